This is an optimization exercise on Yosys and OpenROAD, whose aim is a short achievable clock period and few clock cycles, not a production implementation.
The RTL was checked by simulation tests, not by an equivalence proof against the original design.
The runs stand in the order in which they began. Some may have run side by side, so a run need not build on the results above it, and the first need not be the original design.
The series may have gaps, and a smaller design here may also do less where the tests do not look.

==> design.v <==
`timescale 1ns / 1ps
module maze(
    input clk,
    input rst,
    input [5:0] starting_col, starting_row,
    input maze_in,
    output reg [5:0] row, col,
    output reg maze_oe,
    output reg maze_we,
    output reg done
);
reg [1:0] dir;  
reg [5:0] x, y;  
reg [5:0] prev_x, prev_y;  
reg [4:0] state;  
reg init_flag;  
reg [1:0] dir_n;
reg [5:0] x_n, y_n;
reg [5:0] prev_x_n, prev_y_n;
reg [4:0] next_state;
reg init_flag_n;
reg wall_flag;  
task is_wall_front; begin
    maze_oe = 1'b1;
    case(dir_n)
        0: begin
            row = y_n - 1;
            col = x_n;
        end
        1: begin
            row = y_n;
            col = x_n + 1;
        end
        2: begin
            row = y_n + 1;
            col = x_n;
        end
        3: begin
            row = y_n;
            col = x_n - 1;
        end
    endcase
end endtask
task is_wall_right; begin
    maze_oe = 1'b1;
    case(dir_n)
        0: begin
            row = y_n;
            col = x_n + 1;
        end
        1: begin
            row = y_n + 1;
            col = x_n;
        end
        2: begin
            row = y_n;
            col = x_n - 1;
        end
        3: begin
            row = y_n - 1;
            col = x_n;
        end
    endcase
end endtask
task is_wall_left; begin
    maze_oe = 1'b1;
    case(dir_n)
        0: begin
            row = y_n;
            col = x_n - 1;
        end
        1: begin
            row = y_n - 1;
            col = x_n;
        end
        2: begin
            row = y_n;
            col = x_n + 1;
        end
        3: begin
            row = y_n + 1;
            col = x_n;
        end
    endcase
end endtask
task check_wall; begin
    wall_flag = maze_in;
    maze_oe = 1'b0;
end endtask
task turn_right; begin
    if(dir_n == 3) begin
        dir_n = 0;
    end else begin
        dir_n = dir_n + 1;
    end
end endtask
task turn_left; begin
    if(dir_n == 0) begin
        dir_n = 3;
    end else begin
        dir_n = dir_n - 1;
    end
end endtask
task turn_arround; begin
    turn_right;
    turn_right;
end endtask
task mark_path; begin
    row = y_n;
    col = x_n;
    maze_we = 1'b1;
end endtask
task move_forward; begin
    mark_path;
    prev_x_n = x_n;
    prev_y_n = y_n;
    case(dir_n)
        0: begin
            y_n = y_n - 1;
        end
        1: begin
            x_n = x_n + 1;
        end
        2: begin
            y_n = y_n + 1;
        end
        3: begin
            x_n = x_n - 1;
        end
    endcase
end endtask
task check_end; begin
    if(x_n == 6'd0 || x_n == 6'd63 || y_n == 6'd0 || y_n == 6'd63) begin
        mark_path;
        next_state = 4;
    end else begin
        next_state = 0;
    end
end endtask
always @(posedge clk) begin
    if (rst) begin
        state <= 0;
        init_flag <= 1'b0;
        dir <= 0;
    end else begin
        state <= next_state;
        init_flag <= init_flag_n;
        dir <= dir_n;
        x <= x_n;
        y <= y_n;
        prev_x <= prev_x_n;
        prev_y <= prev_y_n;
    end
end
always @(*) begin
    dir_n = dir;
    x_n = x;
    y_n = y;
    prev_x_n = prev_x;
    prev_y_n = prev_y;
    init_flag_n = init_flag;
    next_state = state;
    row = y;
    col = x;
    done = 1'b0;
    maze_we = 1'b0;  
    check_wall;  
    case(state)
        0: begin
            if(init_flag == 1'b0) begin
                init_flag_n = 1'b1;
                x_n = starting_col;
                y_n = starting_row;
            end
            is_wall_right;
            next_state = 1;
        end
        1: begin
            if(wall_flag == 1'b1) begin
                is_wall_front;
                next_state = 2;
            end else begin
                turn_right;
                move_forward;
                check_end;
            end
        end
        2: begin
            if(wall_flag == 1'b1) begin
                is_wall_left;
                next_state = 3;
            end else begin
                move_forward;
                check_end;
            end
        end
        3: begin
            if(wall_flag == 1'b1) begin
                turn_arround;
                move_forward;
                check_end;
            end else begin
                turn_left;
                move_forward;
                check_end;
            end
        end
        4: begin
            row = prev_y;
            col = prev_x;
            maze_we = 1'b1;
            done = 1'b1;
        end
    endcase
end
endmodule
==> run.sh <==
#!/bin/bash
# synth_recipe.tcl (not shown) runs the flow's synth.tcl, then flattens the netlist and writes it again
# the make line also repeats each setting of config.mk as NAME=value (left out here)
make -C /OpenROAD-flow-scripts/flow DESIGN_CONFIG=/design/flow/config.mk WORK_HOME=/design/flow/orfs CLKGATE_MAP_FILE= SYNTH_SCRIPT=/design/flow/synth_recipe.tcl finish
==> config.mk <==
export PLATFORM = sky130hd
export DESIGN_NAME = maze
export DESIGN_NICKNAME = maze
export VERILOG_FILES = /design/flow/design.v
export SDC_FILE = /design/flow/constraint.sdc
export NUM_CORES = 4
export LEC_CHECK = 0
export CAP_MARGIN = 20
export CORE_MARGIN = 2
export CORE_UTILIZATION = 40
export SETUP_SLACK_MARGIN = 0.2
export SLEW_MARGIN = 20
==> constraint.sdc <==
create_clock -name core_clock -period 5.5 [get_ports {clk}]
set_input_delay 1.1000 -clock core_clock [delete_from_list [all_inputs] [get_ports {clk}]]
set_output_delay 1.1000 -clock core_clock [all_outputs]
set_load 0.01 [all_outputs]
==> flow_summary.ini, run 1 <==
[worst_setup_path]
worst-setup-path-type = flip-flop to primary output
crit_start = dir[0]$_SDFFE_PP0P_
r2r_start = x[3]$_DFFE_PP_
critical_path.max_fanout = 14
cp_cell_sequence = inv_2 -> ha_1 -> buf_6 -> clkinv_1 -> or3_1 -> a32oi_4 -> buf_4 -> nor4_2 -> mux2i_1 -> nand2_1 -> buf_8 -> mux2_2 -> o21ai_0 -> o21ai_0 -> o32a_1 -> clkdlybuf4s50_1
crit_path_max_incr_delay_ps = 470
path_buf_inv = 6
cpLargestDelayFamily = buffers and inverters
regToRegSetupSlack_ps = 2180
worst_path_max_delay_cell = clkdlybuf4s50_1
startpoint_type = flip-flop
crit_path_end_kind = primary output
r2r_end = state[2]$_SDFFE_PP0N_
crit_arrival_ps = 4220
crit_path_frequent_cell = o21ai_0
crit_required_ps = 4400
rr_worst_depth = 12

[timing]
finalHoldViolations = 0
finalSetupViolCount = 0
clock_skew_ps = 12.4
tightestPinTransition_ps = 792
fin_crit_sh_pct = 96.7
min_period_ps = 5320
rsz0062_at_grt = true
drv_slew = 0
fin_tns_setup_ps = 0
timing.fmax_ghz = 0.188
maxSlewHeadroom_pct = 47.0

[placement]
numPortBuffers = 29
placed_cell_area_sq_um = 6060
post-dp-hpwl_mm = 16.4
gp_congestion = 0.993

[logic_synthesis]
async_reset_ff_share_pct = 0
yosys_warnings = 1
syn_inst = 753
ys_types = 70
synth_fp_nets = 788
ys_ff_latch = 30
synth-simple-area-share_pct = 19.9
synth_edf_count = 24
synth-xor-area-share_pct = 5.85
synth_area_sq_um = 5370
syn_area_per_cell_sq_um = 7.13
synth_ff_type = edfxtp_1
synth_mux_area_share_pct = 11.7
synth_compound_area_share_pct = 34.3
synth_top_family_by_area = compound AO/OA/AOI/OAI gates
synth_fa_ha_area_share_pct = 4.94
ys_seq_area_share_pct = 15.7

[cells_and_area]
final_area_sq_um = 6570
nets = 828
post-route-util_pct = 49.8
diodes = 0
nFillCells = 1283
area_delta_synth_final_pct = 22.3
final_layout_size_suffix_gt1_share_pct = 18.9
final_common_cell = a21oi_1
final_cell_mix = a21oi_1, buf_4, nor2_1

[hold_path]
hold_start = dir[1]$_SDFFE_PP0P_
whs_path_depth = 2
hold_class = flip-flop to flip-flop
hold-path-endpoint = dir[1]$_SDFFE_PP0P_

[floorplan]
dieArea_sq_um = 14400
die_height_um = 120
design.core.area_sq_um = 13200
die_w_um = 120
ios = 30
row_count = 42
start_util_pct = 40.7

[status]
status = finished clean

[clock_network]
clock_latency_ps = 280
cts_root_buf = clkbuf_16
cts.path.max_buffers = 2
cts_inserted_buffers = 5
tritoncts = done
clock_sinks = 30
clk_pin_slew_ps = 50
htree_levels = 2

[grt]
grt_pass1_wl_mm = 33.9
grt_pass1_vias = 5786
grt_use_total_pct = 30.3
grt_max_degree = 36
antenna_found_initial = 0
grt.overflow.total = 0

[route]
wl_per_cell_um = 23.0
drtPass1Iterations = 6
drt_iter0_drc = 878
antenna_left = 0
vias_per_cell = 6.57
vias = 6375
wl_mm = 22.3
drcViolationCount = 0

[run]
drv_cap = 0
[worst max-delay path by stage]
| stage | end | slack [ps] | depth (start not counted) |
|---|---|---|---|
| after floorplan | row[0] | 990 | 14 |
| after global placement | col[4] | 190 | 15 |
| after detailed placement | col[4] | 110 | 15 |
| final | col[2] | 180 | 16 |
| after global routing | col[2] | 40 | 16 |
| after CTS | col[2] | 200 | 15 |
[through the flow]
stage               setup WS (ps)  std cells  hold slack [ps]
finish                        182        970              579
global route                 42.2        970              600
CTS                           200        958              577
detailed placement            111        949              569
global placement              189        949              545
floorplan                     986        753              421
[layer usage]
metal	track usage [%]	part of all wire [%]	up-vias
met2	46.5	45	422
met4	7.72	1.8	0
met1	44.5	43	3014
met5	0	0	-
li1	-	-	2891
met3	4.13	10	48
[what timing repair did]
action	in CTS	in global routing
pin swaps	2	5
hold buffers	0	0
setup buffers	1	12
setup endpoints to repair	11	12
gates resized for setup	19	42
[tightest hold or removal path, stage by stage (launching register included)]
cell and delay, ps:
dfxtp_2 340, a21oi_1 130, a211oi_1 60
[sequential cells by signal, summed over array words and instances (netlist names)]
name / cells
y: 6
prev_y: 6
state: 3
x: 6
init_flag: 1
prev_x: 6
dir: 2
[synthesized netlist by cell type, types with 5 or more instances]
master	instances	area share (%)
a32oi_1	8	1.3
a22oi_1	18	2.5
nand3_1	22	2.1
nor2b_1	5	0.58
nor3b_1	6	0.84
o22a_1	5	0.82
ha_1	18	4.2
nor3_1	13	1.2
o21ai_0	62	5.8
mux2i_1	50	9.3
a221oi_1	14	2.3
buf_2	15	1.4
or2_2	5	0.58
mux2_2	10	2.1
dfxtp_1	6	2.2
xor2_1	9	1.5
xnor2_1	25	4.1
nand2b_1	8	0.93
inv_1	25	1.7
nand2_1	57	4.0
o211ai_1	7	0.98
o22ai_1	10	1.2
edfxtp_1	24	13
nor2_1	64	4.5
buf_1	11	0.77
clkbuf_1	42	2.9
a211oi_1	5	0.70
or3_1	12	1.4
a21oi_1	96	8.9
a31oi_1	7	0.82
a21o_1	6	0.84
o21a_1	7	0.98
[kinds of logic after synthesis]
family | after synthesis
buffers and inverters | 100
adder cells (fa/ha/maj) | 20
XOR/XNOR | 35
flip-flops | 30
AO/OA/AOI/OAI | 287
AND/OR/NAND/NOR | 220
multiplexers | 61
[final cells by class]
class / instances / area (sq um) / area share, %
clock inverters: 1 / 3.75 / 0.0572
multi-input cells: 623 / 4370 / 66.5
well taps: 176 / 220 / 3.35
repair buffers: 104 / 891 / 13.6
clock buffers: 7 / 133 / 2.02
inverters: 29 / 109 / 1.66
flip-flops and latches: 30 / 842 / 12.8
Testbench counts, summed over its fixed seeds: cycles 267,051.
Power of run 1 is not shown: the default activity estimate is doubtful for this run.
==> run 2: changes to the inputs <==
==> design.v (replaced) <==
`timescale 1ns / 1ps
module maze(
    input clk,
    input rst,
    input [5:0] starting_col, starting_row,
    input maze_in,
    output reg [5:0] row, col,
    output reg maze_oe,
    output reg maze_we,
    output reg done
);
localparam UP = 2'd0, RIGHT = 2'd1, DOWN = 2'd2, LEFT = 2'd3;
localparam RD_R   = 3'd0;  
localparam RD_F   = 3'd1;  
localparam WAIT_R = 3'd2;  
localparam RD_F2  = 3'd3;  
localparam WAIT_F = 3'd4;  
localparam RD_L   = 3'd5;  
localparam WAIT_L = 3'd6;  
localparam FIN    = 3'd7;  
localparam QN = 8;
reg [2:0] ph;
reg [5:0] x, y;
reg [1:0] d;
reg [5:0] qx [0:QN-1];
reg [5:0] qy [0:QN-1];
reg [3:0] qc;
wire [5:0] xp = x + 6'd1, xm = x - 6'd1, yp = y + 6'd1, ym = y - 6'd1;
function [11:0] nb; input [1:0] k; begin
    case (k)
        UP:    nb = {ym, x};
        RIGHT: nb = {y, xp};
        DOWN:  nb = {yp, x};
        default: nb = {y, xm};
    endcase
end endfunction
function [11:0] dg; input [1:0] k1; input [1:0] k2; reg [5:0] ny, nx; begin
    ny = (k1 == UP || k2 == UP) ? ym : yp;
    nx = (k1 == RIGHT || k2 == RIGHT) ? xp : xm;
    dg = {ny, nx};
end endfunction
function edge_at; input [1:0] k; begin
    case (k)
        UP:    edge_at = (y == 6'd1);
        RIGHT: edge_at = (x == 6'd62);
        DOWN:  edge_at = (y == 6'd62);
        default: edge_at = (x == 6'd1);
    endcase
end endfunction
wire [1:0] dr = d + 2'd1, db = d + 2'd2, dl = d + 2'd3;
reg        mv;
reg [1:0]  md;
reg        push, pop;
reg [2:0]  ph_n;
reg        oe_n, we_n, done_n;
reg [11:0] addr_n;
wire qempty = (qc == 4'd0);
wire [11:0] head = {qy[0], qx[0]};
always @(*) begin
    mv = 1'b0; md = d; push = 1'b0; pop = 1'b0;
    ph_n = ph; oe_n = 1'b0; we_n = 1'b0; done_n = done; addr_n = head;
    case (ph)
        RD_R: begin
            if (qc == QN) begin
                pop = 1'b1; we_n = 1'b1; ph_n = WAIT_R;
            end else begin
                oe_n = 1'b1; addr_n = nb(d); ph_n = RD_F;
            end
        end
        RD_F: begin
            if (!maze_in) begin
                mv = 1'b1; md = dr;
            end else begin
                pop = !qempty; we_n = !qempty; ph_n = WAIT_F;
            end
        end
        WAIT_R: begin
            if (!maze_in) begin
                mv = 1'b1; md = dr;
            end else begin
                oe_n = 1'b1; addr_n = nb(d); ph_n = RD_F2;
            end
        end
        RD_F2: begin
            pop = !qempty; we_n = !qempty; ph_n = WAIT_F;
        end
        WAIT_F: begin
            if (!maze_in) begin
                mv = 1'b1; md = d;
            end else begin
                oe_n = 1'b1; addr_n = nb(dl); ph_n = RD_L;
            end
        end
        RD_L: begin
            pop = !qempty; we_n = !qempty; ph_n = WAIT_L;
        end
        WAIT_L: begin
            mv = 1'b1; md = maze_in ? db : dl;
        end
        default: begin  
            if (!qempty) begin
                pop = 1'b1; we_n = 1'b1;
                if (qc == 4'd1) done_n = 1'b1;
            end
        end
    endcase
    if (mv) begin
        push = 1'b1;
        if (edge_at(md)) begin
            ph_n = FIN;
        end else begin
            oe_n = 1'b1; addr_n = dg(md, md + 2'd1); ph_n = RD_R;
        end
    end
end
wire [11:0] newpos = nb(md);
integer i;
always @(posedge clk) begin
    if (rst) begin
        ph <= RD_R;
        x <= starting_col;
        y <= starting_row;
        d <= UP;
        qc <= 4'd1;
        qx[0] <= starting_col;
        qy[0] <= starting_row;
        row <= starting_row;
        col <= starting_col + 6'd1;
        maze_oe <= 1'b1;
        maze_we <= 1'b0;
        done <= 1'b0;
    end else begin
        ph <= ph_n;
        if (mv) begin
            d <= md;
            x <= newpos[5:0];
            y <= newpos[11:6];
        end
        for (i = 0; i < QN; i = i + 1) begin
            if (push && (i == qc - pop)) begin
                qx[i] <= newpos[5:0];
                qy[i] <= newpos[11:6];
            end else if (pop) begin
                if (i < QN - 1) begin
                    qx[i] <= qx[i+1];
                    qy[i] <= qy[i+1];
                end
            end
        end
        qc <= qc + push - pop;
        row <= addr_n[11:6];
        col <= addr_n[5:0];
        maze_oe <= oe_n;
        maze_we <= we_n;
        done <= done_n;
    end
end
endmodule
--- a/config.mk
+++ b/config.mk
@@ -6,7 +6,8 @@
 export NUM_CORES = 4
 export LEC_CHECK = 0
+export ABC_CLOCK_PERIOD_IN_PS = 2000
 export CAP_MARGIN = 20
 export CORE_MARGIN = 2
 export CORE_UTILIZATION = 40
-export SETUP_SLACK_MARGIN = 0.2
+export SETUP_SLACK_MARGIN = 3.4
 export SLEW_MARGIN = 20
==> run 2 against run 1 <==
Against the previous run:
- synthesized cell count is 3.9% lower
- sequential share of layout area rose by 20 points
- worst setup slack better by 2200 ps
- core utilization up 10 points
- cell count grew 16%
- hold slack got worse by 110 ps
- highest routed layer unchanged
- flip-flop and latch count is 102 higher
- area after synthesis grew 46%
- via count increased by 3.5%
==> flow_summary.ini, run 2 <==
[timing]
hold_ws_ps = 465
clock_skew_ps = 9.82
finalSetupViolCount = 0
fin_tns_setup_ps = 0
fin_crit_sh_pct = 56.6
tightestPinTransition_ps = 829
drv_slew = 0
min_period_ps = 3110
timing.fmax_ghz = 0.321
rsz0062_at_grt = true
finalHoldViolations = 0
maxSlewHeadroom_pct = 44.7

[logic_synthesis]
ys_ff_latch = 132
synthTopCellsByArea = edfxtp_1, mux2_2, dfxtp_1
synth_top_cell_area_share_pct = 41.3
syn_inst = 724
synth_fp_nets = 767
async_reset_ff_share_pct = 0
syn_area_per_cell_sq_um = 10.8
synth_most_common_cell = edfxtp_1
synth_largest_area_cell = edfxtp_1
synth_commonest_cells = edfxtp_1, mux2_2, o21ai_0
synth_ff_type = edfxtp_1
yosys_warnings = 3
synth_edf_count = 108
ys_types = 73
ys_seq_area_share_pct = 47.5
synth_area_sq_um = 7850

[cells_and_area]
final_common_cell = edfxtp_1
final_cell_mix = edfxtp_1, buf_4, mux2_4
post-route-util_pct = 59.9
area_delta_synth_final_pct = 47.6
final_layout_size_suffix_gt1_share_pct = 46.9
diodes = 0
reg_top3 = qx: 48 flops, qy: 48 flops
nets = 892
nFillCells = 1407
instances_no_fill = 1127

[floorplan]
design.core.area_sq_um = 19300
row_count = 51
die_height_um = 144
start_util_pct = 40.6
die_w_um = 144
ios = 30
dieArea_sq_um = 20700

[worst_setup_path]
rr_worst_depth = 15
regToRegSetupSlack_ps = 2480
crit_required_ps = 5670
crit_path_end_kind = flip-flop
startpoint_type = input pin
r2r_end = qy[3][3]$_DFFE_PP_
critical_path.max_fanout = 14
r2r_start = d[1]$_SDFFE_PP0N_
crit_arrival_ps = 3280
worst-setup-path-type = input pin to flip-flop

[hold_path]
hold_start = done$_SDFFE_PP0P_
whs_path_depth = 2
hold-path-endpoint = done$_SDFFE_PP0P_
hold_class = flip-flop to flip-flop

[clock_network]
tritoncts = done
clk_pin_slew_ps = 60
htree_levels = 4
clock_latency_ps = 420
clock_sinks = 132
cts_inserted_buffers = 17
cts_root_buf = clkbuf_16
cts.path.max_buffers = 2

[run]
drv_cap = 0

[placement]
placed_cells = 968
numPortBuffers = 29
post-dp-hpwl_mm = 14.0
gp_congestion = 0.881

[grt]
antenna_found_initial = 0
grt_pass1_vias = 6603
grt.overflow.total = 0
grt_use_total_pct = 24.3
grt_pass1_wl_mm = 37.5
grt_max_degree = 41

[route]
drt_iter0_drc = 644
vias = 6599
drcViolationCount = 0
drtPass1Iterations = 5
vias_per_cell = 5.86
antenna_left = 0
wl_mm = 25.3
wl_per_cell_um = 22.4

[status]
status = finished clean
==> run 2: cell types whose count changed after synthesis, moves of 13 or more <==
cell	before	now
mux2_2	10	66
nand2_1	57	44
mux2i_1	50	19
dfxtp_1	6	24
a21oi_1	96	39
a22oi_1	18	5
edfxtp_1	24	108
nor2_1	64	39
==> run 2: worst max-delay path, cell delays in order <==
cell and delay [ps]:
buf_12 120, buf_4 130, buf_6 110, a21oi_4 160
xnor2_4 190, inv_2 110, ha_4 210, buf_4 160
buf_12 170, o21ai_4 280, o221ai_4 220, mux2_2 320
==> run 2: logic make-up after synthesis <==
family	share of synthesized area (%)
DFF	47.5
muxes	12.0
xor gates and xnor gates	3.84
and+or+nand+nor	10.9
buffers and inverters	5.04
adders and majority gates	4.56
AOI/OAI and AO/OA	16.1
==> run 2: worst max path at each step <==
stage	depth (start not counted)	endpoint	from	slack [ps]
floorplan	13	qx[3][0]$_DFFE_PP_	maze_in	1740
global placement	11	qx[3][3]$_DFFE_PP_	maze_in	840
detailed placement	11	qx[3][2]$_DFFE_PP_	maze_in	750
CTS	13	qx[3][1]$_DFFE_PP_	maze_in	2420
global route	13	qy[3][2]$_DFFE_PP_	maze_in	2330
finish	12	y[5]$_DFFE_PP_	maze_in	2390
==> run 2: per-layer routing <==
metal,GRT usage [%],vias to the layer above,part of all wire [%]
met4,10.9,0,3.5
met1,30.6,3252,41
li1,-,2989,-
met5,0,-,0
met3,5.66,66,6.9
met2,39.8,292,49
==> run 2: cell type report <==
cell class,instances,area [sq um],share of cell area [%]
multi-input combinational,509,5070,43.8
sequential,132,3750,32.4
timing repair buffer,155,1660,14.3
clock buffer,19,433,3.74
tap,265,332,2.86
clock inverter,13,180,1.56
inverter,34,153,1.32
==> run 2: per-stage QoR <==
step                      setup slack [ps]  area, sq um
after floorplan                       1740         8340
after global placement                 838         8660
after detailed placement               750         8660
after CTS                             2420        11100
after global routing                  2330        11600
final                                 2390        11600
==> run 2: repair_timing <==
action                     4_1_cts  5_1_grt
gates resized for setup        239       67
setup buffers                   84       28
pin swaps                       50       33
gates cloned                    14        1
setup endpoints to repair      254      239
hold buffers                     0        0
Testbench counts for the RTL of run 2, summed over its fixed seeds: cycles 282,602.
Power of run 2 is not shown: the default activity estimate is doubtful for this run.
==> run 3: changes to the inputs <==
--- a/config.mk
+++ b/config.mk
@@ -6,8 +6,7 @@
 export NUM_CORES = 4
 export LEC_CHECK = 0
-export ABC_CLOCK_PERIOD_IN_PS = 2000
 export CAP_MARGIN = 20
 export CORE_MARGIN = 2
 export CORE_UTILIZATION = 40
-export SETUP_SLACK_MARGIN = 3.4
+export SETUP_SLACK_MARGIN = 0.2
 export SLEW_MARGIN = 20
==> run 3 against run 2 <==
Against the previous run:
- still clean
- synthesized cell count unchanged
- worst setup slack worse by 1700 ps
- register-to-register slack worse by 1500 ps
- flip-flop and latch count unchanged
- core utilization down 14 points
- count of clock-buffer cells in the layout up 1
- clock skew about the same
- non-clock buffer count down 113
- cell area down 24%
==> flow_summary.ini, run 3 <==
[worst_setup_path]
path_buf_inv = 3
crit_arrival_ps = 5050
crit_path_end_kind = flip-flop
r2r_end = row[0]$_DFF_P_
crit_required_ps = 5760
regToRegSetupSlack_ps = 1000
worst_path_max_delay_cell = clkdlybuf4s50_1
cpLargestDelayFamily = simple AND/OR/NAND/NOR gates
startpoint_type = input pin
r2r_start = d[0]$_SDFFE_PP0N_
rr_worst_depth = 14
worst-setup-path-type = input pin to flip-flop
crit_path_frequent_cell = nor2_1
crit_path_max_incr_delay_ps = 720
critical_path.max_fanout = 17
cp_cell_sequence = clkdlybuf4s50_1 -> nor2_1 -> a32oi_1 -> nor2_1 -> a21oi_1 -> nand3_1 -> inv_1 -> ha_1 -> buf_4 -> nand2_1 -> nor4b_1 -> a31oi_1 -> and3_1 -> a2111oi_0 -> o31ai_1

[timing]
finalHoldViolations = 0
drv_slew = 0
timing.fmax_ghz = 0.209
hold_ws_ps = 482
finalSetupViolCount = 0
fin_crit_sh_pct = 87.1
maxSlewHeadroom_pct = 37.8
rsz0062_at_grt = false
fin_tns_setup_ps = 0
tightestPinTransition_ps = 933
clock_skew_ps = 10.0
min_period_ps = 4790

[clock_network]
clock_sinks = 132
ctsHoldBuffers = 0
cts_resized = 0
post_cts_buffers = 0
cts_inserted_buffers = 17
cts_root_buf = clkbuf_16
clock_latency_ps = 410
tritoncts = done
cts.path.max_buffers = 2
htree_levels = 4
clk_pin_slew_ps = 60

[placement]
placed_cells = 973
post-dp-hpwl_mm = 13.6
numPortBuffers = 29
gp_congestion = 0.907
placed_cell_area_sq_um = 8300

[route]
drtPass1Iterations = 5
drcViolationCount = 0
wl_per_cell_um = 19.1
wl_mm = 19.2
antenna_left = 0
drt_iter0_drc = 470
vias_per_cell = 5.72
vias = 5740

[floorplan]
start_util_pct = 40.6
die_height_um = 144
dieArea_sq_um = 20700
row_count = 51
die_w_um = 144
ios = 30
design.core.area_sq_um = 19300

[grt]
grt_use_total_pct = 19.4
grt_pass1_vias = 5720
grt.overflow.total = 0
antenna_found_initial = 0
grt_max_degree = 48
grt_pass1_wl_mm = 30.8

[cells_and_area]
nFillCells = 1779
instances_no_fill = 1004
final_common_cell = edfxtp_1
final_area_sq_um = 8850
area_delta_synth_final_pct = 12.8
reg_top3 = qx: 48 flops, qy: 48 flops
diodes = 0
final_layout_size_suffix_gt1_share_pct = 18.3
final_cell_mix = edfxtp_1, mux2_2, o21ai_0
nets = 770

[logic_synthesis]
syn_inst = 724
synth_largest_area_cell = edfxtp_1
synth_top_cell_area_share_pct = 41.3
yosys_warnings = 3
synth_ff_type = edfxtp_1
syn_area_per_cell_sq_um = 10.8
synth_area_sq_um = 7850
ys_types = 73
synth_commonest_cells = edfxtp_1, mux2_2, o21ai_0
synth_fp_nets = 767
synth_edf_count = 108
ys_ff_latch = 132
synthTopCellsByArea = edfxtp_1, mux2_2, dfxtp_1
async_reset_ff_share_pct = 0
ys_seq_area_share_pct = 47.5
synth_most_common_cell = edfxtp_1

[hold_path]
hold_class = flip-flop to flip-flop
hold_start = done$_SDFFE_PP0P_
whs_path_depth = 2
hold-path-endpoint = done$_SDFFE_PP0P_

[run]
drv_cap = 0

[status]
status = finished clean
==> run 3: cell counts after synthesis <==
Identical to the previous run, type by type.
==> run 3: cells by family (layout without fill, tap and decap cells) <==
family,Yosys count,count (layout),synth area share [%]
flip-flops,132,132,47.5
adder cells (fa/ha/maj),28,28,4.56
multiplexers,86,86,12.0
AO/OA/AOI/OAI,190,190,16.1
buffers and inverters,92,107,5.04
XOR/XNOR,28,28,3.84
AND/OR/NAND/NOR,168,168,10.9
==> run 3: how the worst max path moves through the flow <==
stage	startpoint	to	slack, ps	cells past startpoint
floorplan	maze_in	qx[3][0]$_DFFE_PP_	1100	13
global placement	maze_in	row[0]$_DFF_P_	360	15
detailed placement	maze_in	row[0]$_DFF_P_	310	15
CTS	maze_in	row[0]$_DFF_P_	760	15
global route	maze_in	row[0]$_DFF_P_	460	15
finish	maze_in	row[0]$_DFF_P_	710	15
==> run 3: through the flow <==
step | worst slack, ps | utilization, %
floorplan | 1100 | -
global placement | 363 | 42.9
detailed placement | 307 | 42.9
CTS | 762 | 45.8
global route | 456 | 45.8
finish | 708 | 45.8
==> run 3: worst register-to-register path, stage by stage, from the launching register on <==
cell       delay, ps
dfxtp_1          640
inv_1            140
ha_1             360
nor2b_1          140
o311ai_0         290
nand3_1          300
inv_1            170
ha_1             270
buf_4            260
nand2_1           80
nor4b_1          510
a31oi_1          180
and3_1           430
a2111oi_0        440
o31ai_1          140
==> run 3: cell type report <==
| class | instances | area, sq um | share of cell area, % |
|---|---|---|---|
| tap | 265 | 332 | 3.75 |
| clock buffer | 20 | 437 | 4.94 |
| sequential | 132 | 3720 | 42.1 |
| inverter | 34 | 128 | 1.44 |
| multi-input combinational | 500 | 3730 | 42.2 |
| timing repair buffer | 42 | 383 | 4.33 |
| clock inverter | 11 | 113 | 1.27 |
==> run 3: metal layers <==
metal  GRT usage [%]  wire length [um]  up-vias
met2            31.7              9250      206
met1            25.6              8460     2800
li1                -                 -     2700
met4            7.84               403        0
met3            3.41              1070       34
met5               0                 0        -
Power of run 3 is not shown: the default activity estimate is doubtful for this run.
==> run 4: changes to the inputs <==
==> design.v (replaced) <==
`timescale 1ns / 1ps
module maze(
    input clk,
    input rst,
    input [5:0] starting_col, starting_row,
    input maze_in,
    output reg [5:0] row, col,
    output reg maze_oe,
    output reg maze_we,
    output reg done
);
localparam UP = 2'd0, RIGHT = 2'd1, DOWN = 2'd2, LEFT = 2'd3;
localparam MR = 2'd1, MF = 2'd0, ML = 2'd3, MB = 2'd2;
localparam RD_R   = 3'd0;  
localparam RD_F   = 3'd1;  
localparam WAIT_R = 3'd2;  
localparam RD_F2  = 3'd3;  
localparam WAIT_F = 3'd4;  
localparam RD_L   = 3'd5;  
localparam WAIT_L = 3'd6;  
localparam GO_R   = 3'd7;  
localparam QN = 8;             
localparam SD = 512;           
localparam SW = 10;            
reg [2:0] ph;
reg fin;
reg [5:0] x, y;
reg [1:0] d;
reg [5:0] qx [0:QN-1];
reg [5:0] qy [0:QN-1];
reg [2:0] qh, qt;
reg [3:0] qc;
reg [1:0] st [0:SD-1];
reg [SW-1:0] sc;             
reg sp_push, sp_pop;
reg [1:0] sp_val;
reg [1:0] top0, top1;
always @(*) begin
    if (sp_push) begin
        top0 = sp_val; top1 = st[0];
    end else if (sp_pop) begin
        top0 = st[1]; top1 = st[2];
    end else begin
        top0 = st[0]; top1 = st[1];
    end
end
wire tv0 = (sc != 0);
wire tv1 = (sc > 1);
wire [5:0] xp = x + 6'd1, xm = x - 6'd1, yp = y + 6'd1, ym = y - 6'd1;
function [11:0] nb; input [1:0] k; begin
    case (k)
        UP:    nb = {ym, x};
        RIGHT: nb = {y, xp};
        DOWN:  nb = {yp, x};
        default: nb = {y, xm};
    endcase
end endfunction
function [11:0] dg; input [1:0] k; begin
    case (k)
        UP:    dg = {ym, xp};
        RIGHT: dg = {yp, xp};
        DOWN:  dg = {yp, xm};
        default: dg = {ym, xm};
    endcase
end endfunction
function edge_at; input [1:0] k; begin
    case (k)
        UP:    edge_at = (y == 6'd1);
        RIGHT: edge_at = (x == 6'd62);
        DOWN:  edge_at = (y == 6'd62);
        default: edge_at = (x == 6'd1);
    endcase
end endfunction
reg [11:0] npos [0:3];
reg [11:0] ndg  [0:3];
reg        par  [0:3];    
reg        gor  [0:3];    
reg        edg  [0:3];
integer k;
always @(*) begin
    for (k = 0; k < 4; k = k + 1) begin
        npos[k] = nb(d + k[1:0]);
        ndg[k]  = dg(d + k[1:0]);
        par[k]  = tv0 && (top0 == d + k[1:0]);
        gor[k]  = tv1 && (top1 == d + k[1:0] + 2'd1);
        edg[k]  = edge_at(d + k[1:0]);
    end
end
wire qempty = (qc == 4'd0);
wire qfull  = (qc == QN);
wire [11:0] head = {qy[qh], qx[qh]};
reg        o_mv   [0:1];
reg [1:0]  o_rel  [0:1];
reg        o_push [0:1];
reg        o_pop  [0:1];
reg        o_back [0:1];
reg [2:0]  o_ph   [0:1];
reg        o_fin  [0:1];
reg        o_oe   [0:1];
reg        o_we   [0:1];
reg        o_done [0:1];
reg [11:0] o_addr [0:1];
integer o;
always @(*) begin
    for (o = 0; o < 2; o = o + 1) begin
        o_mv[o] = 1'b0; o_rel[o] = MF; o_push[o] = 1'b0; o_pop[o] = 1'b0; o_back[o] = 1'b0;
        o_ph[o] = ph; o_fin[o] = fin; o_oe[o] = 1'b0; o_we[o] = 1'b0; o_done[o] = done;
        o_addr[o] = head;
        if (fin) begin
            if (!qempty) begin
                o_pop[o] = 1'b1; o_we[o] = 1'b1;
                if (qc == 4'd1) o_done[o] = 1'b1;
            end
        end else begin
            case (ph)
                RD_R: begin
                    if (qfull || par[MF]) begin
                        o_pop[o] = !qempty; o_we[o] = !qempty; o_ph[o] = WAIT_R;
                    end else begin
                        o_oe[o] = 1'b1; o_addr[o] = npos[MF]; o_ph[o] = RD_F;
                    end
                end
                RD_F: begin
                    if (o == 0) begin
                        o_mv[o] = 1'b1; o_rel[o] = MR;
                    end else begin
                        o_pop[o] = !qempty; o_we[o] = !qempty; o_ph[o] = WAIT_F;
                    end
                end
                WAIT_R: begin
                    if (o == 0) begin
                        o_mv[o] = 1'b1; o_rel[o] = MR;
                    end else if (par[MF]) begin
                        o_mv[o] = 1'b1; o_rel[o] = MF;
                    end else begin
                        o_oe[o] = 1'b1; o_addr[o] = npos[MF]; o_ph[o] = RD_F2;
                    end
                end
                RD_F2: begin
                    o_pop[o] = !qempty; o_we[o] = !qempty; o_ph[o] = WAIT_F;
                end
                WAIT_F: begin
                    if (o == 0) begin
                        o_mv[o] = 1'b1; o_rel[o] = MF;
                    end else if (par[ML]) begin
                        o_mv[o] = 1'b1; o_rel[o] = ML;
                    end else begin
                        o_oe[o] = 1'b1; o_addr[o] = npos[ML]; o_ph[o] = RD_L;
                    end
                end
                RD_L: begin
                    o_pop[o] = !qempty; o_we[o] = !qempty; o_ph[o] = WAIT_L;
                end
                WAIT_L: begin
                    o_mv[o] = 1'b1; o_rel[o] = (o == 0) ? ML : MB;
                end
                default: begin  
                    o_mv[o] = 1'b1; o_rel[o] = MR;
                end
            endcase
            if (o_mv[o]) begin
                o_back[o] = par[o_rel[o]];
                o_push[o] = !par[o_rel[o]];
                if (edg[o_rel[o]]) begin
                    o_fin[o] = 1'b1;
                end else if (par[o_rel[o]] && gor[o_rel[o]]) begin
                    o_ph[o] = GO_R;
                    o_pop[o] = !qempty; o_we[o] = !qempty;
                end else begin
                    o_oe[o] = 1'b1; o_addr[o] = ndg[o_rel[o]]; o_ph[o] = RD_R;
                end
            end
        end
    end
end
wire        mi   = maze_in;
wire        mv   = o_mv[mi];
wire [1:0]  rel  = o_rel[mi];
wire        push = o_push[mi];
wire        pop  = o_pop[mi];
wire        back = o_back[mi];
wire [11:0] newpos0 = npos[o_rel[0]];
wire [11:0] newpos1 = npos[o_rel[1]];
wire [11:0] newpos = mi ? newpos1 : newpos0;
wire [1:0]  md0 = d + o_rel[0];
wire [1:0]  md1 = d + o_rel[1];
wire [1:0]  md = mi ? md1 : md0;
wire [3:0]  qc0 = qc + o_push[0] - o_pop[0];
wire [3:0]  qc1 = qc + o_push[1] - o_pop[1];
wire [SW-1:0] sc0 = !o_mv[0] ? sc : o_back[0] ? sc - 1'b1 : (sc == SD) ? sc : sc + 1'b1;
wire [SW-1:0] sc1 = !o_mv[1] ? sc : o_back[1] ? sc - 1'b1 : (sc == SD) ? sc : sc + 1'b1;
integer i;
always @(posedge clk) begin
    if (rst) begin
        ph <= RD_R;
        fin <= 1'b0;
        x <= starting_col;
        y <= starting_row;
        d <= UP;
        qc <= 4'd1;
        qh <= 3'd0;
        qt <= 3'd1;
        qx[0] <= starting_col;
        qy[0] <= starting_row;
        row <= starting_row;
        col <= starting_col + 6'd1;
        maze_oe <= 1'b1;
        maze_we <= 1'b0;
        done <= 1'b0;
        sc <= 0;
        sp_push <= 1'b0;
        sp_pop <= 1'b0;
    end else begin
        ph <= mi ? o_ph[1] : o_ph[0];
        fin <= mi ? o_fin[1] : o_fin[0];
        if (mv) begin
            d <= md;
            x <= newpos[5:0];
            y <= newpos[11:6];
        end
        for (i = 0; i < QN; i = i + 1) begin
            if (push && qt == i) begin
                qx[i] <= newpos[5:0];
                qy[i] <= newpos[11:6];
            end
        end
        if (push) qt <= qt + 3'd1;
        if (pop) qh <= qh + 3'd1;
        qc <= mi ? qc1 : qc0;
        row <= mi ? o_addr[1][11:6] : o_addr[0][11:6];
        col <= mi ? o_addr[1][5:0] : o_addr[0][5:0];
        maze_oe <= mi ? o_oe[1] : o_oe[0];
        maze_we <= mi ? o_we[1] : o_we[0];
        done <= mi ? o_done[1] : o_done[0];
        sp_push <= mv && !back;
        sp_pop <= mv && back;
        sp_val <= md + 2'd2;
        sc <= mi ? sc1 : sc0;
    end
end
always @(posedge clk) begin
    if (sp_push) begin
        st[0] <= sp_val;
        for (i = 1; i < SD; i = i + 1) st[i] <= st[i-1];
    end else if (sp_pop) begin
        for (i = 0; i < SD - 1; i = i + 1) st[i] <= st[i+1];
    end
end
endmodule
--- a/config.mk
+++ b/config.mk
@@ -6,7 +6,8 @@
 export NUM_CORES = 4
 export LEC_CHECK = 0
+export ABC_CLOCK_PERIOD_IN_PS = 2000
 export CAP_MARGIN = 20
 export CORE_MARGIN = 2
 export CORE_UTILIZATION = 40
-export SETUP_SLACK_MARGIN = 0.2
+export SETUP_SLACK_MARGIN = 3.4
 export SLEW_MARGIN = 20
==> run 4 against run 3 <==
Against the previous run:
- cell count increased to 5.5 times the previous value
- area after synthesis grew to 6.9 times the previous value
- clock skew grew 42 ps
- critical path depth is 2 higher
- via count rose to 5.4 times the previous value
- non-clock buffer count up 231
- flip-flop and latch count grew 1045
- hold slack got worse by 33 ps
- maximum frequency is 25% higher
- largest cell class is now registers
==> flow_summary.ini, run 4 <==
[cells_and_area]
seqCellArea_sq_um = 34900
multi_input_area_sq_um = 19500
area_delta_synth_final_pct = 18.9
reg_top3 = st: 1024 flops, qx: 48 flops, qy: 48 flops
largest_register_ff_count = 1024
final_cell_mix = edfxtp_1, mux2_2, clkbuf_16
diodes = 0
instances_no_fill = 5536
final_area_sq_um = 64200
largest-register = st
final_layout_size_suffix_gt1_share_pct = 45.4
nFillCells = 11400
nets = 3727
final_common_cell = edfxtp_1

[logic_synthesis]
synthTopCellsByArea = edfxtp_1, mux2_2, dfxtp_1
synth_area_sq_um = 54100
syn_inst = 3477
synth_most_common_cell = edfxtp_1
ys_ff_latch = 1177
ys_seq_area_share_pct = 64.5
synth_fp_nets = 3533
synth_commonest_cells = edfxtp_1, mux2_2, clkbuf_1
ys_types = 85
synth_top_cell_area_share_pct = 62.8
synth_edf_count = 1130
synth_largest_area_cell = edfxtp_1
synth_ff_type = edfxtp_1
syn_area_per_cell_sq_um = 15.5
yosys_warnings = 20
async_reset_ff_share_pct = 0

[floorplan]
die_height_um = 372
die_w_um = 372
design.core.area_sq_um = 134000
dieArea_sq_um = 138000
start_util_pct = 40.4
ios = 30
row_count = 134

[worst_setup_path]
crit_path_max_incr_delay_ps = 470
crit_start = y[0]$_DFFE_PP_
startpoint_type = flip-flop
regToRegSetupSlack_ps = 1660
r2r_start = y[0]$_DFFE_PP_
r2r_end = qc[2]$_SDFF_PP0_
crit_arrival_ps = 4450
worst-setup-path-type = flip-flop to flip-flop
critical_path.max_fanout = 4
endpoint = qc[2]$_SDFF_PP0_
rr_worst_depth = 17
worst_path_max_delay_cell = edfxtp_1
crit_path_end_kind = flip-flop
cp_cell_sequence = buf_6 -> ha_1 -> nor4b_4 -> and2_1 -> a221o_1 -> a22oi_2 -> o221ai_2 -> nand4b_1 -> a31oi_2 -> ha_1 -> inv_1 -> ha_2 -> inv_1 -> fa_1 -> mux2i_2 -> xnor2_1 -> nor2_1
crit_required_ps = 6120

[route]
wl_per_cell_um = 20.2
vias = 30900
met1_length_mm = 50.4
wl_mm = 112
drt_iter0_drc = 3134
drcViolationCount = 0
drtPass1Iterations = 6
met3_length_mm = 6.92
dr_wl_met2_mm = 49.7
antenna_left = 0
vias_per_cell = 5.57
top_layer = met5

[timing]
maxSlewHeadroom_pct = 26.7
drv_slew = 0
finalHoldViolations = 0
min_period_ps = 3840
fin_crit_sh_pct = 69.8
clock_skew_ps = 52.0
tightestPinTransition_ps = 1100
finalSetupViolCount = 0
rsz0062_at_grt = true
timing.fmax_ghz = 0.261

[clock_network]
cts.path.max_buffers = 3
tritoncts = done
htree_levels = 4
clock_latency_ps = 760
ctsHoldBuffers = 0
clock_sinks = 1177
cts_inserted_buffers = 131
cts_root_buf = clkbuf_16
clk_pin_slew_ps = 60

[hold_path]
hold_class = flip-flop to flip-flop

[placement]
numPortBuffers = 29
placed_cell_area_sq_um = 56400
gp_congestion = 1.01
post-dp-hpwl_mm = 61.1
placed_cells = 5112

[grt]
grt.overflow.total = 0
antenna_found_initial = 1
grt_use_total_pct = 15.7
grt_pass1_wl_mm = 173
grt_pass1_vias = 30900
grt_max_degree = 93

[run]
drv_cap = 0

[status]
status = finished clean
==> run 4: critical path, delay by kind of cell, from the launching register on <==
kind                     cells  cell delay [ps]
AND/OR/NAND/NOR              4              620
XOR/XNOR                     1              140
flip-flops                   1              470
buffers and inverters        3              280
adder cells (fa/ha/maj)      4             1020
multiplexers                 1              180
AO/OA/AOI/OAI                4             1010
==> run 4: what timing repair did <==
item / in CTS / in global routing
gates resized for setup: 396 / 82
pin swaps: 65 / 33
setup endpoints to repair: 2137 / 1002
cloned: 30 / 12
buffers inserted: 126 / 26
==> run 4: how the worst min path moves through the flow <==
stage	start	cells after the start	slack, ps	end
after floorplan	st[510][0]$_DFFE_PP_	0	420	st[511][0]$_DFFE_PP_
after global placement	st[510][0]$_DFFE_PP_	0	430	st[511][0]$_DFFE_PP_
after detailed placement	st[510][1]$_DFFE_PP_	0	450	st[511][1]$_DFFE_PP_
after CTS	st[510][1]$_DFFE_PP_	0	460	st[511][1]$_DFFE_PP_
after global routing	st[510][1]$_DFFE_PP_	0	460	st[511][1]$_DFFE_PP_
final	st[510][1]$_DFFE_PP_	0	450	st[511][1]$_DFFE_PP_
==> run 4: layout make-up <==
type / instances / share of cell area [%]
clock inverter: 66 / 0.943
multi-input combinational: 2044 / 30.4
sequential: 1177 / 54.3
clock buffer: 164 / 5.36
tap: 1768 / 3.44
timing repair buffer: 273 / 5.27
inverter: 44 / 0.279
==> run 4: cell families (layout without fill, tap and decap cells) <==
family | count (synthesis) | count (layout) | share of synthesized area (%)
buffers and inverters | 266 | 547 | 1.88
AND/OR/NAND/NOR | 398 | 408 | 3.42
XOR/XNOR | 41 | 41 | 0.664
adder cells (fa/ha/maj) | 41 | 41 | 0.977
flip-flops | 1177 | 1177 | 64.5
multiplexers | 1076 | 1076 | 22.4
AO/OA/AOI/OAI | 478 | 478 | 6.18
==> run 4: per-layer routing <==
| layer | track usage [%] | vias up |
|---|---|---|
| met5 | 0 | - |
| met4 | 7.65 | 2 |
| met3 | 3.33 | 305 |
| met2 | 23.5 | 978 |
| met1 | 21.7 | 15500 |
| li1 | - | 14100 |
==> run 4: through the flow <==
step,hold WS [ps],TNS [ps],util [%],setup slack [ps]
finish,450,0,48.0,1660
CTS,456,0,47.4,1720
global placement,428,0,42.2,1240
global route,458,0,48.0,1570
floorplan,422,-3429610,-,-3370
detailed placement,449,0,42.2,1130
Testbench counts for the RTL of run 4, summed over its fixed seeds: cycles 243,671.
Power of run 4 is not shown: the default activity estimate is doubtful for this run.
==> run 5: changes to the inputs <==
--- a/design.v
+++ b/design.v
@@ -11,17 +11,19 @@
 );
 localparam UP = 2'd0, RIGHT = 2'd1, DOWN = 2'd2, LEFT = 2'd3;
-localparam MR = 2'd1, MF = 2'd0, ML = 2'd3, MB = 2'd2;
-localparam RD_R   = 3'd0;  
-localparam RD_F   = 3'd1;  
-localparam WAIT_R = 3'd2;  
-localparam RD_F2  = 3'd3;  
-localparam WAIT_F = 3'd4;  
-localparam RD_L   = 3'd5;  
-localparam WAIT_L = 3'd6;  
-localparam GO_R   = 3'd7;  
+localparam MF = 2'd0, MR = 2'd1, MB = 2'd2, ML = 2'd3;
+localparam RD_R   = 4'd0;  
+localparam RD_F   = 4'd1;  
+localparam WAIT_R = 4'd2;  
+localparam RD_F2  = 4'd3;  
+localparam WAIT_F = 4'd4;  
+localparam RD_L   = 4'd5;  
+localparam WAIT_L = 4'd6;  
+localparam GO_R   = 4'd7;  
+localparam SPEC   = 4'd8;  
 localparam QN = 8;             
 localparam SD = 512;           
 localparam SW = 10;            
-reg [2:0] ph;
+localparam SCAP = SD + 2;      
+reg [3:0] ph;
 reg fin;
 reg [5:0] x, y;
@@ -31,21 +33,18 @@
 reg [2:0] qh, qt;
 reg [3:0] qc;
-reg [1:0] st [0:SD-1];
+reg [1:0] p0, p1;
+reg tv0, tv1;                
 reg [SW-1:0] sc;             
-reg sp_push, sp_pop;
-reg [1:0] sp_val;
-reg [1:0] top0, top1;
+reg [1:0] sr [0:SD-1];
+reg sp_push, sp_pop, sp_push2;
+reg [1:0] sp_a, sp_b;
+reg [1:0] l2;
 always @(*) begin
-    if (sp_push) begin
-        top0 = sp_val; top1 = st[0];
-    end else if (sp_pop) begin
-        top0 = st[1]; top1 = st[2];
-    end else begin
-        top0 = st[0]; top1 = st[1];
-    end
-end
-wire tv0 = (sc != 0);
-wire tv1 = (sc > 1);
+    if (sp_push || sp_push2) l2 = sp_a;
+    else if (sp_pop) l2 = sr[1];
+    else l2 = sr[0];
+end
 wire [5:0] xp = x + 6'd1, xm = x - 6'd1, yp = y + 6'd1, ym = y - 6'd1;
+wire [5:0] xp2 = x + 6'd2, xm2 = x - 6'd2, yp2 = y + 6'd2, ym2 = y - 6'd2;
 function [11:0] nb; input [1:0] k; begin
     case (k)
@@ -62,4 +61,12 @@
         DOWN:  dg = {yp, xm};
         default: dg = {ym, xm};
+    endcase
+end endfunction
+function [11:0] rb_rd; input [1:0] k; begin
+    case (k)
+        UP:    rb_rd = {yp2, xp};
+        RIGHT: rb_rd = {yp, xm2};
+        DOWN:  rb_rd = {ym2, xm};
+        default: rb_rd = {ym, xp2};
     endcase
 end endfunction
@@ -82,9 +89,11 @@
         npos[k] = nb(d + k[1:0]);
         ndg[k]  = dg(d + k[1:0]);
-        par[k]  = tv0 && (top0 == d + k[1:0]);
-        gor[k]  = tv1 && (top1 == d + k[1:0] + 2'd1);
+        par[k]  = tv0 && (p0 == k[1:0]);
+        gor[k]  = tv1 && (p1 == k[1:0] + 2'd1);
         edg[k]  = edge_at(d + k[1:0]);
     end
 end
+wire [11:0] rb_t = ndg[MR];
+wire rb_edge = (rb_t[5:0] == 6'd0) || (rb_t[5:0] == 6'd63) || (rb_t[11:6] == 6'd0) || (rb_t[11:6] == 6'd63);
 wire qempty = (qc == 4'd0);
 wire qfull  = (qc == QN);
@@ -95,5 +104,6 @@
 reg        o_pop  [0:1];
 reg        o_back [0:1];
-reg [2:0]  o_ph   [0:1];
+reg        o_rb   [0:1];    
+reg [3:0]  o_ph   [0:1];
 reg        o_fin  [0:1];
 reg        o_oe   [0:1];
@@ -106,5 +116,5 @@
         o_mv[o] = 1'b0; o_rel[o] = MF; o_push[o] = 1'b0; o_pop[o] = 1'b0; o_back[o] = 1'b0;
         o_ph[o] = ph; o_fin[o] = fin; o_oe[o] = 1'b0; o_we[o] = 1'b0; o_done[o] = done;
-        o_addr[o] = head;
+        o_addr[o] = head; o_rb[o] = 1'b0;
         if (fin) begin
             if (!qempty) begin
@@ -114,7 +124,11 @@
         end else begin
             case (ph)
-                RD_R: begin
-                    if (qfull || par[MF]) begin
+                RD_R, SPEC: begin
+                    if (ph == SPEC && o == 0) begin
+                        o_rb[o] = 1'b1;
+                    end else if (qfull || (par[MF] && gor[MF])) begin
                         o_pop[o] = !qempty; o_we[o] = !qempty; o_ph[o] = WAIT_R;
+                    end else if (par[MF]) begin
+                        o_mv[o] = 1'b1; o_rel[o] = MF;
                     end else begin
                         o_oe[o] = 1'b1; o_addr[o] = npos[MF]; o_ph[o] = RD_F;
@@ -168,5 +182,14 @@
                     o_pop[o] = !qempty; o_we[o] = !qempty;
                 end else begin
-                    o_oe[o] = 1'b1; o_addr[o] = ndg[o_rel[o]]; o_ph[o] = RD_R;
+                    o_oe[o] = 1'b1; o_addr[o] = ndg[o_rel[o]];
+                    o_ph[o] = (ph == RD_R || ph == SPEC) ? SPEC : RD_R;
+                end
+            end
+            if (o_rb[o]) begin
+                o_push[o] = 1'b1;
+                if (rb_edge) begin
+                    o_fin[o] = 1'b1;
+                end else begin
+                    o_oe[o] = 1'b1; o_addr[o] = rb_rd(d); o_ph[o] = RD_R;
                 end
             end
@@ -174,20 +197,38 @@
     end
 end
-wire        mi   = maze_in;
-wire        mv   = o_mv[mi];
-wire [1:0]  rel  = o_rel[mi];
-wire        push = o_push[mi];
-wire        pop  = o_pop[mi];
-wire        back = o_back[mi];
-wire [11:0] newpos0 = npos[o_rel[0]];
-wire [11:0] newpos1 = npos[o_rel[1]];
-wire [11:0] newpos = mi ? newpos1 : newpos0;
-wire [1:0]  md0 = d + o_rel[0];
-wire [1:0]  md1 = d + o_rel[1];
-wire [1:0]  md = mi ? md1 : md0;
-wire [3:0]  qc0 = qc + o_push[0] - o_pop[0];
-wire [3:0]  qc1 = qc + o_push[1] - o_pop[1];
-wire [SW-1:0] sc0 = !o_mv[0] ? sc : o_back[0] ? sc - 1'b1 : (sc == SD) ? sc : sc + 1'b1;
-wire [SW-1:0] sc1 = !o_mv[1] ? sc : o_back[1] ? sc - 1'b1 : (sc == SD) ? sc : sc + 1'b1;
+wire [3:0] qc_inc = qc + 4'd1, qc_dec = qc - 4'd1;
+wire [SW-1:0] sc_inc  = (sc == SCAP) ? sc : sc + 1'b1;
+wire [SW-1:0] sc_inc2 = (sc >= SCAP - 1) ? SCAP : sc + 2'd2;
+wire [SW-1:0] sc_dec  = sc - 1'b1;
+wire sc_ge3 = (sc >= 3);
+wire [1:0] l2r = l2 - d;     
+reg [11:0] n_pos [0:1];
+reg [1:0]  n_d   [0:1];
+reg [3:0]  n_qc  [0:1];
+reg [SW-1:0] n_sc [0:1];
+reg [1:0]  n_p0 [0:1], n_p1 [0:1];
+reg        n_tv0 [0:1], n_tv1 [0:1];
+always @(*) begin
+    for (o = 0; o < 2; o = o + 1) begin
+        n_pos[o] = o_rb[o] ? rb_t : npos[o_rel[o]];
+        n_d[o] = o_rb[o] ? d + 2'd1 : d + o_rel[o];
+        n_qc[o] = (o_push[o] && !o_pop[o]) ? qc_inc : (!o_push[o] && o_pop[o]) ? qc_dec : qc;
+        n_sc[o] = sc; n_p0[o] = p0; n_p1[o] = p1; n_tv0[o] = tv0; n_tv1[o] = tv1;
+        if (o_rb[o]) begin
+            n_sc[o] = sc_inc2; n_p0[o] = 2'd2; n_p1[o] = 2'd3; n_tv0[o] = 1'b1; n_tv1[o] = 1'b1;
+        end else if (o_mv[o] && o_back[o]) begin
+            n_sc[o] = sc_dec; n_p0[o] = p1 - o_rel[o]; n_p1[o] = l2r - o_rel[o];
+            n_tv0[o] = tv1; n_tv1[o] = sc_ge3;
+        end else if (o_mv[o]) begin
+            n_sc[o] = sc_inc; n_p0[o] = 2'd2; n_p1[o] = p0 - o_rel[o];
+            n_tv0[o] = 1'b1; n_tv1[o] = tv0;
+        end
+    end
+end
+wire mi = maze_in;
+wire mv = o_mv[mi] || o_rb[mi];
+wire push = o_push[mi];
+wire pop = o_pop[mi];
+wire [11:0] newpos = n_pos[mi];
 integer i;
 always @(posedge clk) begin
@@ -209,11 +250,14 @@
         done <= 1'b0;
         sc <= 0;
+        tv0 <= 1'b0;
+        tv1 <= 1'b0;
         sp_push <= 1'b0;
         sp_pop <= 1'b0;
+        sp_push2 <= 1'b0;
     end else begin
-        ph <= mi ? o_ph[1] : o_ph[0];
-        fin <= mi ? o_fin[1] : o_fin[0];
+        ph <= o_ph[mi];
+        fin <= o_fin[mi];
         if (mv) begin
-            d <= md;
+            d <= n_d[mi];
             x <= newpos[5:0];
             y <= newpos[11:6];
@@ -227,22 +271,32 @@
         if (push) qt <= qt + 3'd1;
         if (pop) qh <= qh + 3'd1;
-        qc <= mi ? qc1 : qc0;
-        row <= mi ? o_addr[1][11:6] : o_addr[0][11:6];
-        col <= mi ? o_addr[1][5:0] : o_addr[0][5:0];
-        maze_oe <= mi ? o_oe[1] : o_oe[0];
-        maze_we <= mi ? o_we[1] : o_we[0];
-        done <= mi ? o_done[1] : o_done[0];
-        sp_push <= mv && !back;
-        sp_pop <= mv && back;
-        sp_val <= md + 2'd2;
-        sc <= mi ? sc1 : sc0;
+        qc <= n_qc[mi];
+        row <= o_addr[mi][11:6];
+        col <= o_addr[mi][5:0];
+        maze_oe <= o_oe[mi];
+        maze_we <= o_we[mi];
+        done <= o_done[mi];
+        sc <= n_sc[mi];
+        p0 <= n_p0[mi];
+        p1 <= n_p1[mi];
+        tv0 <= n_tv0[mi];
+        tv1 <= n_tv1[mi];
+        sp_push2 <= o_rb[mi];
+        sp_push <= o_mv[mi] && !o_back[mi];
+        sp_pop <= o_mv[mi] && o_back[mi];
+        sp_a <= o_rb[mi] ? p0 + d : p1 + d;
+        sp_b <= p1 + d;
     end
 end
 always @(posedge clk) begin
-    if (sp_push) begin
-        st[0] <= sp_val;
-        for (i = 1; i < SD; i = i + 1) st[i] <= st[i-1];
+    if (sp_push2) begin
+        sr[0] <= sp_a;
+        sr[1] <= sp_b;
+        for (i = 2; i < SD; i = i + 1) sr[i] <= sr[i-2];
+    end else if (sp_push) begin
+        sr[0] <= sp_a;
+        for (i = 1; i < SD; i = i + 1) sr[i] <= sr[i-1];
     end else if (sp_pop) begin
-        for (i = 0; i < SD - 1; i = i + 1) st[i] <= st[i+1];
+        for (i = 0; i < SD - 1; i = i + 1) sr[i] <= sr[i+1];
     end
 end
==> run 5 against run 4 <==
Against the previous run:
- via count increased by 53%
- global-route usage increased by 2.0 points
- maximum frequency grew 11%
- area after synthesis grew 19%
- critical path type unchanged
- still clean on timing, DRC and antenna
- core utilization is 0.85 points lower
==> flow_summary.ini, run 5 <==
[clock_network]
clk_pin_slew_ps = 60
cts_root_buf = clkbuf_16
clock_latency_ps = 790
tritoncts = done
cts_inserted_buffers = 138
htree_levels = 4
clock_sinks = 1187
cts.path.max_buffers = 3

[logic_synthesis]
synth_commonest_cells = nand2_1, edfxtp_1, o21ai_0
synth_edf_count = 1138
yosys_warnings = 29
synth_largest_area_cell = edfxtp_1
ys_ff_latch = 1187
syn_area_per_cell_sq_um = 10.8
synth_fp_nets = 6072
synthTopCellsByArea = edfxtp_1, mux2i_1, o21ai_0
ys_seq_area_share_pct = 54.5
async_reset_ff_share_pct = 0
synth_ff_type = edfxtp_1
syn_inst = 5996
synth_most_common_cell = nand2_1
synth_area_sq_um = 64500
ys_types = 91
synth_top_cell_area_share_pct = 53.0

[worst_setup_path]
path_buf_inv = 1
crit_start = y[0]$_DFFE_PP_
worst-setup-path-type = flip-flop to flip-flop
crit_required_ps = 6200
rr_worst_depth = 15
crit_path_end_kind = flip-flop
r2r_start = y[0]$_DFFE_PP_
worst_path_max_delay_cell = edfxtp_1
crit_arrival_ps = 4140
cp_cell_sequence = inv_2 -> ha_4 -> and3_4 -> and4_4 -> a2111oi_4 -> o2bb2ai_2 -> or3b_4 -> nor2_4 -> o31ai_2 -> ha_2 -> nor2_2 -> nor2_1 -> o21a_2 -> or3_4 -> a21oi_2
startpoint_type = flip-flop
regToRegSetupSlack_ps = 2060
crit_path_max_incr_delay_ps = 580
cpLargestDelayFamily = simple AND/OR/NAND/NOR gates
critical_path.max_fanout = 6
r2r_end = qc[3]$_SDFFE_PP0P_

[placement]
gp_congestion = 0.944
numPortBuffers = 29
placed_cell_area_sq_um = 66600
post-dp-hpwl_mm = 80.5
placed_cells = 7774

[cells_and_area]
final_area_sq_um = 75700
final_common_cell = nand2_1
final_cell_mix = nand2_1, edfxtp_1, o21ai_0
nets = 6084
diodes = 0
area_delta_synth_final_pct = 17.3
final_layout_size_suffix_gt1_share_pct = 13.8
instances_no_fill = 8277
largest-register = sr
largest_register_ff_count = 1024
reg_top3 = sr: 1024 flops, qx: 48 flops, qy: 48 flops

[run]
drv_cap = 0

[grt]
grt_max_degree = 296
grt_pass1_vias = 44600
grt_pass1_wl_mm = 241
grt.overflow.total = 0
antenna_found_initial = 0
grt_use_total_pct = 17.7

[route]
vias = 47300
drtPass1Iterations = 6
drt_iter0_drc = 4552
wl_mm = 156
antenna_left = 0
vias_per_cell = 5.71
drcViolationCount = 0
wl_per_cell_um = 18.8

[timing]
finalHoldViolations = 0
min_period_ps = 3440
fin_crit_sh_pct = 62.6
hold_ws_ps = 486
rsz0062_at_grt = true
fin_tns_setup_ps = 0
timing.fmax_ghz = 0.291
maxSlewHeadroom_pct = 15.6
tightestPinTransition_ps = 1260
clock_skew_ps = 33.2
finalSetupViolCount = 0
drv_slew = 0

[status]
status = finished clean

[hold_path]
hold_class = flip-flop to flip-flop
whs_path_depth = 2
hold-path-endpoint = done$_SDFFE_PP0P_
hold_start = done$_SDFFE_PP0P_

[floorplan]
ios = 30
die_w_um = 406
start_util_pct = 40.2
design.core.area_sq_um = 160000
dieArea_sq_um = 164000
die_height_um = 406
row_count = 147
[run 5: changes by cell type after synthesis, sizes merged, moves of 10 or more]
cell	previous run	this run
nand2	123	1186
mux2i	34	1058
mux2	1042	34
o21ai	109	1116
clkbuf	195	447
a21oi	88	111
nor3	25	46
ha	39	59
xnor2	27	45
nor2	121	134
a31oi	11	22
o211ai	17	28
a221oi	36	46
[run 5: final cells by class]
type,instances,area [sq um]
clock buffer,176,3690
clock inverter,73,711
fill,14600,84700
inverter,36,150
multi-input combinational,4298,28900
sequential,1187,35200
tap,2160,2700
timing repair buffer,346,4240
timing repair inverter,1,5.00
[run 5: worst register-to-register path, cell delays in order, from the launching register on]
cell,delay (ps)
edfxtp_1,580
inv_2,110
ha_4,170
and3_4,190
and4_4,190
a2111oi_4,340
o2bb2ai_2,120
or3b_4,440
nor2_4,90
o31ai_2,60
ha_2,290
nor2_2,70
nor2_1,50
o21a_2,150
or3_4,380
a21oi_2,130
[run 5: how the worst max path moves through the flow]
stage	endpoint	slack [ps]	depth (start not counted)
finish	qc[3]$_SDFFE_PP0P_	2060	15
global route	qc[3]$_SDFFE_PP0P_	1950	15
CTS	qc[3]$_SDFFE_PP0P_	2170	15
detailed placement	col[0]$_DFF_P_	1310	12
global placement	col[0]$_DFF_P_	1430	12
floorplan	sr[100][0]$_DFFE_PP_	-3080	6
[run 5: kinds of logic after synthesis]
family,share of synthesized area [%]
mux,17.0
fa+ha+maj,1.21
compound gates,13.9
flops,54.5
simple gates,9.46
xor+xnor,0.842
buf+inv,3.06
[run 5: timing repair]
action / in CTS / in global routing
resized for setup: 355 / 203
pin swaps: 38 / 61
endpoints found under the setup margin: 2186 / 830
hold buffers: 0 / 0
cloned: 24 / 11
hold endpoints to repair: 0 / 0
setup buffers: 128 / 90
[run 5: through the flow]
| step | utilization [%] | setup WS, ps |
|---|---|---|
| floorplan | - | -3080 |
| global placement | 41.5 | 1430 |
| detailed placement | 41.5 | 1310 |
| CTS | 46.0 | 2170 |
| global route | 47.2 | 1950 |
| finish | 47.2 | 2060 |
[run 5: layer usage]
layer / share of wire, % / global-route usage, % / routed length (um) / vias up
met1: 45 / 24.5 / 70300 / 23100
met5: 0 / 0 / 0 / -
li1: - / - / - / 22300
met4: 4.5 / 8.34 / 6940 / 0
met2: 44 / 27.0 / 69100 / 1433
met3: 5.9 / 3.28 / 9220 / 429
Testbench counts for the RTL of run 5, summed over its fixed seeds: cycles 225,904.
Power of run 5 is not shown: the default activity estimate is doubtful for this run.
==> run 6: changes to the inputs <==
--- a/design.v
+++ b/design.v
@@ -22,6 +22,6 @@
 localparam SPEC   = 4'd8;  
 localparam QN = 8;             
-localparam SD = 512;           
-localparam SW = 10;            
+localparam SD = 2;           
+localparam SW = 3;            
 localparam SCAP = SD + 2;      
 reg [3:0] ph;
==> run 6 against run 5 <==
Against the previous run:
- via count fell by 69%
- critical path depth decreased by 3
- cell count down 75%
- clock skew is 10 ps lower
- first-iteration DRC count fell by 49%
- flip-flop and latch count fell by 1027
- die area fell by 80%
- area after synthesis down 80%
- global-route usage up 17 points
- highest routed layer is now met5
==> flow_summary.ini, run 6 <==
[logic_synthesis]
synth_top_cell_area_share_pct = 27.7
async_reset_ff_share_pct = 0
synth_edf_count = 118
ys_types = 106
synth_ff_type = edfxtp_1
ys_ff_latch = 160
ys_seq_area_share_pct = 34.3
yosys_warnings = 29
synth_fp_nets = 1516
synth_most_common_cell = nand2_1
synthTopCellsByArea = edfxtp_1, dfxtp_1, ha_1
syn_inst = 1443
synth_area_sq_um = 12800
syn_area_per_cell_sq_um = 8.86
synth_largest_area_cell = edfxtp_1
synth_commonest_cells = nand2_1, nor2_1, edfxtp_1

[worst_setup_path]
regToRegSetupSlack_ps = 2160
worst-setup-path-type = flip-flop to flip-flop
crit_arrival_ps = 3660
cp_cell_sequence = clkinvlp_4 -> ha_4 -> or2_4 -> a221o_1 -> and2_4 -> or4_4 -> mux2i_4 -> nor2_4 -> buf_12 -> a311o_1 -> a21oi_2 -> o41ai_2
path_buf_inv = 2
worst_path_max_delay_cell = or4_4
critical_path.max_fanout = 6
crit_path_max_incr_delay_ps = 490
crit_path_end_kind = flip-flop
startpoint_type = flip-flop
crit_required_ps = 5830
cpLargestDelayFamily = simple AND/OR/NAND/NOR gates

[clock_network]
cts_root_buf = clkbuf_16
clk_pin_slew_ps = 90
htree_levels = 4
ctsHoldBuffers = 0
clock_sinks = 160
clock_latency_ps = 460
tritoncts = done
cts_inserted_buffers = 17
cts.path.max_buffers = 2

[route]
met3_length_mm = 9.02
vias = 14800
dr_wl_met2_mm = 25.4
wl_mm = 61.5
drtPass1Iterations = 10
vias_per_cell = 7.08
top_layer = met5
drcViolationCount = 0
drt_iter0_drc = 2307
wl_per_cell_um = 29.4
antenna_left = 0
met1_length_mm = 21.7

[timing]
fin_crit_sh_pct = 60.7
timing.fmax_ghz = 0.300
tightestPinTransition_ps = 843
min_period_ps = 3340
maxSlewHeadroom_pct = 43.4
clock_skew_ps = 22.9
fin_tns_setup_ps = 0
drv_slew = 0
finalSetupViolCount = 0
finalHoldViolations = 0
rsz0062_at_grt = true

[grt]
grt_max_degree = 40
grt_pass1_wl_mm = 86.1
grt_use_total_pct = 34.6
grt.overflow.total = 0
grt_pass1_vias = 13500
antenna_found_initial = 3

[cells_and_area]
area_delta_synth_final_pct = 44.0
reg_top3 = qx: 48 flops, qy: 48 flops
seqCellArea_sq_um = 4430
multi_input_area_sq_um = 9600
final_cell_mix = buf_4, edfxtp_1, nand2_1
final_common_cell = buf_4
final_layout_size_suffix_gt1_share_pct = 41.8
nets = 1752
nFillCells = 2589

[floorplan]
die_height_um = 183
dieArea_sq_um = 33400
row_count = 65
ios = 30
start_util_pct = 40.5
die_w_um = 183
design.core.area_sq_um = 31600

[placement]
gp_congestion = 1.05
numPortBuffers = 29
post-dp-hpwl_mm = 33.8

[status]
status = finished clean

[run]
drv_cap = 0

[hold_path]
hold_class = flip-flop to flip-flop
[run 6: path summary, 6_finish.rpt]
check,from,end,cells after the start
worst max-delay path,d[1]$_SDFFE_PP0P_,row[0]$_DFF_P_,12
worst min-delay path,done$_SDFFE_PP0P_,done$_SDFFE_PP0P_,2
worst max register to register,d[1]$_SDFFE_PP0P_,row[0]$_DFF_P_,12
worst min register to register,done$_SDFFE_PP0P_,done$_SDFFE_PP0P_,2
[run 6: final cells by class]
type | count | share of cell area, %
clock inverters | 15 | 1.01
clock buffers | 17 | 2.31
multi-input cells | 1137 | 52.2
repair inverters | 1 | 0.0883
repair buffers | 327 | 16.8
diodes | 1 | 0.0136
inverters | 35 | 0.843
flip-flops and latches | 160 | 24.1
well taps | 402 | 2.73
[run 6: cells by family after synthesis]
group           Yosys count  synth area share [%]
flops                   160                  34.3
buf+inv                 155                  4.92
xor+xnor                 57                  3.90
simple gates            432                  16.8
fa+ha+maj                58                  5.79
compound gates          524                  29.5
mux                      57                  4.80
[run 6: metal layers]
| layer | vias up | GRT usage, % |
|---|---|---|
| met5 | - | 0 |
| met4 | 6 | 22.0 |
| met3 | 436 | 11.6 |
| met2 | 1278 | 51.1 |
| met1 | 7023 | 43.4 |
| li1 | 6088 | - |
[run 6: worst min-delay path: cells and delay by family, from the launching register on]
| family | cells | cell delay, ps |
|---|---|---|
| and+or+nand+nor | 1 | 70 |
| AOI/OAI and AO/OA | 1 | 40 |
| DFF | 1 | 340 |
[run 6: timing repair]
action / in CTS / in global routing
endpoints found under the hold margin: 0 / 0
resized for setup: 344 / 146
cloned: 13 / 0
pin swaps: 99 / 89
setup endpoints to repair: 280 / 269
buffers inserted: 202 / 68
[run 6: metrics by stage]
step           util [%]  std cells  instance area [sq um]  setup WS [ps]  hold WS [ps]
5_1_grt            58.3       2094                  18400           2100           514
2_1_floorplan         -       1443                  13400           2440           489
3_3_place_gp       43.4       1779                  13700           1320           503
6_report           58.4       2095                  18400           2160           486
3_5_place_dp       43.4       1779                  13700           1240           500
4_1_cts            54.4       2026                  17200           2310           488
Testbench counts for the RTL of run 6, summed over its fixed seeds: cycles 271,850.
Power of run 6 is not shown: the default activity estimate is doubtful for this run.
==> run 7: changes to the inputs <==
==> design.v (replaced) <==
`timescale 1ns / 1ps
module maze(
    input clk,
    input rst,
    input [5:0] starting_col, starting_row,
    input maze_in,
    output reg [5:0] row, col,
    output reg maze_oe,
    output reg maze_we,
    output reg done
);
localparam UP = 2'd0, RIGHT = 2'd1, DOWN = 2'd2, LEFT = 2'd3;
localparam MF = 0, MR = 1, MB = 2, ML = 3;
localparam RB = 4;             
localparam RD_R   = 0;  
localparam RD_F   = 1;  
localparam WAIT_R = 2;  
localparam RD_F2  = 3;  
localparam WAIT_F = 4;  
localparam RD_L   = 5;  
localparam WAIT_L = 6;  
localparam GO_R   = 7;  
localparam SPEC   = 8;  
localparam NPH    = 9;
localparam QN = 8;             
localparam SD = 512;           
localparam SW = 10;            
localparam SCAP = SD + 2;      
reg [NPH-1:0] ph;
reg fin;
reg [1:0] d;
reg [5:0] xm2, xm1, x0, xp1, xp2, ym2, ym1, y0, yp1, yp2;
function [5:0] XO; input integer j; begin
    case (j) 0: XO = xm2; 1: XO = xm1; 2: XO = x0; 3: XO = xp1; default: XO = xp2; endcase
end endfunction
function [5:0] YO; input integer j; begin
    case (j) 0: YO = ym2; 1: YO = ym1; 2: YO = y0; 3: YO = yp1; default: YO = yp2; endcase
end endfunction
reg        eg [0:3];
reg        et;               
reg [5:0] qx [0:QN-1];
reg [5:0] qy [0:QN-1];
reg [2:0] qh;
reg [QN-1:0] qt;             
reg [3:0] qc;
reg qempty, qfull;
reg [1:0] p0, p1;
reg tv0, tv1;
reg [SW-1:0] sc;
reg [1:0] sr [0:SD-1];
reg sp_push, sp_pop, sp_push2;
reg [1:0] sp_a, sp_b;
reg [1:0] l2;
always @(*) begin
    if (sp_push || sp_push2) l2 = sp_a;
    else if (sp_pop) l2 = sr[1];
    else l2 = sr[0];
end
function integer ef; input integer k; begin
    case (k & 3) 0: ef = 1; 2: ef = -1; default: ef = 0; endcase
end endfunction
function integer es; input integer k; begin
    case (k & 3) 1: es = 1; 3: es = -1; default: es = 0; endcase
end endfunction
function [11:0] fc; input integer f; input integer s; reg [5:0] cx, cy; begin
    case (d)
        UP:    begin cx = XO(2 + s); cy = YO(2 - f); end
        RIGHT: begin cx = XO(2 + f); cy = YO(2 + s); end
        DOWN:  begin cx = XO(2 - s); cy = YO(2 + f); end
        default: begin cx = XO(2 - f); cy = YO(2 - s); end
    endcase
    fc = {cy, cx};
end endfunction
wire [4:0] bxo, byo;
genvar gj;
generate for (gj = 0; gj < 5; gj = gj + 1) begin : g_b
    assign bxo[gj] = (XO(gj) == 6'd0) || (XO(gj) == 6'd63);
    assign byo[gj] = (YO(gj) == 6'd0) || (YO(gj) == 6'd63);
end endgenerate
function bfc; input integer f; input integer s; begin
    case (d)
        UP:    bfc = bxo[2 + s] || byo[2 - f];
        RIGHT: bfc = bxo[2 + f] || byo[2 + s];
        DOWN:  bfc = bxo[2 - s] || byo[2 + f];
        default: bfc = bxo[2 - f] || byo[2 - s];
    endcase
end endfunction
reg        c_eg [0:4][0:3];
reg [11:0] c_pos [0:4];
reg        c_et [0:4];
reg [1:0]  c_d [0:4];
reg signed [2:0] c_dx [0:4], c_dy [0:4];
integer m, k, bf, bs, af, as_;
always @(*) begin
    for (m = 0; m < 5; m = m + 1) begin
        if (m < 4) begin
            bf = ef(m); bs = es(m);
            af = m; as_ = m + 1;
        end else begin
            bf = -1; bs = 1;
            af = 1; as_ = 2;
        end
        c_pos[m] = fc(bf, bs);
        case (d)
            UP:    begin c_dx[m] = bs;  c_dy[m] = -bf; end
            RIGHT: begin c_dx[m] = bf;  c_dy[m] = bs;  end
            DOWN:  begin c_dx[m] = -bs; c_dy[m] = bf;  end
            default: begin c_dx[m] = -bf; c_dy[m] = -bs; end
        endcase
        c_d[m] = d + af[1:0];
        c_et[m] = bfc(bf + (-1) * ef(af) + 1 * ef(as_), bs + (-1) * es(af) + 1 * es(as_));
        for (k = 0; k < 4; k = k + 1) begin
            c_eg[m][k] = bfc(bf + ef(k) * ef(af) + es(k) * ef(as_),
                             bs + ef(k) * es(af) + es(k) * es(as_));
        end
    end
end
reg [3:0] par, gor;
wire [11:0] head = {qy[qh], qx[qh]};
wire [4:0] pm_fin, pm_gor, pm_rd, pm_back;
genvar gm;
generate for (gm = 0; gm < 4; gm = gm + 1) begin : g_pm
    assign pm_fin[gm] = eg[gm];
    assign pm_gor[gm] = !eg[gm] && par[gm] && gor[gm];
    assign pm_rd[gm]  = !eg[gm] && !(par[gm] && gor[gm]);
    assign pm_back[gm] = par[gm];
end endgenerate
assign pm_fin[4] = et;
assign pm_gor[4] = 1'b0;
assign pm_rd[4] = !et;
assign pm_back[4] = 1'b0;
wire a_wr = qfull || (par[MF] && gor[MF]);
wire a_mv = !a_wr && par[MF];
wire a_rd = !a_wr && !par[MF];
reg [4:0]  o_sel  [0:1];    
reg        o_mv   [0:1];
reg        o_push [0:1];
reg        o_pop  [0:1];
reg        o_back [0:1];
reg [NPH-1:0] o_ph [0:1];
reg        o_fin  [0:1];
reg        o_oe   [0:1];
reg        o_done [0:1];
reg        o_rdf  [0:1], o_rdl [0:1], o_wr [0:1];
integer o;
reg o1, o0, s_rdr;
reg [4:0] rdm;
always @(*) begin
    for (o = 0; o < 2; o = o + 1) begin
        o1 = (o == 1); o0 = (o == 0);
        s_rdr = ph[RD_R] || (ph[SPEC] && o1);
        o_sel[o][MF] = !fin && ((s_rdr && a_mv) || (ph[WAIT_R] && o1 && par[MF]) || (ph[WAIT_F] && o0));
        o_sel[o][MR] = !fin && ((ph[RD_F] && o0) || (ph[WAIT_R] && o0) || ph[GO_R]);
        o_sel[o][MB] = !fin && (ph[WAIT_L] && o1);
        o_sel[o][ML] = !fin && ((ph[WAIT_F] && o1 && par[ML]) || (ph[WAIT_L] && o0));
        o_sel[o][RB] = !fin && (ph[SPEC] && o0);
        o_mv[o] = |o_sel[o];
        rdm = o_sel[o] & pm_rd;
        o_rdf[o] = !fin && ((s_rdr && a_rd) || (ph[WAIT_R] && o1 && !par[MF]));
        o_rdl[o] = !fin && (ph[WAIT_F] && o1 && !par[ML]);
        o_wr[o] = fin || (!fin && ((s_rdr && a_wr) || (ph[RD_F] && o1) || ph[RD_F2] || ph[RD_L]))
                  || |(o_sel[o] & pm_gor);
        o_fin[o] = fin || |(o_sel[o] & pm_fin);
        o_back[o] = |(o_sel[o] & pm_back);
        o_push[o] = (o_mv[o] && !o_back[o]);
        o_pop[o] = o_wr[o] && !qempty;
        o_oe[o] = o_rdf[o] || o_rdl[o] || |rdm;
        o_done[o] = done || (fin && qc == 4'd1);
        o_ph[o] = 0;
        o_ph[o][WAIT_R] = !fin && s_rdr && a_wr;
        o_ph[o][RD_F]   = !fin && s_rdr && a_rd;
        o_ph[o][RD_F2]  = !fin && ph[WAIT_R] && o1 && !par[MF];
        o_ph[o][WAIT_F] = !fin && ((ph[RD_F] && o1) || ph[RD_F2]);
        o_ph[o][RD_L]   = o_rdl[o];
        o_ph[o][WAIT_L] = !fin && ph[RD_L];
        o_ph[o][GO_R]   = |(o_sel[o] & pm_gor);
        o_ph[o][SPEC]   = s_rdr && rdm[MF];
        o_ph[o][RD_R]   = |(rdm & ~(s_rdr ? 5'b00001 : 5'b00000));
    end
end
reg [11:0] n_addr [0:1];
reg [11:0] n_pos  [0:1];
reg [5:0]  n_xo   [0:1][0:4];
reg [5:0]  n_yo   [0:1][0:4];
wire [5:0] xo_m3 = XO(0) - 6'd1, xo_p3 = XO(4) + 6'd1;
wire [5:0] yo_m3 = YO(0) - 6'd1, yo_p3 = YO(4) + 6'd1;
reg xinc, xdec, yinc, ydec;
integer j;
reg [1:0]  n_d    [0:1];
wire [11:0] a_f = fc(1, 0), a_l = fc(0, -1), a_rb = fc(-2, 1);
wire [11:0] a_dg [0:3];
assign a_dg[0] = fc(1, 1);
assign a_dg[1] = fc(-1, 1);
assign a_dg[2] = fc(-1, -1);
assign a_dg[3] = fc(1, -1);
reg        n_eg   [0:1][0:3];
reg        n_et   [0:1];
reg [3:0]  n_qc   [0:1];
reg [SW-1:0] n_sc [0:1];
reg [1:0]  n_p0 [0:1], n_p1 [0:1];
reg        n_tv0 [0:1], n_tv1 [0:1];
reg [3:0]  n_par [0:1], n_gor [0:1];
reg [1:0]  n_spa [0:1];
wire [3:0] qc_inc = qc + 4'd1, qc_dec = qc - 4'd1;
wire [SW-1:0] sc_inc  = (sc == SCAP) ? sc : sc + 1'b1;
wire [SW-1:0] sc_inc2 = (sc >= SCAP - 1) ? SCAP : sc + 2'd2;
wire [SW-1:0] sc_dec  = sc - 1'b1;
wire sc_ge3 = (sc >= 3);
wire [1:0] l2r = l2 - d;
integer mm;
always @(*) begin
    for (o = 0; o < 2; o = o + 1) begin
        n_addr[o] = 12'd0;
        if (o_wr[o]) n_addr[o] = n_addr[o] | head;
        if (o_rdf[o]) n_addr[o] = n_addr[o] | a_f;
        if (o_rdl[o]) n_addr[o] = n_addr[o] | a_l;
        for (mm = 0; mm < 4; mm = mm + 1)
            if (o_sel[o][mm] && pm_rd[mm]) n_addr[o] = n_addr[o] | a_dg[mm];
        if (o_sel[o][RB] && pm_rd[RB]) n_addr[o] = n_addr[o] | a_rb;
        n_pos[o] = 12'd0; n_d[o] = 2'd0; n_et[o] = 1'b0;
        xinc = 1'b0; xdec = 1'b0; yinc = 1'b0; ydec = 1'b0;
        for (k = 0; k < 4; k = k + 1) begin
            n_eg[o][k] = o_mv[o] ? 1'b0 : eg[k];
        end
        if (!o_mv[o]) begin n_d[o] = d; n_et[o] = et; end
        for (mm = 0; mm < 5; mm = mm + 1) begin
            if (o_sel[o][mm]) begin
                n_pos[o] = n_pos[o] | c_pos[mm];
                n_d[o] = n_d[o] | c_d[mm];
                n_et[o] = n_et[o] | c_et[mm];
                xinc = xinc | (c_dx[mm] == 3'sd1);
                xdec = xdec | (c_dx[mm] == -3'sd1);
                yinc = yinc | (c_dy[mm] == 3'sd1);
                ydec = ydec | (c_dy[mm] == -3'sd1);
                for (k = 0; k < 4; k = k + 1) begin
                    n_eg[o][k] = n_eg[o][k] | c_eg[mm][k];
                end
            end
        end
        for (j = 0; j < 5; j = j + 1) begin
            n_xo[o][j] = xinc ? ((j == 4) ? xo_p3 : XO(j + 1)) : xdec ? ((j == 0) ? xo_m3 : XO(j - 1)) : XO(j);
            n_yo[o][j] = yinc ? ((j == 4) ? yo_p3 : YO(j + 1)) : ydec ? ((j == 0) ? yo_m3 : YO(j - 1)) : YO(j);
        end
        n_qc[o] = (o_push[o] && !o_pop[o]) ? qc_inc : (!o_push[o] && o_pop[o]) ? qc_dec : qc;
        n_sc[o] = sc; n_p0[o] = p0; n_p1[o] = p1; n_tv0[o] = tv0; n_tv1[o] = tv1;
        n_spa[o] = p1 + d;
        if (o_sel[o][RB]) begin
            n_sc[o] = sc_inc2; n_p0[o] = 2'd2; n_p1[o] = 2'd3; n_tv0[o] = 1'b1; n_tv1[o] = 1'b1;
            n_spa[o] = p0 + d;
        end else if (o_mv[o] && o_back[o]) begin
            n_sc[o] = sc_dec; n_tv0[o] = tv1; n_tv1[o] = sc_ge3;
            n_p0[o] = 2'd0; n_p1[o] = 2'd0;
            for (mm = 0; mm < 4; mm = mm + 1)
                if (o_sel[o][mm]) begin
                    n_p0[o] = n_p0[o] | (p1 - mm[1:0]);
                    n_p1[o] = n_p1[o] | (l2r - mm[1:0]);
                end
        end else if (o_mv[o]) begin
            n_sc[o] = sc_inc; n_p0[o] = 2'd2; n_tv0[o] = 1'b1; n_tv1[o] = tv0;
            n_p1[o] = 2'd0;
            for (mm = 0; mm < 4; mm = mm + 1)
                if (o_sel[o][mm]) n_p1[o] = n_p1[o] | (p0 - mm[1:0]);
        end
        n_par[o] = {n_tv0[o] && (n_p0[o] == 2'd3), n_tv0[o] && (n_p0[o] == 2'd2),
                    n_tv0[o] && (n_p0[o] == 2'd1), n_tv0[o] && (n_p0[o] == 2'd0)};
        n_gor[o] = {n_tv1[o] && (n_p1[o] == 2'd0), n_tv1[o] && (n_p1[o] == 2'd3),
                    n_tv1[o] && (n_p1[o] == 2'd2), n_tv1[o] && (n_p1[o] == 2'd1)};
    end
end
wire mi = maze_in;
wire mv = o_mv[mi];
wire push = o_push[mi];
wire pop = o_pop[mi];
wire [11:0] newpos = n_pos[mi];
integer i;
function [11:0] sfc; input integer f; input integer s; reg [5:0] cx, cy; begin
    cx = starting_col + s; cy = starting_row - f;
    sfc = {cy, cx};
end endfunction
function sbfc; input integer f; input integer s; reg [5:0] cx, cy; begin
    cx = starting_col + s; cy = starting_row - f;
    sbfc = (cx == 6'd0) || (cx == 6'd63) || (cy == 6'd0) || (cy == 6'd63);
end endfunction
always @(posedge clk) begin
    if (rst) begin
        ph <= 1 << RD_R;
        fin <= 1'b0;
        xm2 <= starting_col - 6'd2; xm1 <= starting_col - 6'd1; x0 <= starting_col;
        xp1 <= starting_col + 6'd1; xp2 <= starting_col + 6'd2;
        ym2 <= starting_row - 6'd2; ym1 <= starting_row - 6'd1; y0 <= starting_row;
        yp1 <= starting_row + 6'd1; yp2 <= starting_row + 6'd2;
        d <= UP;
        for (k = 0; k < 4; k = k + 1) begin
            eg[k] <= sbfc(ef(k), es(k));
        end
        et <= sbfc(-1, 1);
        qc <= 4'd1;
        qempty <= 1'b0;
        qfull <= 1'b0;
        qh <= 3'd0;
        qt <= 2;
        qx[0] <= starting_col;
        qy[0] <= starting_row;
        row <= starting_row;
        col <= starting_col + 6'd1;
        maze_oe <= 1'b1;
        maze_we <= 1'b0;
        done <= 1'b0;
        sc <= 0;
        tv0 <= 1'b0;
        tv1 <= 1'b0;
        par <= 4'd0;
        gor <= 4'd0;
        sp_push <= 1'b0;
        sp_pop <= 1'b0;
        sp_push2 <= 1'b0;
    end else begin
        ph <= o_ph[mi];
        fin <= o_fin[mi];
        d <= n_d[mi];
        xm2 <= n_xo[mi][0]; xm1 <= n_xo[mi][1]; x0 <= n_xo[mi][2]; xp1 <= n_xo[mi][3]; xp2 <= n_xo[mi][4];
        ym2 <= n_yo[mi][0]; ym1 <= n_yo[mi][1]; y0 <= n_yo[mi][2]; yp1 <= n_yo[mi][3]; yp2 <= n_yo[mi][4];
        for (k = 0; k < 4; k = k + 1) begin
            eg[k] <= n_eg[mi][k];
        end
        et <= n_et[mi];
        for (i = 0; i < QN; i = i + 1) begin
            if (push && qt[i]) begin
                qx[i] <= newpos[5:0];
                qy[i] <= newpos[11:6];
            end
        end
        if (push) qt <= {qt[QN-2:0], qt[QN-1]};
        if (pop) qh <= qh + 3'd1;
        qc <= n_qc[mi];
        qempty <= (n_qc[mi] == 4'd0);
        qfull <= (n_qc[mi] == QN);
        row <= n_addr[mi][11:6];
        col <= n_addr[mi][5:0];
        maze_oe <= o_oe[mi];
        maze_we <= pop;
        done <= o_done[mi];
        sc <= n_sc[mi];
        p0 <= n_p0[mi];
        p1 <= n_p1[mi];
        tv0 <= n_tv0[mi];
        tv1 <= n_tv1[mi];
        par <= n_par[mi];
        gor <= n_gor[mi];
        sp_push2 <= o_sel[mi][RB];
        sp_push <= mv && !o_sel[mi][RB] && !o_back[mi];
        sp_pop <= o_back[mi];
        sp_a <= n_spa[mi];
        sp_b <= p1 + d;
    end
end
always @(posedge clk) begin
    if (sp_push2) begin
        sr[0] <= sp_a;
        sr[1] <= sp_b;
        for (i = 2; i < SD; i = i + 1) sr[i] <= sr[i-2];
    end else if (sp_push) begin
        sr[0] <= sp_a;
        for (i = 1; i < SD; i = i + 1) sr[i] <= sr[i-1];
    end else if (sp_pop) begin
        for (i = 0; i < SD - 1; i = i + 1) sr[i] <= sr[i+1];
    end
end
endmodule
--- a/config.mk
+++ b/config.mk
@@ -8,6 +8,8 @@
 export ABC_CLOCK_PERIOD_IN_PS = 2000
 export CAP_MARGIN = 20
+export CELL_PAD_IN_SITES_DETAIL_PLACEMENT = 1
 export CORE_MARGIN = 2
 export CORE_UTILIZATION = 40
+export PLACE_DENSITY = 0.5
 export SETUP_SLACK_MARGIN = 3.4
 export SLEW_MARGIN = 20
==> run 7 against run 6 <==
Against the previous run:
- flip-flop and latch count rose by 1100
- global-route usage fell by 13 points
- cell count rose to 4.3 times the previous value
- synthesized cell count rose to 4.5 times the previous value
- via count rose to 3.6 times the previous value
- critical path depth fell by 2
- highest routed layer unchanged
- die area rose to 5.2 times the previous value
- still clean on timing, DRC and antenna
- maximum frequency rose by 14%
==> flow_summary.ini, run 7 <==
[status]
status = finished clean

[cells_and_area]
nets = 6733
instances_no_fill = 9102
multi_input_area_sq_um = 33000
final_common_cell = nand2_1
reg_top3 = sr: 1024 flops, qx: 48 flops, qy: 48 flops
seqCellArea_sq_um = 37200
final_cell_mix = nand2_1, edfxtp_1, o21ai_0
post-route-util_pct = 49.5
area_delta_synth_final_pct = 23.3
final_layout_size_suffix_gt1_share_pct = 20.1
largest_register_ff_count = 1024
nFillCells = 17800
largest-register = sr

[hold_path]
hold_class = flip-flop to flip-flop
hold_start = sc[8]$_SDFFE_PP0P_

[route]
vias_per_cell = 5.94
wl_per_cell_um = 22.7
vias = 54100
wl_mm = 207
drtPass1Iterations = 7
drcViolationCount = 0
drt_iter0_drc = 4782
antenna_left = 0

[floorplan]
start_util_pct = 40.2
row_count = 152
design.core.area_sq_um = 171000
ios = 30
dieArea_sq_um = 175000
die_height_um = 419
die_w_um = 419

[worst_setup_path]
crit_start = d[1]$_SDFF_PP0_
startpoint_type = flip-flop
r2r_start = d[1]$_SDFF_PP0_
crit_path_end_kind = flip-flop
critical_path.max_fanout = 26
crit_required_ps = 6150
crit_arrival_ps = 3570
worst-setup-path-type = flip-flop to flip-flop

[logic_synthesis]
ys_seq_area_share_pct = 53.9
ys_ff_latch = 1260
synth_top_cell_area_share_pct = 51.7
synth_most_common_cell = nand2_1
ys_types = 96
synth_area_sq_um = 68800
synthTopCellsByArea = edfxtp_1, mux2i_1, o21ai_0
yosys_warnings = 39
synth_commonest_cells = nand2_1, edfxtp_1, o21ai_0
synth_largest_area_cell = edfxtp_1
syn_area_per_cell_sq_um = 10.6
async_reset_ff_share_pct = 0
synth_fp_nets = 6538
synth_edf_count = 1184
syn_inst = 6472
synth_ff_type = edfxtp_1

[clock_network]
htree_levels = 4
cts_inserted_buffers = 150
tritoncts = done
clock_latency_ps = 860
cts_root_buf = clkbuf_16
clk_pin_slew_ps = 60
clock_sinks = 1260
cts.path.max_buffers = 3
ctsHoldBuffers = 0

[timing]
fin_tns_setup_ps = 0
finalSetupViolCount = 0
min_period_ps = 2920
tightestPinTransition_ps = 932
drv_slew = 0
fin_crit_sh_pct = 53.1
rsz0062_at_grt = true
maxSlewHeadroom_pct = 37.7
timing.fmax_ghz = 0.342
clock_skew_ps = 77.7
finalHoldViolations = 0

[grt]
grt.overflow.total = 0
grtUsageMet2_pct = 33.3
top_usage_layer = met2
grt_use_total_pct = 21.9
grt_max_degree = 137
antenna_found_initial = 7
grt_pass1_vias = 54300
grtUsageMet1_pct = 29.9
met3_usage_pct = 4.55
grt_pass1_wl_mm = 312

[run]
drv_cap = 0

[placement]
gp_congestion = 0.880
numPortBuffers = 29
placed_cells = 8334
post-dp-hpwl_mm = 101
-- run 7: what timing repair did --
| action | CTS | global route |
|---|---|---|
| setup buffers | 324 | 103 |
| cloned | 56 | 8 |
| resized for setup | 854 | 310 |
| pin swaps | 191 | 221 |
| setup endpoints to repair | 2377 | 803 |
-- run 7: path summary, 6_finish.rpt --
path | endpoint | slack, ps | cells after the start
max | row[4]$_DFF_P_ | 2580 | 10
min | sc[8]$_SDFFE_PP0P_ | 540 | 2
max reg2reg | row[4]$_DFF_P_ | 2580 | 10
min reg2reg | sc[8]$_SDFFE_PP0P_ | 540 | 2
-- run 7: cell type report --
class	count	share of cell area [%]
sequential	1260	43.8
multi-input combinational	4629	38.8
timing repair buffer	576	8.14
clock buffer	203	4.80
tap	2310	3.41
clock inverter	69	0.711
inverter	50	0.264
antenna	5	0.0147
-- run 7: cell families (layout without fill, tap and decap cells) --
kind of cell | after synthesis | after routing | share of synthesized area [%]
AO/OA/AOI/OAI | 1757 | 1763 | 15.2
buffers and inverters | 601 | 898 | 3.38
other | 0 | 5 | 0
multiplexers | 1081 | 1081 | 15.8
flip-flops | 1260 | 1260 | 53.9
AND/OR/NAND/NOR | 1662 | 1674 | 10.1
adder cells (fa/ha/maj) | 51 | 51 | 0.927
XOR/XNOR | 60 | 60 | 0.764
-- run 7: metal layers --
layer	wire length (um)	up-vias
met5	59	-
met1	90700	26900
met4	9840	8
met2	92600	1821
met3	13500	708
li1	-	24600
-- run 7: per-stage QoR --
stage | hold WS, ps | setup WS (ps) | instance area (sq um)
6_report | 544 | 2580 | 84900
5_1_grt | 566 | 2610 | 84800
4_1_cts | 536 | 2810 | 82500
3_5_place_dp | 507 | 1720 | 70800
3_3_place_gp | 498 | 1790 | 70800
2_1_floorplan | 460 | -3090 | 69100
-- run 7: worst max-delay path: stages (launching register included) --
cell and delay [ps]:
dfxtp_4 360, buf_6 140, ha_4 180, buf_12 140, buf_6 190, a22oi_1 730
a211oi_1 230, a21oi_1 200, o2111ai_1 140, a221oi_2 270, o31ai_2 140
Testbench counts for the RTL of run 7, summed over its fixed seeds: cycles 225,904.
Power of run 7 is not shown: the default activity estimate is doubtful for this run.
==> run 8: changes to the inputs <==
--- a/design.v
+++ b/design.v
@@ -30,4 +30,5 @@
 reg fin;
 reg [1:0] d;
+reg [3:0] dh;                 
 reg [5:0] xm2, xm1, x0, xp1, xp2, ym2, ym1, y0, yp1, yp2;
 function [5:0] XO; input integer j; begin
@@ -43,5 +44,8 @@
 reg [2:0] qh;
 reg [QN-1:0] qt;             
-reg [3:0] qc;
+reg [3:0] qc;                
+reg qpend;
+reg [3:0] pc;                
+reg qpe;                     
 reg qempty, qfull;
 reg [1:0] p0, p1;
@@ -64,9 +68,9 @@
 end endfunction
 function [11:0] fc; input integer f; input integer s; reg [5:0] cx, cy; begin
-    case (d)
-        UP:    begin cx = XO(2 + s); cy = YO(2 - f); end
-        RIGHT: begin cx = XO(2 + f); cy = YO(2 + s); end
-        DOWN:  begin cx = XO(2 - s); cy = YO(2 + f); end
-        default: begin cx = XO(2 - f); cy = YO(2 - s); end
+    case (1'b1)
+        dh[UP]:    begin cx = XO(2 + s); cy = YO(2 - f); end
+        dh[RIGHT]: begin cx = XO(2 + f); cy = YO(2 + s); end
+        dh[DOWN]:  begin cx = XO(2 - s); cy = YO(2 + f); end
+        default:   begin cx = XO(2 - f); cy = YO(2 - s); end
     endcase
     fc = {cy, cx};
@@ -79,10 +83,6 @@
 end endgenerate
 function bfc; input integer f; input integer s; begin
-    case (d)
-        UP:    bfc = bxo[2 + s] || byo[2 - f];
-        RIGHT: bfc = bxo[2 + f] || byo[2 + s];
-        DOWN:  bfc = bxo[2 - s] || byo[2 + f];
-        default: bfc = bxo[2 - f] || byo[2 - s];
-    endcase
+    bfc = (dh[UP] && (bxo[2 + s] || byo[2 - f])) || (dh[RIGHT] && (bxo[2 + f] || byo[2 + s])) ||
+          (dh[DOWN] && (bxo[2 - s] || byo[2 + f])) || (dh[LEFT] && (bxo[2 - f] || byo[2 - s]));
 end endfunction
 reg        c_eg [0:4][0:3];
@@ -102,10 +102,6 @@
         end
         c_pos[m] = fc(bf, bs);
-        case (d)
-            UP:    begin c_dx[m] = bs;  c_dy[m] = -bf; end
-            RIGHT: begin c_dx[m] = bf;  c_dy[m] = bs;  end
-            DOWN:  begin c_dx[m] = -bs; c_dy[m] = bf;  end
-            default: begin c_dx[m] = -bf; c_dy[m] = -bs; end
-        endcase
+        c_dx[m] = ({3{dh[UP]}} & bs) | ({3{dh[RIGHT]}} & bf) | ({3{dh[DOWN]}} & -bs) | ({3{dh[LEFT]}} & -bf);
+        c_dy[m] = ({3{dh[UP]}} & -bf) | ({3{dh[RIGHT]}} & bs) | ({3{dh[DOWN]}} & bf) | ({3{dh[LEFT]}} & -bs);
         c_d[m] = d + af[1:0];
         c_et[m] = bfc(bf + (-1) * ef(af) + 1 * ef(as_), bs + (-1) * es(af) + 1 * es(as_));
@@ -117,5 +113,5 @@
 end
 reg [3:0] par, gor;
-wire [11:0] head = {qy[qh], qx[qh]};
+wire [11:0] head = qpe ? {y0, x0} : {qy[qh], qx[qh]};
 wire [4:0] pm_fin, pm_gor, pm_rd, pm_back;
 genvar gm;
@@ -150,14 +146,14 @@
         o1 = (o == 1); o0 = (o == 0);
         s_rdr = ph[RD_R] || (ph[SPEC] && o1);
-        o_sel[o][MF] = !fin && ((s_rdr && a_mv) || (ph[WAIT_R] && o1 && par[MF]) || (ph[WAIT_F] && o0));
-        o_sel[o][MR] = !fin && ((ph[RD_F] && o0) || (ph[WAIT_R] && o0) || ph[GO_R]);
-        o_sel[o][MB] = !fin && (ph[WAIT_L] && o1);
-        o_sel[o][ML] = !fin && ((ph[WAIT_F] && o1 && par[ML]) || (ph[WAIT_L] && o0));
-        o_sel[o][RB] = !fin && (ph[SPEC] && o0);
+        o_sel[o][MF] = ((s_rdr && a_mv) || (ph[WAIT_R] && o1 && par[MF]) || (ph[WAIT_F] && o0));
+        o_sel[o][MR] = ((ph[RD_F] && o0) || (ph[WAIT_R] && o0) || ph[GO_R]);
+        o_sel[o][MB] = (ph[WAIT_L] && o1);
+        o_sel[o][ML] = ((ph[WAIT_F] && o1 && par[ML]) || (ph[WAIT_L] && o0));
+        o_sel[o][RB] = (ph[SPEC] && o0);
         o_mv[o] = |o_sel[o];
         rdm = o_sel[o] & pm_rd;
-        o_rdf[o] = !fin && ((s_rdr && a_rd) || (ph[WAIT_R] && o1 && !par[MF]));
-        o_rdl[o] = !fin && (ph[WAIT_F] && o1 && !par[ML]);
-        o_wr[o] = fin || (!fin && ((s_rdr && a_wr) || (ph[RD_F] && o1) || ph[RD_F2] || ph[RD_L]))
+        o_rdf[o] = ((s_rdr && a_rd) || (ph[WAIT_R] && o1 && !par[MF]));
+        o_rdl[o] = (ph[WAIT_F] && o1 && !par[ML]);
+        o_wr[o] = fin || (((s_rdr && a_wr) || (ph[RD_F] && o1) || ph[RD_F2] || ph[RD_L]))
                   || |(o_sel[o] & pm_gor);
         o_fin[o] = fin || |(o_sel[o] & pm_fin);
@@ -168,10 +164,10 @@
         o_done[o] = done || (fin && qc == 4'd1);
         o_ph[o] = 0;
-        o_ph[o][WAIT_R] = !fin && s_rdr && a_wr;
-        o_ph[o][RD_F]   = !fin && s_rdr && a_rd;
-        o_ph[o][RD_F2]  = !fin && ph[WAIT_R] && o1 && !par[MF];
-        o_ph[o][WAIT_F] = !fin && ((ph[RD_F] && o1) || ph[RD_F2]);
+        o_ph[o][WAIT_R] = s_rdr && a_wr;
+        o_ph[o][RD_F]   = s_rdr && a_rd;
+        o_ph[o][RD_F2]  = ph[WAIT_R] && o1 && !par[MF];
+        o_ph[o][WAIT_F] = ((ph[RD_F] && o1) || ph[RD_F2]);
         o_ph[o][RD_L]   = o_rdl[o];
-        o_ph[o][WAIT_L] = !fin && ph[RD_L];
+        o_ph[o][WAIT_L] = ph[RD_L];
         o_ph[o][GO_R]   = |(o_sel[o] & pm_gor);
         o_ph[o][SPEC]   = s_rdr && rdm[MF];
@@ -180,5 +176,4 @@
 end
 reg [11:0] n_addr [0:1];
-reg [11:0] n_pos  [0:1];
 reg [5:0]  n_xo   [0:1][0:4];
 reg [5:0]  n_yo   [0:1][0:4];
@@ -197,4 +192,6 @@
 reg        n_et   [0:1];
 reg [3:0]  n_qc   [0:1];
+reg        n_qe   [0:1], n_qf [0:1];
+wire qc_is1 = (qc == 4'd1), qc_is7 = (qc == QN - 1);
 reg [SW-1:0] n_sc [0:1];
 reg [1:0]  n_p0 [0:1], n_p1 [0:1];
@@ -218,5 +215,5 @@
             if (o_sel[o][mm] && pm_rd[mm]) n_addr[o] = n_addr[o] | a_dg[mm];
         if (o_sel[o][RB] && pm_rd[RB]) n_addr[o] = n_addr[o] | a_rb;
-        n_pos[o] = 12'd0; n_d[o] = 2'd0; n_et[o] = 1'b0;
+        n_d[o] = 2'd0; n_et[o] = 1'b0;
         xinc = 1'b0; xdec = 1'b0; yinc = 1'b0; ydec = 1'b0;
         for (k = 0; k < 4; k = k + 1) begin
@@ -226,5 +223,4 @@
         for (mm = 0; mm < 5; mm = mm + 1) begin
             if (o_sel[o][mm]) begin
-                n_pos[o] = n_pos[o] | c_pos[mm];
                 n_d[o] = n_d[o] | c_d[mm];
                 n_et[o] = n_et[o] | c_et[mm];
@@ -243,4 +239,6 @@
         end
         n_qc[o] = (o_push[o] && !o_pop[o]) ? qc_inc : (!o_push[o] && o_pop[o]) ? qc_dec : qc;
+        n_qe[o] = (o_push[o] && !o_pop[o]) ? 1'b0 : (!o_push[o] && o_pop[o]) ? qc_is1 : qempty;
+        n_qf[o] = (o_push[o] && !o_pop[o]) ? qc_is7 : (!o_push[o] && o_pop[o]) ? 1'b0 : qfull;
         n_sc[o] = sc; n_p0[o] = p0; n_p1[o] = p1; n_tv0[o] = tv0; n_tv1[o] = tv1;
         n_spa[o] = p1 + d;
@@ -271,6 +269,7 @@
 wire mv = o_mv[mi];
 wire push = o_push[mi];
+wire ppush = qpend && !(pop && qpe);
+wire ppop = pop && !qpe;
 wire pop = o_pop[mi];
-wire [11:0] newpos = n_pos[mi];
 integer i;
 function [11:0] sfc; input integer f; input integer s; reg [5:0] cx, cy; begin
@@ -291,4 +290,5 @@
         yp1 <= starting_row + 6'd1; yp2 <= starting_row + 6'd2;
         d <= UP;
+        dh <= 4'b0001;
         for (k = 0; k < 4; k = k + 1) begin
             eg[k] <= sbfc(ef(k), es(k));
@@ -300,4 +300,7 @@
         qh <= 3'd0;
         qt <= 2;
+        qpend <= 1'b0;
+        pc <= 4'd1;
+        qpe <= 1'b0;
         qx[0] <= starting_col;
         qy[0] <= starting_row;
@@ -319,4 +322,5 @@
         fin <= o_fin[mi];
         d <= n_d[mi];
+        dh <= 4'b0001 << n_d[mi];
         xm2 <= n_xo[mi][0]; xm1 <= n_xo[mi][1]; x0 <= n_xo[mi][2]; xp1 <= n_xo[mi][3]; xp2 <= n_xo[mi][4];
         ym2 <= n_yo[mi][0]; ym1 <= n_yo[mi][1]; y0 <= n_yo[mi][2]; yp1 <= n_yo[mi][3]; yp2 <= n_yo[mi][4];
@@ -326,14 +330,17 @@
         et <= n_et[mi];
         for (i = 0; i < QN; i = i + 1) begin
-            if (push && qt[i]) begin
-                qx[i] <= newpos[5:0];
-                qy[i] <= newpos[11:6];
+            if (ppush && qt[i]) begin
+                qx[i] <= x0;
+                qy[i] <= y0;
             end
         end
-        if (push) qt <= {qt[QN-2:0], qt[QN-1]};
-        if (pop) qh <= qh + 3'd1;
+        if (ppush) qt <= {qt[QN-2:0], qt[QN-1]};
+        if (ppop) qh <= qh + 3'd1;
+        qpend <= push;
+        pc <= (ppush && !ppop) ? pc + 4'd1 : (!ppush && ppop) ? pc - 4'd1 : pc;
+        qpe <= (ppush && !ppop) ? 1'b0 : (!ppush && ppop) ? (pc == 4'd1) : qpe;
         qc <= n_qc[mi];
-        qempty <= (n_qc[mi] == 4'd0);
-        qfull <= (n_qc[mi] == QN);
+        qempty <= n_qe[mi];
+        qfull <= n_qf[mi];
         row <= n_addr[mi][11:6];
         col <= n_addr[mi][5:0];
==> run 8 against run 7 <==
Against the previous run:
- first-iteration DRC count decreased by 5.9%
- clock skew down 38 ps
- die area decreased by 1.3%
- cell area decreased by 4.0%
- hold slack got worse by 46 ps
- worst setup slack improved by 230 ps
- count of clock-buffer cells in the layout is 2 higher
- synthesized cell count decreased by 3.0%
- area after synthesis is 1.3% lower
==> flow_summary.ini, run 8 <==
[clock_network]
cts_root_buf = clkbuf_16
htree_levels = 4
tritoncts = done
clk_pin_slew_ps = 60
cts.path.max_buffers = 3
clock_latency_ps = 810
clock_sinks = 1270
cts_inserted_buffers = 153
ctsHoldBuffers = 0

[timing]
hold_ws_ps = 497
rsz0062_at_grt = true
finalHoldViolations = 0
maxSlewHeadroom_pct = 14.2
finalSetupViolCount = 0
fin_crit_sh_pct = 49.0
drv_slew = 0
min_period_ps = 2690
clock_skew_ps = 39.8
tightestPinTransition_ps = 1270
timing.fmax_ghz = 0.371

[worst_setup_path]
r2r_start = par[0]$_SDFF_PP0_
crit_required_ps = 6180
crit_path_max_incr_delay_ps = 440
cpLargestDelayFamily = compound AO/OA/AOI/OAI gates
critical_path.max_fanout = 7
rr_worst_depth = 10
startpoint_type = flip-flop
cp_cell_sequence = and4bb_4 -> buf_4 -> buf_6 -> nor2_4 -> o21ai_4 -> buf_4 -> mux2i_1 -> mux2i_1 -> a311o_1 -> a32o_1
r2r_end = gor[0]$_SDFF_PP0_
crit_path_end_kind = flip-flop
crit_arrival_ps = 3370
path_buf_inv = 3
worst_path_max_delay_cell = dfxtp_4
worst-setup-path-type = flip-flop to flip-flop
regToRegSetupSlack_ps = 2810

[route]
vias = 51700
drtPass1Iterations = 7
wl_per_cell_um = 22.4
antenna_left = 0
drt_iter0_drc = 4501
drcViolationCount = 0
wl_mm = 196
vias_per_cell = 5.90

[grt]
grt.overflow.total = 0
grt_pass1_vias = 52200
grt_max_degree = 155
antenna_found_initial = 4
grt_use_total_pct = 21.2
grt_pass1_wl_mm = 301

[cells_and_area]
largest_register_ff_count = 1024
final_area_sq_um = 81500
seqCellArea_sq_um = 37400
multi_input_area_sq_um = 30500
post-route-util_pct = 48.2
instances_no_fill = 8760
reg_top3 = sr: 1024 flops, qx: 48 flops, qy: 48 flops
nets = 6485
final_cell_mix = edfxtp_1, nand2_1, o21ai_0
largest-register = sr
area_delta_synth_final_pct = 20.0
final_common_cell = edfxtp_1
final_layout_size_suffix_gt1_share_pct = 16.7
nFillCells = 17700

[placement]
placed_cell_area_sq_um = 69900
post-dp-hpwl_mm = 99.1
numPortBuffers = 29
placed_cells = 8081
gp_congestion = 0.935

[run]
drv_cap = 0

[logic_synthesis]
ys_seq_area_share_pct = 54.9
synth_largest_area_cell = edfxtp_1
synth_fp_nets = 6345
ys_ff_latch = 1270
synth_edf_count = 1186
synth_area_sq_um = 67900
syn_inst = 6279
async_reset_ff_share_pct = 0
synth_ff_type = edfxtp_1
syn_area_per_cell_sq_um = 10.8
ys_types = 99
synth_commonest_cells = nand2_1, edfxtp_1, o21ai_0
synth_most_common_cell = nand2_1
synthTopCellsByArea = edfxtp_1, mux2i_1, o21ai_0
synth_top_cell_area_share_pct = 52.4
yosys_warnings = 40

[hold_path]
hold-path-endpoint = done$_SDFF_PP0_
hold_class = flip-flop to flip-flop
hold_start = done$_SDFF_PP0_
whs_path_depth = 2

[floorplan]
ios = 30
dieArea_sq_um = 173000
row_count = 151
die_w_um = 416
die_height_um = 416
start_util_pct = 40.2
design.core.area_sq_um = 169000

[status]
status = finished clean
-- run 8: cell count changes in the layout (fill, tap and decap cells not counted), moves of 16 or more --
cell,change
buf_12,-18
buf_4,-29
a221oi_1,-16
buf_6,-42
mux2i_1,+16
a222oi_1,+30
inv_1,+37
a22oi_2,-41
nand2_1,-30
o21ai_1,-25
nand3_1,-20
-- run 8: cell families (layout without fill, tap and decap cells) --
group                    after synthesis  in the layout  share of synthesized area, %
AO/OA/AOI/OAI                       1632           1640                          14.2
AND/OR/NAND/NOR                     1573           1587                          9.56
flip-flops                          1270           1270                          54.9
multiplexers                        1087           1087                          16.1
buffers and inverters                603            841                          3.49
XOR/XNOR                              63             63                         0.823
adder cells (fa/ha/maj)               51             51                         0.939
other                                  0              3                             0
-- run 8: tightest hold or removal path, cell delays in order, from the launching register on --
cell and delay (ps):
dfxtp_2 350, a31oi_1 50, nor2_1 70
-- run 8: per-stage QoR --
step	worst slack (ps)	TNS, ps
floorplan	-3050	-3115190
CTS	2920	0
detailed placement	1550	0
finish	2810	0
global placement	1730	0
global route	2730	0
-- run 8: how the worst max path moves through the flow --
stage,start,end,slack [ps],cells after the start
after floorplan,sp_push2$_SDFF_PP0_,sr[100][0]$_DFFE_PP_,-3050,6
after global placement,starting_row[2],eg[0]$_DFF_P_,1730,9
after global routing,eg[1]$_DFF_P_,pc[3]$_SDFFE_PP0P_,2730,11
after CTS,sp_push$_SDFF_PP0_,p1[1]$_DFFE_PN_,2920,10
after detailed placement,starting_row[2],eg[0]$_DFF_P_,1550,9
final,par[0]$_SDFF_PP0_,gor[0]$_SDFF_PP0_,2810,10
-- run 8: area by class of cell --
cell class / instances / area share [%]
Sequential cell: 1270 / 45.9
Multi-Input combinational cell: 4428 / 37.4
Timing Repair Buffer: 475 / 6.91
Clock buffer: 205 / 5.15
Tap cell: 2218 / 3.41
Clock inverter: 70 / 0.725
Inverter: 91 / 0.451
Antenna cell: 3 / 0.00921
-- run 8: timing repair --
action / in CTS / in global routing
gates cloned: 49 / 16
gates resized for setup: 612 / 210
buffers inserted: 245 / 91
endpoints found under the setup margin: 2252 / 1582
pin swaps: 149 / 115
-- run 8: layer usage --
metal / routed length, um / GRT usage [%] / up-vias
li1: - / - / 23700
met1: 88300 / 29.1 / 26000
met2: 90000 / 33.0 / 1457
met3: 10500 / 4.19 / 507
met4: 7340 / 8.52 / 0
met5: 0 / 0 / -
Testbench counts for the RTL of run 8, summed over its fixed seeds: cycles 225,904.
Power of run 8 is not shown: the default activity estimate is doubtful for this run.
==> run 9: changes to the inputs <==
--- a/config.mk
+++ b/config.mk
@@ -10,6 +10,6 @@
 export CELL_PAD_IN_SITES_DETAIL_PLACEMENT = 1
 export CORE_MARGIN = 2
-export CORE_UTILIZATION = 40
-export PLACE_DENSITY = 0.5
+export CORE_UTILIZATION = 45
+export PLACE_DENSITY = 0.55
 export SETUP_SLACK_MARGIN = 3.4
 export SLEW_MARGIN = 20
==> run 9 against run 8 <==
Against the previous run:
- synthesized cell count did not move
- global-route usage rose by 2.6 points
- register-to-register slack got worse by 160 ps
- maximum frequency fell by 5.7%
- hold slack got worse by 22 ps
- highest routed layer unchanged
- count of clock-buffer cells in the layout fell by 4
- cell count fell by 2.7%
- wire length rose by 0.49%
- die area fell by 11%
- cell area fell by 0.62%
- still clean on timing, DRC and antenna
==> flow_summary.ini, run 9 <==
[logic_synthesis]
synth_edf_count = 1186
async_reset_ff_share_pct = 0
ys_types = 99
synth_most_common_cell = nand2_1
ys_seq_area_share_pct = 54.9
synth_commonest_cells = nand2_1, edfxtp_1, o21ai_0
synth_ff_type = edfxtp_1
synth_area_sq_um = 67900
synth_top_cell_area_share_pct = 52.4
syn_inst = 6279
synthTopCellsByArea = edfxtp_1, mux2i_1, o21ai_0
yosys_warnings = 40
synth_fp_nets = 6345
ys_ff_latch = 1270
synth_largest_area_cell = edfxtp_1
syn_area_per_cell_sq_um = 10.8

[route]
drtPass1Iterations = 10
wl_mm = 197
vias = 52100
antenna_left = 0
drt_iter0_drc = 5349
vias_per_cell = 6.11
drcViolationCount = 0
wl_per_cell_um = 23.1

[worst_setup_path]
rr_worst_depth = 12
crit_path_max_incr_delay_ps = 440
crit_path_end_kind = flip-flop
crit_arrival_ps = 3510
r2r_end = sc[6]$_SDFFE_PP0P_
startpoint_type = flip-flop
worst_path_max_delay_cell = or3_4
worst-setup-path-type = flip-flop to flip-flop
crit_path_frequent_cell = buf_6
r2r_start = ph[7]$_SDFF_PP0_
cp_cell_sequence = buf_12 -> or3_4 -> a22oi_4 -> a21boi_4 -> buf_6 -> buf_6 -> buf_6 -> buf_6 -> mux2i_4 -> nor3_1 -> o21ai_2 -> a21oi_2
critical_path.max_fanout = 6
crit_required_ps = 6160
regToRegSetupSlack_ps = 2640

[cells_and_area]
largest-register = sr
final_cell_mix = edfxtp_1, nand2_1, o21ai_0
multi_input_area_sq_um = 30700
instances_no_fill = 8527
area_delta_synth_final_pct = 19.2
nFillCells = 15500
nets = 6462
reg_top3 = sr: 1024 flops, qx: 48 flops, qy: 48 flops
seqCellArea_sq_um = 37400
largest_register_ff_count = 1024
final_common_cell = edfxtp_1
final_layout_size_suffix_gt1_share_pct = 16.6

[floorplan]
ios = 30
start_util_pct = 45.4
dieArea_sq_um = 154000
row_count = 142
die_height_um = 393
design.core.area_sq_um = 150000
die_w_um = 393

[placement]
gp_congestion = 0.914
numPortBuffers = 29
post-dp-hpwl_mm = 95.4
placed_cells = 7868

[timing]
fin_tns_setup_ps = 0
drv_slew = 0
fin_crit_sh_pct = 51.9
clock_skew_ps = 42.3
timing.fmax_ghz = 0.350
maxSlewHeadroom_pct = 22.1
finalHoldViolations = 0
tightestPinTransition_ps = 1160
min_period_ps = 2860
finalSetupViolCount = 0
rsz0062_at_grt = true

[status]
status = finished clean

[grt]
grt_pass1_wl_mm = 299
grt_pass1_vias = 52800
grt_max_degree = 151
grt_use_total_pct = 23.9
grt.overflow.total = 0
antenna_found_initial = 2

[hold_path]
hold-path-endpoint = ph[6]$_SDFF_PP0_
hold_start = ph[5]$_SDFF_PP0_
hold_class = flip-flop to flip-flop
whs_path_depth = 1

[clock_network]
htree_levels = 4
clock_latency_ps = 810
clk_pin_slew_ps = 80
ctsHoldBuffers = 0
cts_root_buf = clkbuf_16
cts_inserted_buffers = 150
tritoncts = done
cts.path.max_buffers = 3
clock_sinks = 1270

[run]
drv_cap = 0
[run 9: cell counts after synthesis]
No cell type changed its count.
[run 9: what timing repair did]
item                                    4_1_cts  5_1_grt
pin swaps                                   182      147
endpoints found under the setup margin     2330     1304
cloned                                       41       11
endpoints found under the hold margin         0        0
gates resized for setup                     675      178
setup buffers                               275       65
[run 9: routing by layer]
layer / vias to the layer above / share of wire, % / global-route usage, %
met3: 722 / 6.7 / 4.91
met2: 1907 / 45 / 37.1
met5: - / 0 / 0
li1: 23600 / - / -
met1: 25900 / 43 / 32.5
met4: 0 / 4.6 / 9.82
[run 9: worst max-delay path by stage]
stage	cells past startpoint	start	slack, ps	endpoint
after floorplan	6	sp_push2$_SDFF_PP0_	-3050	sr[100][0]$_DFFE_PP_
after global placement	9	starting_row[2]	1770	eg[0]$_DFF_P_
after detailed placement	9	starting_row[2]	1690	eg[0]$_DFF_P_
after CTS	8	ph[5]$_SDFF_PP0_	2860	pc[2]$_SDFFE_PP0P_
after global routing	8	ph[7]$_SDFF_PP0_	2630	p1[1]$_DFFE_PN_
final	12	ph[7]$_SDFF_PP0_	2640	sc[6]$_SDFFE_PP0P_
[run 9: metrics by stage]
stage | setup WS, ps | hold slack [ps] | cell area, sq um | utilization [%]
after floorplan | -3050 | 430 | 68100 | -
after global placement | 1770 | 447 | 69500 | 46.4
after detailed placement | 1690 | 452 | 69500 | 46.4
after CTS | 2860 | 459 | 79500 | 53.1
after global routing | 2630 | 485 | 81000 | 54.1
final | 2640 | 476 | 81000 | 54.1
[run 9: final cells by class]
type | instances | area share [%]
Sequential cell | 1270 | 46.2
Multi-Input combinational cell | 4424 | 37.9
Timing Repair Buffer | 458 | 6.53
Clock buffer | 201 | 5.09
Tap cell | 2016 | 3.12
Clock inverter | 65 | 0.709
Inverter | 91 | 0.470
Timing Repair inverter | 1 | 0.00927
Antenna cell | 1 | 0.00309
[run 9: cells by family (layout without fill, tap and decap cells)]
logic type,Yosys count,after routing,share of synthesized area [%]
muxes,1087,1087,16.1
adders and majority gates,51,51,0.939
AOI/OAI and AO/OA,1632,1637,14.2
and+or+nand+nor,1573,1586,9.56
other,0,1,0
DFF,1270,1270,54.9
xor gates and xnor gates,63,63,0.823
buffers and inverters,603,816,3.49
[run 9: worst max-delay path, delay by kind of cell, from the launching register on]
kind | cells | cell delay [ps]
flip-flops | 1 | 360
buffers and inverters | 5 | 610
AO/OA/AOI/OAI | 4 | 950
multiplexers | 1 | 240
AND/OR/NAND/NOR | 2 | 550
Power of run 9 is not shown: the default activity estimate is doubtful for this run.
==> run 10: changes to the inputs <==
--- a/config.mk
+++ b/config.mk
@@ -12,4 +12,5 @@
 export CORE_UTILIZATION = 45
 export PLACE_DENSITY = 0.55
-export SETUP_SLACK_MARGIN = 3.4
+export SETUP_SLACK_MARGIN = 3.0
 export SLEW_MARGIN = 20
+export TNS_END_PERCENT = 30
==> run 10 against run 9 <==
Against the previous run:
- via count shrank 4.9%
- first-iteration DRC count shrank 21%
- still clean on timing, DRC and antenna
- non-clock buffer count shrank 98
- clock skew shrank 9.1 ps
- critical path depth shrank 2
- cell area shrank 3.5%
- count of clock-buffer cells in the layout shrank 2
- maximum frequency grew 1.6%
==> flow_summary.ini, run 10 <==
[logic_synthesis]
syn_inst = 6279
ys_ff_latch = 1270
async_reset_ff_share_pct = 0
ys_seq_area_share_pct = 54.9
synth_fp_nets = 6345
synth_ff_type = edfxtp_1
yosys_warnings = 40
synthTopCellsByArea = edfxtp_1, mux2i_1, o21ai_0
synth_edf_count = 1186
ys_types = 99
synth_area_sq_um = 67900
synth_commonest_cells = nand2_1, edfxtp_1, o21ai_0
synth_top_cell_area_share_pct = 52.4
synth_most_common_cell = nand2_1
synth_largest_area_cell = edfxtp_1
syn_area_per_cell_sq_um = 10.8

[route]
drtPass1Iterations = 9
wl_per_cell_um = 20.4
vias_per_cell = 5.89
drcViolationCount = 0
wl_mm = 172
vias = 49600
drt_iter0_drc = 4226
antenna_left = 0

[floorplan]
die_w_um = 393
row_count = 142
design.core.area_sq_um = 150000
dieArea_sq_um = 154000
start_util_pct = 45.4
die_height_um = 393
ios = 30

[clock_network]
clock_latency_ps = 780
cts_inserted_buffers = 149
cts.path.max_buffers = 3
clk_pin_slew_ps = 60
ctsHoldBuffers = 0
clock_sinks = 1270
cts_root_buf = clkbuf_16
tritoncts = done
htree_levels = 4

[timing]
finalHoldViolations = 0
clock_skew_ps = 33.2
tightestPinTransition_ps = 1210
rsz0062_at_grt = true
maxSlewHeadroom_pct = 19.0
finalSetupViolCount = 0
min_period_ps = 2810
timing.fmax_ghz = 0.356
fin_crit_sh_pct = 51.1
drv_slew = 0

[hold_path]
hold_class = flip-flop to flip-flop

[cells_and_area]
final_area_sq_um = 78200
final_cell_mix = nand2_1, edfxtp_1, o21ai_0
nets = 6352
final_layout_size_suffix_gt1_share_pct = 12.4
largest_register_ff_count = 1024
reg_top3 = sr: 1024 flops, qx: 48 flops, qy: 48 flops
instances_no_fill = 8415
final_common_cell = nand2_1
area_delta_synth_final_pct = 15.1
diodes = 0
largest-register = sr
nFillCells = 15700
post-route-util_pct = 52.2

[run]
drv_cap = 0

[grt]
grt_max_degree = 259
grt_pass1_vias = 49700
antenna_found_initial = 1
grt_use_total_pct = 21.3
grt_pass1_wl_mm = 271
grt.overflow.total = 0

[worst_setup_path]
crit_start = gor[0]$_SDFF_PP0_
critical_path.max_fanout = 8
regToRegSetupSlack_ps = 2690
rr_worst_depth = 10
crit_required_ps = 6020
crit_path_end_kind = flip-flop
r2r_start = gor[0]$_SDFF_PP0_
crit_arrival_ps = 3330
startpoint_type = flip-flop
worst-setup-path-type = flip-flop to flip-flop

[placement]
post-dp-hpwl_mm = 95.1
gp_congestion = 0.904
placed_cells = 7880
placed_cell_area_sq_um = 69500
numPortBuffers = 29

[status]
status = finished clean
## run 10: changes by cell type in the layout (fill, tap and decap cells not counted), moves of 12 or more
| cell | previous run | this run |
|---|---|---|
| a21oi_1 | 65 | 80 |
| a221oi_1 | 13 | 25 |
| buf_16 | 31 | 8 |
| buf_6 | 101 | 25 |
| dlymetal6s2s_1 | 0 | 15 |
| nand2_1 | 1177 | 1190 |
| nor2_1 | 105 | 119 |
| o21ai_0 | 1102 | 1143 |
| o21ai_1 | 31 | 7 |
| o21ai_2 | 22 | 9 |
## run 10: worst min-delay path by stage
stage	from	endpoint	slack, ps	depth (start not counted)
2_1_floorplan	ph[3]$_SDFF_PP0_	ph[4]$_SDFF_PP0_	430	2
3_3_place_gp	qt[0]$_SDFFE_PP0P_	qt[0]$_SDFFE_PP0P_	440	2
3_5_place_dp	ph[3]$_SDFF_PP0_	ph[4]$_SDFF_PP0_	450	2
4_1_cts	qt[2]$_SDFFE_PP0P_	qt[3]$_SDFFE_PP0P_	470	2
5_1_grt	ph[5]$_SDFF_PP0_	ph[6]$_SDFF_PP0_	520	1
6_report	qt[2]$_SDFFE_PP0P_	qt[3]$_SDFFE_PP0P_	490	2
## run 10: critical path: stages, from the launching register on
cell and delay [ps]:
dfxtp_4 370, buf_4 140, nor2_2 230, a21oi_4 130, buf_4 180, o31ai_4 500
nor2b_4 110, mux2i_4 240, nor2_4 130, clkbuf_16 220, a221o_1 290
## run 10: repair_timing
item	CTS	global route
buffers inserted	112	138
endpoints found under the setup margin	2136	924
cloned	11	10
gates resized for setup	251	177
pin swaps	63	72
## run 10: cell type report
cell class	instances	area [sq um]	area share (%)
clock inverters	65	457	0.584
repair buffers	360	3710	4.74
multi-input cells	4414	29600	37.9
flip-flops and latches	1270	37400	47.8
inverters	91	348	0.445
clock buffers	199	4140	5.29
well taps	2016	2520	3.23
## run 10: metrics by stage
step,setup TNS (ps),setup WS [ps],hold slack [ps]
3_3_place_gp,0,1740,444
4_1_cts,0,2710,468
5_1_grt,0,2650,522
3_5_place_dp,0,1690,452
6_report,0,2690,491
2_1_floorplan,-3115190,-3050,430
## run 10: routing by layer
metal / track usage [%] / vias up / share of wire (%)
li1: - / 23300 / -
met1: 29.2 / 24500 / 45
met2: 33.9 / 1280 / 47
met3: 4.16 / 414 / 5.6
met4: 7.09 / 2 / 3.0
met5: 0 / - / 0.0064
## run 10: cell families after synthesis
| logic type | synth area share [%] |
|---|---|
| fa+ha+maj | 0.939 |
| compound gates | 14.2 |
| flops | 54.9 |
| mux | 16.1 |
| buf+inv | 3.49 |
| xor+xnor | 0.823 |
| simple gates | 9.56 |
Power of run 10 is not shown: the default activity estimate is doubtful for this run.
==> run 11: changes to the inputs <==
--- a/design.v
+++ b/design.v
@@ -271,4 +271,6 @@
 wire ppush = qpend && !(pop && qpe);
 wire ppop = pop && !qpe;
+wire [3:0] pc_inc = pc + 4'd1, pc_dec = pc - 4'd1;
+wire pc_is1 = (pc == 4'd1);
 wire pop = o_pop[mi];
 integer i;
@@ -338,6 +340,6 @@
         if (ppop) qh <= qh + 3'd1;
         qpend <= push;
-        pc <= (ppush && !ppop) ? pc + 4'd1 : (!ppush && ppop) ? pc - 4'd1 : pc;
-        qpe <= (ppush && !ppop) ? 1'b0 : (!ppush && ppop) ? (pc == 4'd1) : qpe;
+        pc <= (ppush && !ppop) ? pc_inc : (!ppush && ppop) ? pc_dec : pc;
+        qpe <= (ppush && !ppop) ? 1'b0 : (!ppush && ppop) ? pc_is1 : qpe;
         qc <= n_qc[mi];
         qempty <= n_qe[mi];
--- a/config.mk
+++ b/config.mk
@@ -10,7 +10,6 @@
 export CELL_PAD_IN_SITES_DETAIL_PLACEMENT = 1
 export CORE_MARGIN = 2
-export CORE_UTILIZATION = 45
-export PLACE_DENSITY = 0.55
-export SETUP_SLACK_MARGIN = 3.0
+export CORE_UTILIZATION = 40
+export PLACE_DENSITY = 0.5
+export SETUP_SLACK_MARGIN = 3.4
 export SLEW_MARGIN = 20
-export TNS_END_PERCENT = 30
==> run 11 against run 10 <==
Against the previous run:
- count of clock-buffer cells in the layout up 4
- cell area up 5.0%
- first-iteration DRC count up 18%
- maximum frequency down 7.2%
- synthesized cell count about the same
- die area up 12%
- flip-flop and latch count unchanged
- wire length up 13%
- area after synthesis down 0.12%
- via count up 4.3%
- core utilization down 3.6 points
- worst setup slack worse by 220 ps
==> flow_summary.ini, run 11 <==
[floorplan]
die_height_um = 416
dieArea_sq_um = 173000
ios = 30
die_w_um = 416
start_util_pct = 40.2
design.core.area_sq_um = 169000
row_count = 151

[timing]
drv_slew = 0
rsz0062_at_grt = true
min_period_ps = 3030
finalHoldViolations = 0
finalSetupViolCount = 0
clock_skew_ps = 38.4
tightestPinTransition_ps = 975
maxSlewHeadroom_pct = 34.3
timing.fmax_ghz = 0.330
fin_crit_sh_pct = 55.1
fin_ws_ps = 2470
hold_ws_ps = 510

[logic_synthesis]
syn_area_per_cell_sq_um = 10.8
ys_seq_area_share_pct = 55.0
synth_top_cell_area_share_pct = 52.5
async_reset_ff_share_pct = 0
synth_most_common_cell = nand2_1
synth_commonest_cells = nand2_1, edfxtp_1, o21ai_0
synth_area_sq_um = 67800
ys_ff_latch = 1270
synth_largest_area_cell = edfxtp_1
synth_edf_count = 1186
synth_ff_type = edfxtp_1
syn_inst = 6277
ys_types = 104
synthTopCellsByArea = edfxtp_1, mux2i_1, o21ai_0
synth_fp_nets = 6343
yosys_warnings = 40

[clock_network]
cts.path.max_buffers = 3
cts_inserted_buffers = 153
htree_levels = 4
tritoncts = done
clock_sinks = 1270
cts_root_buf = clkbuf_16
ctsHoldBuffers = 0
clk_pin_slew_ps = 70
clock_latency_ps = 810

[grt]
grt_pass1_vias = 51200
grt_use_total_pct = 20.6
grt_max_degree = 274
grt.overflow.total = 0
grt_pass1_wl_mm = 293
antenna_found_initial = 2

[cells_and_area]
largest-register = sr
largest_register_ff_count = 1024
final_common_cell = nand2_1
final_area_sq_um = 82100
nets = 6508
reg_top3 = sr: 1024 flops, qx: 48 flops, qy: 48 flops
final_layout_size_suffix_gt1_share_pct = 17.5
nFillCells = 17700
final_cell_mix = nand2_1, edfxtp_1, o21ai_0
area_delta_synth_final_pct = 21.0

[placement]
placed_cell_area_sq_um = 69800
numPortBuffers = 29
pre_cts_ws_ps = 1460
post-dp-hpwl_mm = 96.4
gp_congestion = 0.879

[worst_setup_path]
crit_required_ps = 6180
worst-setup-path-type = flip-flop to flip-flop
path_buf_inv = 2
worst_path_max_delay_cell = o41ai_2
cp_cell_sequence = or3_4 -> buf_6 -> buf_4 -> o41ai_2 -> xor2_1 -> mux2i_4 -> nor2b_1 -> mux2_1
cp.depth = 8
cpLargestDelayFamily = compound AO/OA/AOI/OAI gates
startpoint_type = flip-flop
crit_path_max_incr_delay_ps = 770
crit_path_end_kind = flip-flop
critical_path.max_fanout = 4
rr_worst_depth = 8
crit_arrival_ps = 3710

[hold_path]
whs_path_depth = 2
hold_class = flip-flop to flip-flop

[route]
antenna_left = 0
vias = 51700
drtPass1Iterations = 8
drt_iter0_drc = 4984
wl_mm = 194
wl_per_cell_um = 22.1
drcViolationCount = 0
vias_per_cell = 5.89

[status]
status = finished clean

[run]
drv_cap = 0
run 11: timing repair:
| action | CTS | global route |
|---|---|---|
| gates cloned | 35 | 16 |
| setup buffers | 294 | 79 |
| hold endpoints to repair | 0 | 0 |
| resized for setup | 742 | 168 |
| pin swaps | 193 | 118 |
| setup endpoints to repair | 2343 | 1041 |
run 11: worst paths after layout:
path               startpoint  slack (ps)            endpoint
min reg2reg  ph[3]$_SDFF_PP0_         510    ph[4]$_SDFF_PP0_
max reg2reg  ph[5]$_SDFF_PP0_        2470  qc[2]$_SDFFE_PP0P_
min          ph[3]$_SDFF_PP0_         510    ph[4]$_SDFF_PP0_
max          ph[5]$_SDFF_PP0_        2470  qc[2]$_SDFFE_PP0P_
run 11: per-layer routing:
| metal | wire length, um | share of wire [%] | vias up | track usage, % |
|---|---|---|---|---|
| li1 | - | - | 23700 | - |
| met1 | 87600 | 45 | 25900 | 29.0 |
| met2 | 87000 | 45 | 1593 | 31.6 |
| met3 | 11600 | 6.0 | 579 | 3.64 |
| met4 | 7660 | 4.0 | 2 | 7.53 |
| met5 | 11 | 0.0057 | - | 0 |
run 11: kinds of logic after synthesis:
group | Yosys count | share of synthesized area (%)
compound gates | 1636 | 14.1
xor+xnor | 68 | 0.905
fa+ha+maj | 51 | 0.941
buf+inv | 607 | 3.48
flops | 1270 | 55.0
mux | 1088 | 16.1
simple gates | 1557 | 9.49
run 11: area by class of cell:
| cell class | instances | area, sq um | share of cell area, % |
|---|---|---|---|
| clock inverter | 75 | 729 | 0.889 |
| multi-input combinational | 4421 | 30900 | 37.7 |
| tap | 2218 | 2780 | 3.38 |
| clock buffer | 203 | 4130 | 5.03 |
| antenna | 1 | 2.50 | 0.00305 |
| timing repair buffer | 499 | 5720 | 6.97 |
| sequential | 1270 | 37400 | 45.6 |
| timing repair inverter | 1 | 7.51 | 0.00914 |
| inverter | 96 | 405 | 0.494 |
run 11: metrics by stage:
step | TNS, ps | utilization [%] | instances
after global placement | 0 | 41.3 | 8080
after detailed placement | 0 | 41.3 | 8081
final | 0 | 48.6 | 8784
after global routing | 0 | 48.6 | 8784
after floorplan | -3115120 | - | 6277
after CTS | 0 | 47.6 | 8688
run 11: worst reg2reg max path, cell delays in order (launching register included):
cell	delay, ps
dfxtp_2	340
or3_4	420
buf_6	140
buf_4	130
o41ai_2	770
xor2_1	300
mux2i_4	310
nor2b_1	180
mux2_1	320
Testbench counts for the RTL of run 11, summed over its fixed seeds: cycles 225,904.
Power of run 11 is not shown: the default activity estimate is doubtful for this run.

-- re-timing with driven ports --
In the flow no input, the clock included, has a driving cell. The finished layouts below were timed again as built, in two steps.
Step 1 assumes that a clkbuf_16 drives the clock port and a buf_2 every other input.
Step 2 adds t to the input delays and takes it off the output delays; t is the mean of the earliest and latest rising clock arrival at the registers after step 1. Input paths then give back, and output paths get back, about the clock's delay inside the block.
a / b / c = no drivers / after step 1 / after step 2; a / b = the first two.
| run | shift t [ns] | setup WS [ns] | worst slew at a driven data input, ns | cell pins on the clock port's net |
|---|---|---|---|---|
| run 1 | 0.306 | 0.182 / 0.150 / 0.298 | 0.03 | 1 |
| run 2 | 0.458 | 2.386 / 2.380 / 1.922 | 0.06 | 1 |
| run 3 | 0.453 | 0.708 / 0.724 / 0.271 | 0.03 | 1 |
| run 4 | 0.806 | 1.664 / 1.664 / 1.664 | 0.05 | 1 |
| run 5 | 0.846 | 2.058 / 2.058 / 1.919 | 0.04 | 1 |
| run 6 | 0.504 | 2.161 / 2.161 / 2.161 | 0.04 | 1 |
| run 7 | 0.891 | 2.580 / 2.580 / 2.247 | 0.04 | 1 |
| run 8 | 0.873 | 2.807 / 2.807 / 2.175 | 0.04 | 1 |
| run 9 | 0.865 | 2.645 / 2.645 / 1.950 | 0.04 | 1 |
| run 10 | 0.841 | 2.690 / 2.690 / 1.983 | 0.05 | 1 |
| run 11 | 0.869 | 2.472 / 2.472 / 2.022 | 0.04 | 1 |
After both steps every run listed still meets setup and hold. The setup slack of run 10, which loses most, moves by 0.000 ns with the drivers and by -0.707 ns with both steps.
